Context: an optimization exercise on an open-source flow, tuned for small area, a short achievable clock period and few clock cycles. The choices shown serve that exercise and are no tape-out recipe. At most, simulation tests tie the RTL to the original design; equivalence was not proved. Order is by start time. A run may have started before the one above it ended, and the first run may already hold edits. Not every run is shown, and edits may drop behaviour that the tests do not exercise. For runs 2 and 4, only the layout was checked, not whether the RTL still works. Power and IR drop assume default switching activity.

[design/flow/run.sh]
#!/bin/bash
# synth_recipe.tcl (not shown) runs the flow's synth.tcl, then flattens the netlist and writes it again
# the make line also repeats each setting of config.mk as NAME=value (left out here)
make -C /OpenROAD-flow-scripts/flow DESIGN_CONFIG=/design/flow/config.mk WORK_HOME=/design/flow/orfs CLKGATE_MAP_FILE= SYNTH_SCRIPT=/design/flow/synth_recipe.tcl finish
[design/flow/constraint.sdc]
create_clock -name core_clock -period 10.0 [get_ports {clk}]
set_input_delay 2.0000 -clock core_clock [delete_from_list [all_inputs] [get_ports {clk}]]
set_output_delay 2.0000 -clock core_clock [all_outputs]
set_load 0.01 [all_outputs]
[design/flow/config.mk]
export PLATFORM = sky130hd
export DESIGN_NAME = cpu
export DESIGN_NICKNAME = cpu
export VERILOG_FILES = /design/flow/design.v
export SDC_FILE = /design/flow/constraint.sdc
export NUM_CORES = 4
export LEC_CHECK = 0
export CAP_MARGIN = 20
export CORE_MARGIN = 2
export CORE_UTILIZATION = 40
export PLACE_DENSITY = 0.6
export SLEW_MARGIN = 20
[design/flow/design.v]
module alu (
    input [31:0] a, b,      
    input [2:0] f,             
    output reg [31:0] y,      
    output reg [2:0] t             
);
always @ (*)
begin
    t = 3'b000;
    case(f)
    3'b000: 
    begin
        y = a - b; 
        if(y == 0)
            t[0] = 1;
        if(a < b)
            t[2] = 1;
        if($signed(a) < $signed(b))
            t[1] = 1;
    end
    3'b001: y = a + b;
    3'b010: y = a & b;
    3'b011: y = a | b;
    3'b100: y = a ^ b;
    3'b101: y = a >> b;
    3'b110: y = a << b;
    3'b111: y = $signed(a) >>> b; 
    endcase
end
endmodule
module alu_control(
        input [6:0] opcode,
        input [2:0] funct3,
        input [6:0] funct7,
        output reg [2:0] alu_op);
    parameter R_TYPE = 7'b0110011;  
    parameter I_TYPE = 7'b0010011;  
    parameter I_LOAD = 7'b0000011;  
    parameter S_TYPE = 7'b0100011;  
    parameter I_JALR = 7'b1100111;  
    parameter B_TYPE = 7'b1100011;  
    parameter U_LUI = 7'b0110111;  
    parameter U_AUIPC = 7'b0010111;  
    parameter J_JAL  = 7'b1101111;  
    parameter SUB = 3'b000;
    parameter ADD = 3'b001;
    parameter AND = 3'b010;
    parameter OR  = 3'b011;
    parameter XOR = 3'b100;
    parameter SRL = 3'b101;
    parameter SL = 3'b110;
    parameter SRA = 3'b111;
    always @(*) begin
        alu_op = ADD;
        case(opcode)
            R_TYPE : begin
                case(funct3)
                    3'b000: alu_op = (funct7 == 0) ? ADD : SUB;  
                    3'b100: alu_op = XOR;  
                    3'b110: alu_op = OR;  
                    3'b111: alu_op = AND;  
                endcase
            end
            I_TYPE: begin
                case(funct3)
                    3'b000: alu_op = ADD;     
                    3'b001: alu_op = SL;     
                    3'b101: alu_op = (funct7 == 0) ? SRL : SRA;  
                endcase
            end
            B_TYPE: alu_op = SUB;
            default: alu_op = ADD;
        endcase
    end
endmodule
module branch_control(
        input [6:0] opcode,
        input [2:0] cc,
        input [2:0] funct3,
        output reg branch
    );
    parameter B_TYPE = 7'b1100011;  
    always @(*) begin
        if(opcode != B_TYPE)
            branch = 0;
        else begin
            case(funct3)
                0: branch = cc[0];  
                4: branch = cc[1];  
                6: branch = cc[2];
                default: branch = 0;
            endcase
        end
    end
endmodule
module control(
        input [6:0] opcode,
        input [2:0] funct3,
        input [6:0] funct7,
        output reg [2:0] reg_sel,
        output reg [2:0] pc_sel,
        output reg mem_write,
        output reg alu_src,
        output [2:0] alu_op,
        output reg reg_write
    );
    parameter R_TYPE = 7'b0110011;  
    parameter I_TYPE = 7'b0010011;  
    parameter I_LOAD = 7'b0000011;  
    parameter S_TYPE = 7'b0100011;  
    parameter I_JALR = 7'b1100111;  
    parameter B_TYPE = 7'b1100011;  
    parameter U_LUI = 7'b0110111;  
    parameter U_AUIPC = 7'b0010111;  
    parameter J_JAL  = 7'b1101111;  
    parameter FALSE = 1'b0;
    parameter TRUE = 1'b1;
    parameter rf_rd2 = 1'b0;
    parameter ext_imm = 1'b1;
    parameter next_pc = 3'b000;
    parameter mem_out = 3'b001;
    parameter alu_out = 3'b010;
    parameter imm_pc = 3'b011;
    parameter imm_only = 3'b100;
    always @(*) begin
        reg_sel = 0;
        pc_sel = 0;
        mem_write = 0;
        alu_src = 0;
        reg_write = 0;
        case(opcode)
            R_TYPE: begin
                reg_sel = alu_out;  
                pc_sel = next_pc;  
                mem_write = FALSE; 
                alu_src = rf_rd2;  
                reg_write = TRUE;
            end
            I_TYPE: begin
                reg_sel = alu_out;  
                pc_sel = next_pc;  
                mem_write = FALSE;
                alu_src = ext_imm;  
                reg_write = TRUE;
            end
            I_LOAD: begin
                reg_sel = mem_out;  
                pc_sel = next_pc;  
                mem_write = FALSE;
                alu_src = ext_imm;  
                reg_write = TRUE;
            end
            I_JALR: begin
                reg_sel = next_pc;  
                pc_sel = alu_out;  
                mem_write = FALSE;
                alu_src = ext_imm;  
                reg_write = TRUE;
            end
            S_TYPE: begin
                pc_sel = next_pc;  
                mem_write = TRUE;
                alu_src = ext_imm; 
                reg_write = FALSE;
            end
            B_TYPE: begin
                pc_sel = imm_pc;
                mem_write = FALSE;
                alu_src = rf_rd2;  
                reg_write = FALSE;
            end
            U_LUI: begin
                reg_sel = imm_only;  
                pc_sel = next_pc;  
                mem_write = FALSE;
                alu_src = ext_imm;
                reg_write = TRUE;
            end
            U_AUIPC: begin
                reg_sel = imm_pc;  
                pc_sel = next_pc;  
                mem_write = FALSE;
                alu_src = ext_imm;
                reg_write = TRUE;
            end
            J_JAL: begin
                reg_sel = next_pc;  
                pc_sel = imm_pc;  
                mem_write = FALSE;
                reg_write = TRUE;
            end
            default: begin
                reg_sel = 0;
                pc_sel = 0;
                mem_write = 0;
                alu_src = 0;
                reg_write = 0;
            end
        endcase
    end
    alu_control alu_control_inst(opcode, funct3, funct7,  alu_op);
endmodule
module forward (
    input [4:0] EX_rs1, EX_rs2, MEM_rd, WB_rd,
    input MEM_reg_write, WB_reg_write,
    input [2:0] MEM_reg_sel, WB_reg_sel,
    input [31:0] EX_a, EX_b, MEM_alu_out, WB_rf_wd, MEM_pc, MEM_dm_rd, MEM_imm,
    output reg [31:0] alu_in1, alu_in2
);
    parameter NEXT_PC = 3'b000;
    parameter MEM_OUT = 3'b001;
    parameter ALU_OUT = 3'b010;
    parameter IMM_PC = 3'b011;
    parameter IMM_ONLY = 3'b100;
    always@(*) begin
        if (MEM_rd == EX_rs1 && (MEM_rd != 0) && MEM_reg_write) begin
            case (MEM_reg_sel)
                ALU_OUT: alu_in1 = MEM_alu_out;
                NEXT_PC: alu_in1 = MEM_pc + 4;
                MEM_OUT: alu_in1 = MEM_dm_rd;
                IMM_PC: alu_in1 = MEM_pc + MEM_imm;
                IMM_ONLY: alu_in1 = MEM_imm;
                default: alu_in1 = MEM_alu_out;
            endcase
        end
        else if (WB_rd == EX_rs1 && (WB_rd != 0) && WB_reg_write) begin
            alu_in1 = WB_rf_wd;
        end
        else
            alu_in1 = EX_a;
        if (MEM_rd == EX_rs2 && (MEM_rd != 0) && MEM_reg_write) begin
            case (MEM_reg_sel)
                ALU_OUT: alu_in2 = MEM_alu_out;
                NEXT_PC: alu_in2 = MEM_pc + 4;
                MEM_OUT: alu_in2 = MEM_dm_rd;
                IMM_PC: alu_in2 = MEM_pc + MEM_imm;
                IMM_ONLY: alu_in2 = MEM_imm;
                default: alu_in2 = MEM_alu_out;
            endcase
        end
        else if (WB_rd == EX_rs2 && (WB_rd != 0) && WB_reg_write) begin
            alu_in2 = WB_rf_wd;
        end 
        else
            alu_in2 = EX_b;
    end
endmodule
module imm_gen (
    input [31:0] raw,
    input [6:0] opcode,
    input [2:0] funct3,
    output reg [31:0] ext_imm
);
parameter R_TYPE = 7'b0110011;  
parameter I_TYPE = 7'b0010011;  
parameter I_LOAD = 7'b0000011;  
parameter S_TYPE = 7'b0100011;  
parameter I_JALR = 7'b1100111;  
parameter B_TYPE = 7'b1100011;  
parameter U_LUI = 7'b0110111;  
parameter U_AUIPC = 7'b0010111;  
parameter J_JAL  = 7'b1101111;  
always @(*) begin
    case(opcode)
        R_TYPE: ext_imm = 0;
        I_TYPE: begin
            if (funct3)
                ext_imm = {27'b0, raw[24:20]};
            else 
                ext_imm = {{20{raw[31]}}, raw[31:20]};
        end
        I_JALR: ext_imm = {{20{raw[31]}}, raw[31:20]};
        I_LOAD: ext_imm = {{20{raw[31]}}, raw[31:20]};
        S_TYPE: ext_imm = {{20{raw[31]}}, raw[31:25], raw[11:7]};
        B_TYPE: ext_imm = {{19{raw[31]}}, raw[31], raw[7], raw[30:25], raw[11:8], {1'b0}};
        U_LUI: ext_imm = {raw[31:12], 12'b0};
        U_AUIPC: ext_imm = {raw[31:12], 12'b0};
        J_JAL: ext_imm = {{11{raw[31]}}, raw[31], raw[19:12], raw[20], raw[30:21], {1'b0}};
        default: ext_imm = 0;
    endcase
end
endmodule
module next_pc_sel(
        input [2:0] pc_sel,
        input branch,
        input [31:0] alu_out,
        input [31:0] pc,
        input [31:0] ext_imm,
        input [6:0] opcode,
        output reg [31:0] npc
    );
    parameter B_TYPE = 7'b1100011;  
    parameter J_JAL  = 7'b1101111;  
    parameter NEXT_PC = 3'b000;
    parameter MEM_OUT = 3'b001;
    parameter ALU_OUT = 3'b010;
    parameter IMM_PC = 3'b011;
    parameter IMM_ONLY = 3'b100;
    always@(*) begin
        case (pc_sel)
            ALU_OUT: npc = alu_out;
            NEXT_PC: npc = pc + 4;
            IMM_PC: begin
                if(opcode == B_TYPE)
                    npc = branch ? pc - 8 + ext_imm : pc + 4;
                else if (opcode == J_JAL)
                    npc = pc - 8 + ext_imm;
                else
                    npc = pc + 4;
            end
            default: npc = pc + 4;
        endcase
    end
endmodule
module IF_ID_reg (
    input rstn,
    input clk,
    input stall,
    input flush,
    input [31:0] pcd,
    input [31:0] ir,
    output reg [31:0] _pcd,
    output reg [4:0] _ra1, _ra2,
    output reg [31:0] _ir,
    output reg [4:0] _ire
);
always @ (posedge clk) begin
    if(!rstn) begin
        _pcd <= 0;
        _ir <= 0;
        _ra1 <= 0;
        _ra2 <= 0;
        _ire <= 0;
    end
    else begin
        if (!stall) begin
            if (flush) begin
                _pcd <= 0;
                _ir <= 0;
                _ra1 <= 0;
                _ra2 <= 0;
                _ire <= 0;
            end
            else begin
                _pcd <= pcd;
                _ir <= ir;
                _ra1 <= ir[19:15];
                _ra2 <= ir[24:20];
                _ire <= ir[11:7]; 
            end
        end
    end
end
endmodule
module ID_EX_reg (
    input rstn,
    input clk,
    input stall,
    input flush,
    input [31:0] ir,
    input alu_src,
    input [2:0] alu_op,
    input [2:0] pc_sel,
    input mem_write,
    input reg_write,
    input [2:0] reg_sel,
    input [4:0] rs1, rs2,
    input [31:0] pce,
    input [31:0] a, b,
    input [31:0] imm,
    input [4:0] ire,
    output reg [6:0] _EX,
    output reg _mem_write,
    output reg [3:0] _WB,
    output reg [4:0] _rs1, _rs2,
    output reg [31:0] _pce,
    output reg [31:0] _a, _b,
    output reg [31:0] _imm,
    output reg [4:0] _ire,
    output reg [31:0] _ir
);
always @ (posedge clk) begin
    if (!rstn) begin
        _EX <= 0;
        _mem_write <= 0;
        _WB <= 0;
        _rs1 <= 0;
        _rs2 <= 0;
        _pce <= 0;
        _a <= 0;
        _b <= 0;
        _imm <= 0;
        _ire <= 0;
        _ir <= 0;
    end
    else begin
        if (!stall && !flush) begin
            _EX <= {alu_src, alu_op, pc_sel};
            _mem_write <= mem_write;
            _WB <= {reg_write, reg_sel};
            _pce <= pce;
            _a <= a;
            _b <= b;
            _imm <= imm;
            _ire <= ire;
            _rs1 <= rs1;
            _rs2 <= rs2;
            _ir <= ir;
        end
        else begin
            _EX <= 0;
            _mem_write <= 0;
            _WB <= 0;
            _rs1 <= 0;
            _rs2 <= 0;
            _pce <= 0;
            _a <= 0;
            _b <= 0;
            _imm <= 0;
            _ire <= 0;
            _ir <= 0;
        end
    end
end
endmodule
module EX_MEM_reg (
    input rstn,
    input clk,
    input mem_write,
    input [3:0] WB,
    input [31:0] pcm,
    input [31:0] y,
    input [31:0] mdw,
    input [31:0] imm,
    input [4:0] irm,
    input [31:0] ir,
    input [6:0] opcode,
    output reg _mem_write,
    output reg [3:0] _WB,
    output reg [31:0] _pcm,
    output reg [31:0] _y,
    output reg [31:0] _mdw,
    output reg [4:0] _irm,
    output reg [31:0] _imm,
    output reg [31:0] _ir,
    output reg [6:0] _opcode
);
always @ (posedge clk) begin
    if (!rstn) begin
        _mem_write <= 0;
        _WB <= 0;
        _pcm <= 0;
        _y <= 0;
        _mdw <= 0;
        _irm <= 0;
        _imm <= 0;
        _ir <= 0;
        _opcode <= 0;
    end
    else begin
    _mem_write <= mem_write;
    _WB <= WB;
    _y <= y;
    _mdw <= mdw;
    _irm <= irm;
    _imm <= imm;
    _pcm <= pcm;
    _ir <= ir;
    _opcode <= opcode;
    end
end
endmodule
module MEM_WB_reg (
    input clk,
    input rstn,
    input [3:0] WB,
    input [31:0] pcw,
    input [31:0] mdr,
    input [31:0] vw,
    input [4:0] irw,
    input [31:0] _imm,
    input [31:0] ir,
    input [6:0] opcode,
    output reg [31:0] _pcw,
    output reg _reg_write,
    output reg [2:0] _reg_sel,
    output reg [31:0] _mdr,
    output reg [31:0] _vw,
    output reg [4:0] _irw,
    output reg [31:0] __imm,
    output reg [31:0] _ir,
    output reg [6:0] _opcode
);
always @ (posedge clk) begin
    if(!rstn) begin
        _pcw <= 0;
        _reg_write <= 0;
        _reg_sel <= 0;
        _mdr <= 0;
        _vw <= 0;
        _irw <= 0;
        __imm <= 0;
        _ir <= 0;
        _opcode <= 0;
    end
    else begin
    _reg_write <= WB[3];
    _reg_sel <= WB[2:0];
    _mdr <= mdr;
    _vw <= vw;
    _irw <= irw;
    __imm <= _imm;
    _pcw <= pcw;
    _ir <= ir;
    _opcode <= opcode;
    end
end
endmodule
module  reg_file(
    input  clk,                  
    input [4:0]  ra1, ra2,       
    output [31:0] rd1, rd2,      
    input [4:0]  wa,             
    input [31:0] wd,             
    input we                     
);
reg [31:0] rf [1:31];            
always  @(posedge  clk)
begin
    if (we && wa != 0)  rf[wa]  <=  wd;    
end
    assign rd1 = (ra1 == wa && we && wa != 0) ? wd : ((ra1 == 0) ? 0 : rf[ra1]);
    assign rd2 = (ra2 == wa && we && wa != 0) ? wd : ((ra2 == 0) ? 0 : rf[ra2]);
endmodule
module reg_file_sel(
        input [2:0] reg_sel,
        input [31:0] alu_out,
        input [31:0] pc,
        input [31:0] dm_rd,
        input [31:0] ext_imm,
        output reg [31:0] rf_wd
    );
    parameter NEXT_PC = 3'b000;
    parameter MEM_OUT = 3'b001;
    parameter ALU_OUT = 3'b010;
    parameter IMM_PC = 3'b011;
    parameter IMM_ONLY = 3'b100;
    always@(*) begin
        case (reg_sel)
            ALU_OUT: rf_wd = alu_out;
            NEXT_PC: rf_wd = pc + 4;
            MEM_OUT: rf_wd = dm_rd;
            IMM_PC: rf_wd = pc + ext_imm;
            IMM_ONLY: rf_wd = ext_imm;
            default: rf_wd = alu_out;
            endcase
    end
endmodule
module stall_flush (
    input branch,
    input [6:0] opcode,
    input [4:0] ire, rf_rs1, rf_rs2,
    output reg stall, flush
);
    parameter J_JAL = 7'b1101111;  
    parameter I_JALR = 7'b1100111;  
    parameter I_LOAD = 7'b0000011;  
    always@(*) begin
        stall = 0;
        if (branch || (opcode == J_JAL) || (opcode == I_JALR)) begin
            flush = 1;
        end
        else begin
            flush = 0;
        end
    end
endmodule
module cpu (
        input clk, rstn,
        output [31:0] imem_addr,
        input  [31:0] imem_rdata,
        output [31:0] dmem_addr,
        output [31:0] dmem_wdata,
        output        dmem_we,
        input  [31:0] dmem_rdata
    );
    wire stall, flush;
    wire flag;
    wire branch;
    wire [31:0] a_forward, b_forward;
    reg [31:0] IF_pc;
    wire [31:0] IF_ir;
    wire [31:0] IF_npc_temp;
    wire [31:0] IF_npc;
    wire [4:0] ID_rf_rs1, ID_rf_rs2, ID_rf_rd;
    wire [31:0] ID_pc, ID_ir;
    wire [31:0] ID_rf_rd1, ID_rf_rd2;
    wire [31:0] ID_imm;
    wire [6:0] ID_opcode;
    wire [2:0] ID_funct3;
    wire [6:0] ID_funct7;
    wire [2:0] ID_reg_sel;
    wire [2:0] ID_pc_sel, ID_alu_op;
    wire ID_mem_write;
    wire ID_alu_src;
    wire ID_reg_write;
    wire [31:0] EX_a, EX_b, EX_imm;
    wire [31:0] EX_pc, EX_ir;
    wire [4:0] EX_rf_rs1, EX_rf_rs2, EX_rf_rd;
    wire [6:0] EX_EX;
    wire EX_mem_write;
    wire [3:0] EX_WB;
    wire [31:0] EX_alu_in1, EX_alu_in2, EX_alu_out;
    wire [2:0] EX_alu_flag;
    wire [2:0] EX_alu_op, EX_pc_sel;
    wire EX_alu_src;
    wire [6:0] EX_opcode;
    wire [2:0] EX_funct3;
    wire MEM_mem_write; 
    wire [3:0] MEM_WB;
    wire [31:0] MEM_d, MEM_dm_rd;
    wire [4:0] MEM_rf_rd;
    wire [31:0]  MEM_addr;
    wire [31:0] MEM_pc, MEM_imm, MEM_y, MEM_ir;
    wire [6:0] MEM_opcode;
    wire [4:0] WB_rf_rd;
    wire [31:0] WB_vw, WB_data, WB_rf_wd;
    wire [31:0] WB_pc, WB_imm, WB_ir;
    wire [6:0] WB_opcode;
    wire WB_reg_write;
    wire [2:0] WB_reg_sel;
    assign imem_addr = IF_pc;
    assign IF_ir = imem_rdata;
    assign dmem_addr = MEM_addr;
    assign dmem_wdata = MEM_d;
    assign dmem_we = MEM_mem_write;
    assign MEM_dm_rd = dmem_rdata;
    assign IF_npc = rstn ? IF_npc_temp : 0;
    always@(posedge clk) begin
        if (~rstn) begin
            IF_pc <= 0;
        end
        else if(!stall) begin
            IF_pc <= IF_npc;
        end
    end
    assign ID_opcode = ID_ir[6:0];
    assign ID_funct3 = ID_ir[14:12];
    assign ID_funct7 = ID_ir[31:25];
    stall_flush stall_flush_inst(
        .branch(branch),
        .opcode(EX_opcode),
        .ire(EX_rf_rd),
        .rf_rs1(ID_rf_rs1),
        .rf_rs2(ID_rf_rs2),
        .stall(stall),
        .flush(flush)
    );
    IF_ID_reg IF_ID_reg_inst(
        .clk(clk), 
        .rstn(rstn),
        .stall(stall),
        .flush(flush),
        .pcd(IF_pc), 
        .ir(IF_ir), 
        ._pcd(ID_pc), 
        ._ir(ID_ir), 
        ._ra1(ID_rf_rs1), 
        ._ra2(ID_rf_rs2), 
        ._ire(ID_rf_rd)
    );
    reg_file rf_inst(
        .clk(clk), 
        .ra1(ID_rf_rs1), 
        .ra2(ID_rf_rs2), 
        .rd1(ID_rf_rd1), 
        .rd2(ID_rf_rd2), 
        .wa(WB_rf_rd),      
        .wd(WB_rf_wd), 
        .we(WB_reg_write)     
    );
    imm_gen imm_gen_inst(
        .raw(ID_ir), 
        .opcode(ID_opcode), 
        .funct3(ID_funct3), 
        .ext_imm(ID_imm)
    );
    control control_isnt(
        .opcode(ID_opcode), 
        .funct3(ID_funct3), 
        .funct7(ID_funct7), 
        .reg_sel(ID_reg_sel), 
        .pc_sel(ID_pc_sel), 
        .mem_write(ID_mem_write), 
        .alu_src(ID_alu_src), 
        .alu_op(ID_alu_op), 
        .reg_write(ID_reg_write)
    );
    assign EX_opcode = EX_ir[6:0];
    assign EX_funct3 = EX_ir[14:12];
    assign EX_alu_src = EX_EX[6];
    assign EX_alu_op = EX_EX[5:3];
    assign EX_pc_sel = EX_EX[2:0];
    ID_EX_reg ID_EX_reg_inst(
        .clk(clk), 
        .rstn(rstn),
        .stall(stall),
        .flush(flush),
        .alu_src(ID_alu_src), 
        .alu_op(ID_alu_op),
        .pc_sel(ID_pc_sel),
        .mem_write(ID_mem_write),
        .reg_write(ID_reg_write),
        .reg_sel(ID_reg_sel),
        .pce(ID_pc),
        .ir(ID_ir),
        .a(ID_rf_rd1),
        .b(ID_rf_rd2),
        .rs1(ID_rf_rs1),
        .rs2(ID_rf_rs2),
        .imm(ID_imm),
        .ire(ID_rf_rd),
        ._EX(EX_EX),
        ._mem_write(EX_mem_write),
        ._WB(EX_WB),
        ._pce(EX_pc),
        ._ir(EX_ir),
        ._a(EX_a),
        ._b(EX_b),
        ._imm(EX_imm),
        ._ire(EX_rf_rd),
        ._rs1(EX_rf_rs1),
        ._rs2(EX_rf_rs2)
    );
    assign EX_alu_in1 = a_forward;
    assign EX_alu_in2 = EX_alu_src ? EX_imm : b_forward;
    alu alu_inst(
        .a(EX_alu_in1), 
        .b(EX_alu_in2), 
        .f(EX_alu_op), 
        .y(EX_alu_out), 
        .t(EX_alu_flag)
    );
    branch_control branch_control_inst(
        .opcode(EX_opcode), 
        .cc(EX_alu_flag), 
        .funct3(EX_funct3), 
        .branch(branch)
    );
    next_pc_sel npc_sel_inst(
        .pc_sel(EX_pc_sel), 
        .branch(branch),
        .opcode(EX_opcode),
        .alu_out(EX_alu_out), 
        .pc(IF_pc), 
        .ext_imm(EX_imm), 
        .npc(IF_npc_temp)  
    );
    EX_MEM_reg EX_MEM_reg_inst (
        .clk(clk),
        .rstn(rstn),
        .mem_write(EX_mem_write),
        .WB(EX_WB),
        .imm(EX_imm),
        .pcm(EX_pc),
        .y(EX_alu_out),
        .mdw(b_forward),
        .irm(EX_rf_rd),
        .ir(EX_ir),
        .opcode(EX_opcode),
        ._mem_write(MEM_mem_write),
        ._WB(MEM_WB),
        ._y(MEM_addr),
        ._pcm(MEM_pc),
        ._imm(MEM_imm),
        ._mdw(MEM_d),
        ._irm(MEM_rf_rd),
        ._ir(MEM_ir),
        ._opcode(MEM_opcode)
    );
    MEM_WB_reg MEM_WB_reg_inst(
        .clk(clk),
        .rstn(rstn),
        .WB(MEM_WB),
        ._imm(MEM_imm),
        .pcw(MEM_pc),
        .mdr(MEM_dm_rd),
        .vw(MEM_addr),
        .irw(MEM_rf_rd),
        .ir(MEM_ir),
        .opcode(MEM_opcode),
        ._reg_write(WB_reg_write),
        ._reg_sel(WB_reg_sel),
        ._mdr(WB_data),
        ._vw(WB_vw),
        ._irw(WB_rf_rd),
        ._pcw(WB_pc),
        .__imm(WB_imm),
        ._ir(WB_ir),
        ._opcode(WB_opcode)
    );
    reg_file_sel rf_sel_inst(
        .reg_sel(WB_reg_sel), 
        .alu_out(WB_vw),
        .pc(WB_pc), 
        .dm_rd(WB_data), 
        .ext_imm(WB_imm), 
        .rf_wd(WB_rf_wd)
    );
    forward forward_inst(
        .EX_rs1(EX_rf_rs1),
        .EX_rs2(EX_rf_rs2),
        .MEM_rd(MEM_rf_rd),
        .WB_rd(WB_rf_rd),
        .MEM_reg_write(MEM_WB[3]),
        .WB_reg_write(WB_reg_write),
        .MEM_reg_sel(MEM_WB[2:0]),
        .WB_reg_sel(WB_reg_sel),
        .EX_a(EX_a),
        .EX_b(EX_b),
        .MEM_alu_out(MEM_addr),
        .WB_rf_wd(WB_rf_wd),
        .alu_in1(a_forward),
        .alu_in2(b_forward),
        .MEM_pc(MEM_pc),
        .MEM_dm_rd(MEM_dm_rd),
        .MEM_imm(MEM_imm)
    );
endmodule
==> results.sh, run 1 <==
export IMPL_grt_overflow=0
export IMPL_async_flop_share_pct=0
export IMPL_required_ps=10720
export IMPL_hold_viol=0
export IMPL_drive_above_1_share_pct=15.4
export IMPL_yosysSeqAreaShare_pct=47.5
export IMPL_slew_viol_final=0
export IMPL_synth_fp_nets=7883
export IMPL_cp_num_buf_inv=3
export IMPL_critPathLaunchType="flop"
export IMPL_wl_per_cell_um=36.3
export IMPL_grt_pass1_vias=67000
export IMPL_powerDensity_nw_per_um2=158
export IMPL_cp_common_cell="o21ai_0"
export IMPL_slowest_delay_ps=1020
export IMPL_place_hpwl_um=277000
export IMPL_yosysUniqueCellTypes=109
export IMPL_final_nets=7931
export IMPL_clkSinkCount=1527
export IMPL_ys_ff_latch=1527
export IMPL_area_delta_synth_final_pct=13.2
export IMPL_fin_skew_ps=59.2
export IMPL_pre_cts_ws_ps=702
export IMPL_final_antenna_net_count=0
export IMPL_cp_end_kind="flop"
export IMPL_tns_ps=0
export IMPL_wl_um=385000
export IMPL_ys_flop_type="edfxtp_1"
export IMPL_grt_max_degree=197
export IMPL_antenna_found_initial=38
export IMPL_ys_warn_count=15
export IMPL_placed_cells=10300
export IMPL_worst_slack_ps=757
export IMPL_grt_pass1_wl_um=530000
export IMPL_vdd_drop_max_mv=0.205
export IMPL_final_seq_area_um2=40500
export IMPL_fin_cells=10600
export IMPL_crit_path_top_delay_cell="o21ai_0"
export IMPL_regMostFlops="rf_inst.rf"
export IMPL_crit_family="compound AO/OA/AOI/OAI gates"
export IMPL_gp_congestion=1.06
export IMPL_largest_register_ffs=992
export IMPL_fin_crit_sh_pct=92.4
export IMPL_cp_max_fo=29
export IMPL_cts_inserted_buffers=164
export IMPL_tightest_slew_ps=1290
export IMPL_drc=0
export IMPL_worstHoldPathType="reg -> reg"
export IMPL_drtIter0Drc=10200
export IMPL_arrival_ps=9970
export IMPL_synth_edf_count=992
export IMPL_root_buffer="clkbuf_16"
export IMPL_final_cell_area_um2=96400
export IMPL_htreeDepth=4
export IMPL_finalSetupViolations=0
export IMPL_cts_path_max_buffers=3
export IMPL_multi_input_area_um2=42200
export IMPL_die_w_um=466
export IMPL_fin_crit_ps=9240
export IMPL_p_leak_uw=0.0340
export IMPL_syn_area_per_cell_um2=11.2
export IMPL_slew_headroom_pct=13.2
export IMPL_start_util_pct=40.2
export IMPL_placed_area_um2=90800
export IMPL_crit_chain="nor2b_1 > and2_1 > a221oi_1 > nor2_1 > a21oi_1 > o21ai_0 > o21ai_0 > buf_4 > ha_1 > o21ai_0 > o211ai_1 > a221o_1 > a211oi_1 > o211a_1 > nor2_1 > o21a_1 > o311ai_0 > nor4b_2 > buf_4 > o31ai_4 > buf_4 > mux2i_1 > o21ai_0 > a41o_1"
export IMPL_vias=70400
export IMPL_fillCellCount=19400
export IMPL_cts_resized=0
export IMPL_die_height_um=466
export IMPL_grt_use_total_pct=34.6
export IMPL_fmax_ghz=0.108
export IMPL_post_cts_buffers=0
export IMPL_core_um2=212000
export IMPL_status="complete, no violations"
export IMPL_port_buffers=162
export IMPL_postCtsHoldBufs=0
export IMPL_cap_violations=0
export IMPL_cts_clk_slew_worst_paths_ps=70
export IMPL_dieArea_um2=217000
export IMPL_synthCells=7590
export IMPL_drt_first_pass_iters=9
export IMPL_io_pins=163
export IMPL_synth_cell_area_um2=85200
export IMPL_viasPerCell=6.63
export IMPL_fp_row_count=169
export IMPL_rsz0062_at_grt="false"
export IMPL_worst_setup_path_type="reg -> reg"
export IMPL_worstSkewPairLatency_ps=850
export IMPL_cts_tree="done"
[path summary, 6_finish.rpt]
path	start	to	slack (ps)	cells after the start
max	EX_MEM_reg_inst._WB[0]$_SDFF_PN0_	IF_pc[19]$_SDFF_PN0_	760	24
min	ID_EX_reg_inst._pce[14]$_SDFF_PP0_	EX_MEM_reg_inst._pcm[14]$_SDFF_PN0_	420	1
max reg2reg	EX_MEM_reg_inst._WB[0]$_SDFF_PN0_	IF_pc[19]$_SDFF_PN0_	760	24
min reg2reg	ID_EX_reg_inst._pce[14]$_SDFF_PP0_	EX_MEM_reg_inst._pcm[14]$_SDFF_PN0_	420	1
[cells by family (layout without fill, tap and decap cells)]
family / Yosys count / after routing / share of synthesized area (%)
compound gates: 1846 / 1846 / 14.5
xor+xnor: 174 / 174 / 1.79
fa+ha+maj: 227 / 227 / 3.38
buf+inv: 799 / 982 / 3.65
flops: 1527 / 1527 / 47.5
mux: 823 / 823 / 16.5
other cells: 0 / 25 / 0
simple gates: 2194 / 2194 / 12.6
[per-layer routing]
layer  routed length, µm  part of all wire, %  global-route usage (%)  up-vias
met5                  94                0.024                       0        -
met4               29700                  7.7                    22.2       16
met3               40200                   10                    8.83     1133
met2              171000                   44                    53.1     4726
met1              144000                   37                    43.6    35300
li1                    -                    -                       -    29200
[cell type report]
cell class / instances / share of cell area [%]
antenna: 25 / 0.0649
clock buffer: 212 / 4.63
clock inverter: 89 / 1.01
inverter: 267 / 1.04
multi-input combinational: 5264 / 43.7
sequential: 1527 / 42.0
tap: 2821 / 3.66
timing repair buffer: 414 / 3.81
[placed cells by master, fill, tap and decap left out, drive strengths merged, types with 25 or more instances in the layout]
cell type	count
mux4	463
xnor2	139
o31ai	61
nor2b	53
o221ai	58
a211o	28
o21a	53
or2	31
a31oi	72
a211oi	77
nand2b	53
a221oi	52
and3	69
or4	26
dfxtp	535
edfxtp	992
nor3	152
diode	25
a21oi	538
nor4	54
a22oi	52
or3	48
nand4	62
o21ai	309
xor2	35
mux2	45
o211ai	90
nand3	170
clkinv	72
and2	334
mux2i	315
inv	269
clkdlybuf4s50	161
clkbuf	212
a21o	73
nand2	419
o22ai	71
ha	222
nor2	673
buf	253
[synthesized netlist by cell type, types with 55 or more instances]
cell type | count | area (µm²)
mux2i_1 | 315 | 3150
clkbuf_1 | 357 | 1340
dfxtp_1 | 535 | 10700
a21oi_1 | 536 | 2680
nand3_1 | 170 | 851
o31ai_1 | 61 | 458
o221ai_1 | 58 | 508
edfxtp_1 | 992 | 29800
nand4_1 | 62 | 388
o21ai_0 | 295 | 1480
ha_1 | 222 | 2780
a21o_1 | 73 | 548
and2_1 | 332 | 2080
nor2_1 | 669 | 2510
buf_1 | 111 | 417
buf_2 | 55 | 275
mux4_2 | 463 | 10400
inv_1 | 261 | 980
a31oi_1 | 71 | 444
a211oi_1 | 73 | 548
and3_1 | 69 | 432
o211ai_1 | 89 | 668
nand2_1 | 419 | 1570
o22ai_1 | 71 | 444
nor3_1 | 148 | 741
xnor2_1 | 139 | 1220
[worst register-to-register path, cell delays in order, from the launching register on]
cell,delay (ps)
dfxtp_2,730
nor2b_1,530
and2_1,850
a221oi_1,230
nor2_1,530
a21oi_1,150
o21ai_0,1020
o21ai_0,210
buf_4,240
ha_1,440
o21ai_0,370
o211ai_1,130
a221o_1,350
a211oi_1,410
o211a_1,230
nor2_1,110
o21a_1,210
o311ai_0,550
nor4b_2,220
buf_4,220
o31ai_4,610
buf_4,310
mux2i_1,190
o21ai_0,100
a41o_1,220
[stage by stage]
stage	hold WS (ps)	util, %	total power (µW)
after floorplan	406	-	8120
after global placement	419	42.9	9120
after detailed placement	414	42.9	9110
after CTS	421	45.4	15200
after global routing	426	45.5	15600
final	423	45.5	15200
[power breakdown]
group / switching, µW / leakage [µW] / internal (µW)
Combinational: 1480 / 0.0173 / 735
Sequential: 145 / 0.0140 / 6720
Clock: 2720 / 0.00263 / 3430
Testbench counts, summed over its fixed seeds: cycles 197,364.
==> run 2: changes to the inputs <==
==> design/flow/design.v (replaced) <==
module cpu (
        input clk, rstn,
        output [31:0] imem_addr,
        input  [31:0] imem_rdata,
        output [31:0] dmem_addr,
        output [31:0] dmem_wdata,
        output        dmem_we,
        input  [31:0] dmem_rdata
    );
    reg [31:0] pc;
    reg        d_v;
    reg [31:0] d_ir, d_pc;
    reg [31:0] e_a, e_b, e_c;
    reg [4:0]  e_rd;
    reg        e_wr, e_ld, e_st, e_jalr, e_pred;
    reg        e_beq, e_blt, e_bltu;
    reg        e_selc, e_fa, e_fb, e_sub, e_left, e_arith;
    reg        e_rsum, e_rand, e_ror, e_rxor, e_rsh, e_rc;
    reg        m_we, m_wr, m_ld;
    reg [4:0]  m_rd;
    reg [31:0] m_y, m_sd;
    reg [31:0] rf [1:31];
    assign dmem_addr  = m_y;
    assign dmem_wdata = m_sd;
    assign dmem_we    = m_we;
    wire [31:0] w_data = m_ld ? dmem_rdata : m_y;
    always @(posedge clk)
        if (m_wr) rf[m_rd] <= w_data;
    wire [4:0] op  = d_ir[6:2];
    wire [2:0] f3  = d_ir[14:12];
    wire [4:0] rs1 = d_ir[19:15];
    wire [4:0] rs2 = d_ir[24:20];
    wire [4:0] rd  = d_ir[11:7];
    wire is_r    = op == 5'b01100;
    wire is_i    = op == 5'b00100;
    wire is_ld   = op == 5'b00000;
    wire is_st   = op == 5'b01000;
    wire is_br   = op == 5'b11000;
    wire is_lui  = op == 5'b01101;
    wire is_aui  = op == 5'b00101;
    wire is_jal  = op == 5'b11011;
    wire is_jalr = op == 5'b11001;
    wire use1 = is_r | is_i | is_ld | is_st | is_br | is_jalr;
    wire use2 = is_r | is_st | is_br;
    wire wr   = (is_r | is_i | is_ld | is_lui | is_aui | is_jal | is_jalr) & (rd != 5'd0);
    wire [31:0] imm_i = {{20{d_ir[31]}}, d_ir[31:20]};
    wire [31:0] imm_s = {{20{d_ir[31]}}, d_ir[31:25], d_ir[11:7]};
    wire [31:0] imm_b = {{20{d_ir[31]}}, d_ir[7], d_ir[30:25], d_ir[11:8], 1'b0};
    wire [31:0] imm_u = {d_ir[31:12], 12'b0};
    wire [31:0] imm_j = {{12{d_ir[31]}}, d_ir[19:12], d_ir[20], d_ir[30:21], 1'b0};
    wire [31:0] pc_off = is_jal ? imm_j : is_br ? imm_b : imm_u;
    wire [31:0] pcimm  = d_pc + pc_off;
    wire [31:0] link   = d_pc + 32'd4;
    wire        pred   = is_br & d_ir[31];
    wire [31:0] r1 = (m_wr && m_rd == rs1) ? w_data : (rs1 == 5'd0) ? 32'd0 : rf[rs1];
    wire [31:0] r2 = (m_wr && m_rd == rs2) ? w_data : (rs2 == 5'd0) ? 32'd0 : rf[rs2];
    wire stall = d_v & e_ld & ((use1 && e_rd == rs1) || (use2 && e_rd == rs2));
    wire [31:0] a_f = e_fa ? m_y : e_a;
    wire [31:0] b_f = e_fb ? m_y : e_b;
    wire [31:0] in2 = e_selc ? e_c : b_f;
    wire [32:0] sum33 = {1'b0, a_f} + {1'b0, in2 ^ {32{e_sub}}} + {32'd0, e_sub};
    wire [31:0] sum   = sum33[31:0];
    wire        ltu   = ~sum33[32];
    wire        lts   = (a_f[31] ^ b_f[31]) ? a_f[31] : ltu;
    wire        eq    = a_f == b_f;
    wire        taken = (e_beq & eq) | (e_blt & lts) | (e_bltu & ltu);
    function [31:0] rev32(input [31:0] x);
        integer k;
        for (k = 0; k < 32; k = k + 1) rev32[k] = x[31-k];
    endfunction
    wire [31:0] sh_in = e_left ? rev32(a_f) : a_f;
    wire [32:0] sh_x  = {e_arith & a_f[31], sh_in};
    wire [32:0] sh_r  = $signed(sh_x) >>> e_b[4:0];
    wire [31:0] sh    = e_left ? rev32(sh_r[31:0]) : sh_r[31:0];
    wire [31:0] res = ({32{e_rsum}} & sum)
                    | ({32{e_rand}} & (a_f & b_f))
                    | ({32{e_ror}}  & (a_f | b_f))
                    | ({32{e_rxor}} & (a_f ^ b_f))
                    | ({32{e_rsh}}  & sh)
                    | ({32{e_rc}}   & e_c);
    wire        redir_ex  = e_jalr | (taken ^ e_pred);
    wire [31:0] target_ex = e_jalr ? sum : e_c;
    wire        redir_id  = d_v & ~stall & (is_jal | pred);
    assign imem_addr = pc;
    always @(posedge clk) begin
        if (!rstn)
            pc <= 32'd0;
        else if (redir_ex)
            pc <= target_ex;
        else if (redir_id)
            pc <= pcimm;
        else if (!stall)
            pc <= pc + 32'd4;
    end
    always @(posedge clk) begin
        if (!rstn || redir_ex || redir_id)
            d_v <= 1'b0;
        else if (!stall)
            d_v <= 1'b1;
        if (!stall) begin
            d_ir <= imem_rdata;
            d_pc <= pc;
        end
    end
    wire issue = rstn & d_v & ~stall & ~redir_ex;
    wire alt   = d_ir[30];
    always @(posedge clk) begin
        e_wr   <= issue & wr;
        e_ld   <= issue & is_ld & (rd != 5'd0);
        e_st   <= issue & is_st;
        e_jalr <= issue & is_jalr;
        e_pred <= issue & pred;
        e_beq  <= issue & is_br & (f3 == 3'b000);
        e_blt  <= issue & is_br & (f3 == 3'b100);
        e_bltu <= issue & is_br & (f3 == 3'b110);
        e_rd    <= rd;
        e_fa    <= e_wr & ~e_ld & (e_rd == rs1);
        e_fb    <= e_wr & ~e_ld & (e_rd == rs2) & use2;
        e_selc  <= is_st;
        e_sub   <= is_br | (is_r & f3 == 3'b000 & alt);
        e_left  <= f3 == 3'b001;
        e_arith <= alt;
        e_rsum  <= is_ld | is_st | ((is_r | is_i) & f3 == 3'b000);
        e_rand  <= is_r & f3 == 3'b111;
        e_ror   <= is_r & f3 == 3'b110;
        e_rxor  <= is_r & f3 == 3'b100;
        e_rsh   <= is_i & (f3 == 3'b001 || f3 == 3'b101);
        e_rc    <= is_lui | is_aui | is_jal | is_jalr;
        e_a <= r1;
        e_b <= use2 ? r2 : imm_i;
        e_c <= is_st  ? imm_s :
               is_lui ? imm_u :
               (is_jal | is_jalr | pred) ? link : pcimm;
    end
    always @(posedge clk) begin
        m_we <= rstn & e_st;
        m_wr <= rstn & e_wr;
        m_ld <= e_ld;
        m_rd <= e_rd;
        m_y  <= res;
        m_sd <= b_f;
    end
endmodule
==> run 2 against run 1 <==
  * Synthesized area is 21% lower
  * Utilization is 0.20 points lower
  * Combinational power is 19% lower
  * First-iteration DRC count is 45% lower
  * Critical path depth is 6 lower
  * Worst setup slack better by 3600 ps
  * Fmax is 65% higher
  * Clock power is 19% lower
  * Flip-flop and latch count is 237 lower
  * Critical path type unchanged
  * Highest routed layer unchanged
==> results.sh, run 2 <==
export IMPL_synth_cell_area_um2=67100
export IMPL_slowest_delay_ps=870
export IMPL_htreeDepth=4
export IMPL_drt_first_pass_iters=8
export IMPL_fillCellCount=14600
export IMPL_r2r_start="e_b[1]$_DFF_P_"
export IMPL_async_flop_share_pct=0
export IMPL_cts_resized=0
export IMPL_worst_setup_path_type="reg -> reg"
export IMPL_final_nets=4878
export IMPL_p_leak_uw=0.0257
export IMPL_synthTopCellsByArea="edfxtp_1 (47%), mux4_2 (20%), dfxtp_1 (7.0%)"
export IMPL_largest_register_ffs=992
export IMPL_cts_tree="done"
export IMPL_yosysTopAreaCell="edfxtp_1"
export IMPL_multi_input_area_um2=29200
export IMPL_post_cts_buffers=0
export IMPL_worstHoldPathType="reg -> reg"
export IMPL_root_buffer="clkbuf_16"
export IMPL_yosys_top_cells_count="edfxtp_1 (1054), mux4_2 (589), nand2_1 (304)"
export IMPL_viasPerCell=6.34
export IMPL_final_antenna_net_count=0
export IMPL_syn_area_per_cell_um2=14.5
export IMPL_crit_chain="buf_4 > inv_1 > o21ai_0 > mux2i_1 > xnor2_1 > inv_1 > fa_1 > nand2b_1 > a211o_1 > a31o_1 > o31ai_2 > a211oi_2 > a21oi_4 > xnor2_4 > buf_4 > nor2_4 > nand4_2 > nor4_1"
export IMPL_vdd_drop_max_mv=0.129
export IMPL_whs_ps=392
export IMPL_critPathLaunchType="flop"
export IMPL_final_common_cell="edfxtp_1"
export IMPL_io_pins=163
export IMPL_fin_crit_ps=5620
export IMPL_die_w_um=414
export IMPL_ys_ff_latch=1290
export IMPL_clkSinkCount=1290
export IMPL_cp_end_kind="flop"
export IMPL_worstRegToRegCells=18
export IMPL_cts_clk_slew_worst_paths_ps=60
export IMPL_whs_path_depth=0
export IMPL_core_um2=167000
export IMPL_wl_um=228000
export IMPL_postCtsHoldBufs=0
export IMPL_crit_path_top_delay_cell="o21ai_0"
export IMPL_drive_above_1_share_pct=22.3
export IMPL_ys_flop_type="edfxtp_1"
export IMPL_fin_crit_sh_pct=56.2
export IMPL_grt_overflow=0
export IMPL_grt_pass1_wl_um=321000
export IMPL_final_cell_mix="edfxtp_1 (1054), mux4_2 (589), nand2_1 (304)"
export IMPL_grt_max_degree=90
export IMPL_cts_path_max_buffers=3
export IMPL_arrival_ps=6310
export IMPL_synthCells=4621
export IMPL_hold_viol=0
export IMPL_ys_warn_count=1
export IMPL_min_from="e_rd[2]$_DFF_P_"
export IMPL_start_util_pct=40.2
export IMPL_die_height_um=414
export IMPL_worstSkewPairLatency_ps=790
export IMPL_antenna_found_initial=12
export IMPL_port_buffers=160
export IMPL_wl_per_cell_um=32.6
export IMPL_grt_use_total_pct=26.4
export IMPL_slew_headroom_pct=24.4
export IMPL_holdPathEnd="m_rd[2]$_DFF_P_"
export IMPL_cts_inserted_buffers=139
export IMPL_drc=0
export IMPL_required_ps=10690
export IMPL_synth_fp_nets=4816
export IMPL_area_delta_synth_final_pct=12.7
export IMPL_synth_edf_count=1054
export IMPL_vias=44300
export IMPL_dieArea_um2=171000
export IMPL_drtIter0Drc=5625
export IMPL_rr_endpoint="e_bltu$_DFF_P_"
export IMPL_r2r_slack_ps=4380
export IMPL_rsz0062_at_grt="false"
export IMPL_yosysUniqueCellTypes=97
export IMPL_gp_congestion=0.937
export IMPL_yosysMostFrequentCell="edfxtp_1"
export IMPL_finalSetupViolations=0
export IMPL_status="complete, no violations"
export IMPL_place_hpwl_um=146000
export IMPL_cap_violations=0
export IMPL_slew_viol_final=0
export IMPL_fp_row_count=150
export IMPL_yosysSeqAreaShare_pct=54.2
export IMPL_final_seq_area_um2=36400
export IMPL_fin_skew_ps=48.0
export IMPL_tns_ps=0
export IMPL_fmax_ghz=0.178
export IMPL_grt_pass1_vias=43600
export IMPL_tightest_slew_ps=1110
export IMPL_powerDensity_nw_per_um2=170
export IMPL_netlist_area_leader_share_pct=47.2
export IMPL_cp_max_fo=34
export IMPL_regMostFlops="rf"
[run 2: cell count changes after synthesis, moves of 95 or more]
cell      change
a21oi_1     -316
and2_1      -318
clkbuf_1    -129
dfxtp_1     -299
ha_1         -95
inv_1       -143
mux4_2      +126
nand2_1     -115
nand3_1     -115
nor2_1      -386
nor3_1      -113
o21ai_0     -161
[run 2: critical path, delay by kind of cell (launching register included)]
kind / cells / cell delay, ps
AO/OA/AOI/OAI: 6 / 2170
buffers and inverters: 4 / 820
multiplexers: 1 / 200
adder cells (fa/ha/maj): 1 / 430
flip-flops: 1 / 310
XOR/XNOR: 2 / 470
AND/OR/NAND/NOR: 4 / 1130
[run 2: worst max-delay path by stage]
stage | to | slack, ps | from
2_1_floorplan | pc[16]$_SDFFE_PN0P_ | 5720 | e_b[1]$_DFF_P_
3_3_place_gp | e_bltu$_DFF_P_ | 4490 | e_b[2]$_DFF_P_
3_5_place_dp | e_bltu$_DFF_P_ | 4530 | e_b[2]$_DFF_P_
4_1_cts | pc[16]$_SDFFE_PN0P_ | 4520 | e_fa$_DFF_P_
5_1_grt | e_bltu$_DFF_P_ | 4080 | e_b[1]$_DFF_P_
6_report | e_bltu$_DFF_P_ | 4380 | e_b[1]$_DFF_P_
[run 2: final cells by class]
class	instances	share of cell area (%)
Clock buffer	174	4.95
Antenna cell	2	0.00662
Sequential cell	1290	48.2
Timing Repair Buffer	266	3.22
Clock inverter	75	0.796
Inverter	126	0.627
Tap cell	2204	3.65
Multi-Input combinational cell	2860	38.6
[run 2: where the power goes]
group | switching (µW) | leakage (µW) | total, µW | internal (µW)
combinational | 1090 | 0.0117 | 1780 | 682
sequential | 191 | 0.0119 | 6130 | 5930
clock | 2210 | 0.00212 | 4980 | 2780
[run 2: through the flow]
stage / utilization, % / std cells / worst slack [ps] / total power [µW] / area (µm²)
after floorplan: - / 4621 / 5720 / 7240 / 67100
after detailed placement: 42.7 / 6746 / 4530 / 7980 / 71300
after CTS: 45.3 / 6995 / 4520 / 12900 / 75600
after global routing: 45.3 / 6996 / 4080 / 13300 / 75600
after global placement: 42.7 / 6746 / 4490 / 7980 / 71300
final: 45.3 / 6997 / 4380 / 12900 / 75600
[run 2: cell families after synthesis]
group                      Yosys count  share of synthesized area (%)
xor gates and xnor gates           164                           2.17
buffers and inverters              471                           2.76
adders and majority gates          129                           2.43
AOI/OAI and AO/OA                  811                           8.07
muxes                              912                           24.7
DFF                               1290                           54.2
and+or+nand+nor                    844                           5.67
[run 2: routing by layer]
| layer | routed length [µm] | track usage, % |
|---|---|---|
| met1 | 87500 | 34.3 |
| met2 | 107000 | 41.7 |
| met3 | 20600 | 5.75 |
| met4 | 12900 | 13.4 |
| met5 | 27 | 0 |
==> run 3: changes to the inputs <==
--- a/design/flow/design.v
+++ b/design/flow/design.v
@@ -17,4 +17,5 @@
     reg        e_selc, e_fa, e_fb, e_sub, e_left, e_arith;
     reg        e_rsum, e_rand, e_ror, e_rxor, e_rsh, e_rc;
+    reg [4:0]  e_shamt;
     reg        m_we, m_wr, m_ld;
     reg [4:0]  m_rd;
@@ -53,6 +54,16 @@
     wire [31:0] link   = d_pc + 32'd4;
     wire        pred   = is_br & d_ir[31];
-    wire [31:0] r1 = (m_wr && m_rd == rs1) ? w_data : (rs1 == 5'd0) ? 32'd0 : rf[rs1];
-    wire [31:0] r2 = (m_wr && m_rd == rs2) ? w_data : (rs2 == 5'd0) ? 32'd0 : rf[rs2];
+    reg [31:0] rf1, rf2;
+    integer i;
+    always @(*) begin
+        rf1 = 32'd0;
+        rf2 = 32'd0;
+        for (i = 1; i < 32; i = i + 1) begin
+            rf1 = rf1 | ({32{rs1 == i}} & rf[i]);
+            rf2 = rf2 | ({32{rs2 == i}} & rf[i]);
+        end
+    end
+    wire [31:0] r1 = (m_wr && m_rd == rs1) ? w_data : rf1;
+    wire [31:0] r2 = (m_wr && m_rd == rs2) ? w_data : rf2;
     wire stall = d_v & e_ld & ((use1 && e_rd == rs1) || (use2 && e_rd == rs2));
     wire [31:0] a_f = e_fa ? m_y : e_a;
@@ -71,5 +82,5 @@
     wire [31:0] sh_in = e_left ? rev32(a_f) : a_f;
     wire [32:0] sh_x  = {e_arith & a_f[31], sh_in};
-    wire [32:0] sh_r  = $signed(sh_x) >>> e_b[4:0];
+    wire [32:0] sh_r  = $signed(sh_x) >>> e_shamt;
     wire [31:0] sh    = e_left ? rev32(sh_r[31:0]) : sh_r[31:0];
     wire [31:0] res = ({32{e_rsum}} & sum)
@@ -115,4 +126,5 @@
         e_bltu <= issue & is_br & (f3 == 3'b110);
         e_rd    <= rd;
+        e_shamt <= rs2;
         e_fa    <= e_wr & ~e_ld & (e_rd == rs1);
         e_fb    <= e_wr & ~e_ld & (e_rd == rs2) & use2;
==> design/flow/flow/run.sh (new file) <==
#!/bin/bash
# Standard layout; keep a copy of the scripts for reference.
cp standard.sh standard.sh.txt
bash standard.sh > standard.log 2>&1
==> design/flow/standard.sh (new file) <==
#!/bin/bash
# synth_recipe.tcl (not shown) runs the flow's synth.tcl, then flattens the netlist and writes it again
# the make line also repeats each setting of config.mk as NAME=value (left out here)
make -C /OpenROAD-flow-scripts/flow DESIGN_CONFIG=/design/flow/config.mk WORK_HOME=/design/flow/orfs CLKGATE_MAP_FILE= SYNTH_SCRIPT=/design/flow/synth_recipe.tcl "${@:-finish}"
--- a/design/flow/config.mk
+++ b/design/flow/config.mk
@@ -10,3 +10,4 @@
 export CORE_UTILIZATION = 40
 export PLACE_DENSITY = 0.6
+export SETUP_SLACK_MARGIN = 5
 export SLEW_MARGIN = 20
removed: design/flow/run.sh
==> run 3 against run 2 <==
  * Non-clock buffer count up 33
  * Flip-flop and latch count down 5
  * Final area down 6.2%
  * Largest power group unchanged
  * Critical path type unchanged
  * Global-route usage up 11 points
==> results.sh, run 3 <==
export IMPL_yosysSeqAreaShare_pct=58.7
export IMPL_p_leak_uw=0.0239
export IMPL_synthXorXnorAreaFrac_pct=1.84
export IMPL_status="complete, no violations"
export IMPL_cts_tree="done"
export IMPL_htreeDepth=4
export IMPL_finalSetupViolations=0
export IMPL_worst_setup_path_type="reg -> reg"
export IMPL_ys_ff_latch=1285
export IMPL_placed_cells=6906
export IMPL_critPathLaunchType="flop"
export IMPL_powerDensity_nw_per_um2=181
export IMPL_synth_top_family_by_area="compound AO/OA/AOI/OAI gates"
export IMPL_final_common_cell="edfxtp_1"
export IMPL_die_height_um=397
export IMPL_synth_adder_area_share_pct=2.64
export IMPL_yosysUniqueCellTypes=93
export IMPL_worst_slack_ps=5260
export IMPL_io_pins=163
export IMPL_synth_edf_count=1054
export IMPL_cp_max_fo=32
export IMPL_tightest_slew_ps=1180
export IMPL_yosysMostFrequentCell="edfxtp_1"
export IMPL_fp_row_count=144
export IMPL_final_cell_mix="edfxtp_1 (1054), a221oi_1 (341), a22o_1 (325)"
export IMPL_grt_pass1_vias=49600
export IMPL_wl_per_cell_um=42.2
export IMPL_vias=54100
export IMPL_cp_end_kind="flop"
export IMPL_pre_cts_ws_ps=4690
export IMPL_gp_congestion=1.02
export IMPL_yosys_top_cells_count="edfxtp_1 (1054), a221oi_1 (341), a22o_1 (325)"
export IMPL_slew_headroom_pct=21.0
export IMPL_wl_um=303000
export IMPL_grt_max_degree=82
export IMPL_yosysTopAreaCell="edfxtp_1"
export IMPL_drc=0
export IMPL_cts_path_max_buffers=3
export IMPL_final_antenna_net_count=0
export IMPL_worstSkewPairLatency_ps=800
export IMPL_synth_simple_area_share_pct=7.94
export IMPL_synthTopCellsByArea="edfxtp_1 (51%), dfxtp_1 (7.5%), a221oi_1 (4.8%)"
export IMPL_rsz0062_at_grt="false"
export IMPL_cts_clk_slew_worst_paths_ps=60
export IMPL_antenna_found_initial=15
export IMPL_cts_inserted_buffers=137
export IMPL_area_delta_synth_final_pct=14.8
export IMPL_die_w_um=397
export IMPL_hold_viol=0
export IMPL_required_ps=10630
export IMPL_fin_crit_ps=4740
export IMPL_place_hpwl_um=172000
export IMPL_core_um2=154000
export IMPL_syn_area_per_cell_um2=12.5
export IMPL_fmax_ghz=0.211
export IMPL_async_flop_share_pct=0
export IMPL_post_route_util_pct=46.2
export IMPL_port_buffers=160
export IMPL_synthCells=4928
export IMPL_synth_cell_area_um2=61800
export IMPL_synth_fp_nets=5123
export IMPL_synthMuxAreaShare_pct=5.01
export IMPL_ys_flop_type="edfxtp_1"
export IMPL_worstHoldPathType="reg -> reg"
export IMPL_whs_ps=372
export IMPL_viasPerCell=7.54
export IMPL_arrival_ps=5380
export IMPL_start_util_pct=40.2
export IMPL_grt_use_total_pct=37.1
export IMPL_grt_pass1_wl_um=406000
export IMPL_drtIter0Drc=12600
export IMPL_ys_warn_count=1
export IMPL_clkSinkCount=1285
export IMPL_slew_viol_final=0
export IMPL_fin_crit_sh_pct=47.4
export IMPL_drt_first_pass_iters=10
export IMPL_largest_register_ffs=992
export IMPL_dieArea_um2=158000
export IMPL_root_buffer="clkbuf_16"
export IMPL_vdd_drop_max_mv=0.124
export IMPL_fin_skew_ps=28.8
export IMPL_cap_violations=0
export IMPL_netlist_area_leader_share_pct=51.2
export IMPL_synth_compound_area_share_pct=20.8
export IMPL_final_nets=5201
export IMPL_regMostFlops="rf"
export IMPL_tns_ps=0
export IMPL_fin_cells=7177
export IMPL_drive_above_1_share_pct=11.9
export IMPL_grt_overflow=0
==> run 3: cell types whose count changed after synthesis, moves of 99 or more <==
cell / delta
a22o_1: +310
nand2_1: -99
a22oi_1: +259
nand3_1: +99
a221oi_1: +330
mux2i_1: -129
mux4_2: -550
==> run 3: path summary, 6_finish.rpt <==
| kind | startpoint | endpoint | slack (ps) | cells past startpoint |
|---|---|---|---|---|
| worst max-delay path | e_fb$_DFF_P_ | m_y[31]$_DFF_P_ | 5260 | 14 |
| worst min-delay path | e_ld$_DFF_P_ | m_ld$_DFF_P_ | 370 | 0 |
| worst max register to register | e_fb$_DFF_P_ | m_y[31]$_DFF_P_ | 5260 | 14 |
| worst min register to register | e_ld$_DFF_P_ | m_ld$_DFF_P_ | 370 | 0 |
==> run 3: stage by stage <==
step | total power (µW) | area (µm²)
after floorplan | 6980 | 61800
after global placement | 7690 | 66300
after detailed placement | 7690 | 66300
after CTS | 12800 | 70800
after global routing | 13100 | 70900
final | 12900 | 70900
==> run 3: critical path, stage by stage, from the launching register on <==
cell and delay [ps]:
dfxtp_2 330, buf_8 300, mux2_2 500, mux2i_1 280
xnor2_1 110, ha_1 380, a21o_1 220, a2111o_1 430
o22a_1 230, a41o_1 300, o21ai_1 270, a31oi_1 190
a41oi_1 400, xor2_1 120, o21ai_0 500
==> run 3: area by class of cell <==
class | count | area, µm²
inverter | 124 | 470
timing repair buffer | 299 | 2670
sequential | 1285 | 36300
tap | 2044 | 2560
clock buffer | 186 | 3820
clock inverter | 63 | 679
multi-input combinational | 3159 | 24400
antenna | 17 | 42.5
fill | 13700 | 82800
==> run 3: cell families after synthesis <==
logic type      count (synthesis)
compound gates               1657
flops                        1285
simple gates                  995
buf+inv                       484
mux                           248
xor+xnor                      130
fa+ha+maj                     129
==> run 3: metal layers <==
layer	wire [µm]	vias to the layer above	GRT usage [%]
met1	103000	26200	46.2
met3	49400	1637	14.9
met5	526	-	1.51
li1	-	20400	-
met2	125000	5919	53.4
met4	24400	18	23.0
==> run 3: timing repair <==
action,in CTS,in global routing
setup buffers,0,5
gates resized for setup,7,15
setup endpoints to repair,42,38
hold buffers,0,0
==> run 3: power by group <==
part	leakage [µW]	total, µW	switching, µW	internal, µW
Combinational	0.00992	1570	1050	523
Sequential	0.0118	6100	178	5920
Clock	0.00218	5200	2280	2920
Total	0.0239	12900	3510	9360
Testbench counts for the RTL of run 3, summed over its fixed seeds: cycles 196,791.
==> run 4: changes to the inputs <==
--- a/design/flow/design.v
+++ b/design/flow/design.v
@@ -15,5 +15,5 @@
     reg        e_wr, e_ld, e_st, e_jalr, e_pred;
     reg        e_beq, e_blt, e_bltu;
-    reg        e_selc, e_fa, e_fb, e_sub, e_left, e_arith;
+    reg        e_fa, e_fb, e_fc, e_sub, e_left, e_arith;
     reg        e_rsum, e_rand, e_ror, e_rxor, e_rsh, e_rc;
     reg [4:0]  e_shamt;
@@ -52,5 +52,5 @@
     wire [31:0] pc_off = is_jal ? imm_j : is_br ? imm_b : imm_u;
     wire [31:0] pcimm  = d_pc + pc_off;
-    wire [31:0] link   = d_pc + 32'd4;
+    wire [31:0] link   = pc;
     wire        pred   = is_br & d_ir[31];
     reg [31:0] rf1, rf2;
@@ -68,12 +68,20 @@
     wire stall = d_v & e_ld & ((use1 && e_rd == rs1) || (use2 && e_rd == rs2));
     wire [31:0] a_f = e_fa ? m_y : e_a;
-    wire [31:0] b_f = e_fb ? m_y : e_b;
-    wire [31:0] in2 = e_selc ? e_c : b_f;
-    wire [32:0] sum33 = {1'b0, a_f} + {1'b0, in2 ^ {32{e_sub}}} + {32'd0, e_sub};
-    wire [31:0] sum   = sum33[31:0];
-    wire        ltu   = ~sum33[32];
-    wire        lts   = (a_f[31] ^ b_f[31]) ? a_f[31] : ltu;
-    wire        eq    = a_f == b_f;
-    wire        taken = (e_beq & eq) | (e_blt & lts) | (e_bltu & ltu);
+    wire [31:0] b_f = e_fb ? (m_y ^ {32{e_sub}}) : e_b;    
+    wire [31:0] c_f = e_fc ? m_y : e_c;                     
+    wire [32:0] sum33 = {a_f, 1'b1} + {b_f, e_sub};
+    wire [31:0] sum   = sum33[32:1];
+    wire [32:0] d_ab = {1'b0, e_a} - {1'b0, e_c};
+    wire [32:0] d_yb = {1'b0, m_y} - {1'b0, e_c};
+    wire [32:0] d_ay = {1'b0, e_a} - {1'b0, m_y};
+    wire eq_ab = e_a == e_c, eq_yb = m_y == e_c, eq_ay = e_a == m_y;
+    wire lu_ab = d_ab[32], lu_yb = d_yb[32], lu_ay = d_ay[32];
+    wire ls_ab = (e_a[31] ^ e_c[31]) ? e_a[31] : lu_ab;
+    wire ls_yb = (m_y[31] ^ e_c[31]) ? m_y[31] : lu_yb;
+    wire ls_ay = (e_a[31] ^ m_y[31]) ? e_a[31] : lu_ay;
+    wire eq  = e_fa ? (e_fc ? 1'b1 : eq_yb) : (e_fc ? eq_ay : eq_ab);
+    wire ltu = e_fa ? (e_fc ? 1'b0 : lu_yb) : (e_fc ? lu_ay : lu_ab);
+    wire lts = e_fa ? (e_fc ? 1'b0 : ls_yb) : (e_fc ? ls_ay : ls_ab);
+    wire taken = (e_beq & eq) | (e_blt & lts) | (e_bltu & ltu);
     function [31:0] rev32(input [31:0] x);
         integer k;
@@ -91,5 +99,5 @@
                     | ({32{e_rc}}   & e_c);
     wire        redir_ex  = e_jalr | (taken ^ e_pred);
-    wire [31:0] target_ex = e_jalr ? sum : e_c;
+    wire [31:0] target_ex = e_jalr ? sum : e_b;
     wire        redir_id  = d_v & ~stall & (is_jal | pred);
     assign imem_addr = pc;
@@ -128,7 +136,7 @@
         e_shamt <= rs2;
         e_fa    <= e_wr & ~e_ld & (e_rd == rs1);
-        e_fb    <= e_wr & ~e_ld & (e_rd == rs2) & use2;
-        e_selc  <= is_st;
-        e_sub   <= is_br | (is_r & f3 == 3'b000 & alt);
+        e_fb    <= e_wr & ~e_ld & (e_rd == rs2) & is_r;
+        e_fc    <= e_wr & ~e_ld & (e_rd == rs2) & (is_st | is_br);
+        e_sub   <= is_r & f3 == 3'b000 & alt;
         e_left  <= f3 == 3'b001;
         e_arith <= alt;
@@ -140,8 +148,8 @@
         e_rc    <= is_lui | is_aui | is_jal | is_jalr;
         e_a <= r1;
-        e_b <= use2 ? r2 : imm_i;
-        e_c <= is_st  ? imm_s :
+        e_b <= is_r ? (r2 ^ {32{alt}}) : is_st ? imm_s : is_br ? (pred ? link : pcimm) : imm_i;
+        e_c <= (is_st | is_br) ? r2 :
                is_lui ? imm_u :
-               (is_jal | is_jalr | pred) ? link : pcimm;
+               (is_jal | is_jalr) ? link : pcimm;
     end
     always @(posedge clk) begin
@@ -151,5 +159,5 @@
         m_rd <= e_rd;
         m_y  <= res;
-        m_sd <= b_f;
+        m_sd <= c_f;
     end
 endmodule
==> design/flow/flow/run.sh (replaced) <==
#!/bin/bash
# The standard layout, with a deeper setup repair target (repair_timing -setup_margin).
set -euo pipefail
sed -e "s/SETUP_SLACK_MARGIN=[-0-9.]*/SETUP_SLACK_MARGIN=7/" standard.sh > flow_std.sh
bash flow_std.sh > flow_std.log 2>&1
==> run 4 against run 3 <==
  * Utilization is 6.2 points higher
  * Non-clock buffer count is 526 higher
  * Worst setup slack better by 560 ps
  * Wire length is 17% higher
  * Register-to-register slack better by 560 ps
  * Die area is 3.8% higher
==> results.sh, run 4 <==
export IMPL_drtIter0Drc=13300
export IMPL_powerDensity_nw_per_um2=171
export IMPL_p_leak_uw=0.0294
export IMPL_viasPerCell=7.44
export IMPL_synth_top_family_by_area="compound AO/OA/AOI/OAI gates"
export IMPL_hold_viol=0
export IMPL_final_nets=6406
export IMPL_fin_cells=8357
export IMPL_worstSkewPairLatency_ps=820
export IMPL_synthCells=5555
export IMPL_yosysSeqAreaShare_pct=56.5
export IMPL_drt_first_pass_iters=14
export IMPL_final_cell_mix="edfxtp_1 (1054), a22oi_1 (450), buf_4 (435)"
export IMPL_yosysUniqueCellTypes=79
export IMPL_fin_crit_sh_pct=41.8
export IMPL_core_um2=160000
export IMPL_synth_adder_area_share_pct=3.78
export IMPL_die_w_um=405
export IMPL_synthMuxAreaShare_pct=3.86
export IMPL_htreeDepth=4
export IMPL_clkSinkCount=1285
export IMPL_required_ps=10730
export IMPL_synthTopCellsByArea="edfxtp_1 (49%), dfxtp_1 (7.2%), a22oi_1 (5.3%)"
export IMPL_vias=62200
export IMPL_final_antenna_net_count=0
export IMPL_fin_skew_ps=34.8
export IMPL_io_pins=163
export IMPL_whs_ps=374
export IMPL_cts_path_max_buffers=3
export IMPL_tightest_slew_ps=1300
export IMPL_cap_violations=0
export IMPL_worst_setup_path_type="reg -> reg"
export IMPL_dieArea_um2=164000
export IMPL_yosys_top_cells_count="edfxtp_1 (1054), a22oi_1 (450), nand2_1 (423)"
export IMPL_slowest_delay_ps=440
export IMPL_grt_use_total_pct=41.8
export IMPL_fin_crit_ps=4180
export IMPL_worstHoldPathType="reg -> reg"
export IMPL_die_height_um=405
export IMPL_fp_row_count=147
export IMPL_vdd_drop_max_mv=0.191
export IMPL_synth_edf_count=1054
export IMPL_gp_congestion=0.985
export IMPL_fillCellCount=13500
export IMPL_postCtsHoldBufs=0
export IMPL_ys_warn_count=1
export IMPL_wl_per_cell_um=42.5
export IMPL_critPathLaunchType="flop"
export IMPL_place_hpwl_um=191000
export IMPL_crit_path_top_delay_cell="edfxtp_1"
export IMPL_final_common_cell="edfxtp_1"
export IMPL_ys_flop_type="edfxtp_1"
export IMPL_rsz0062_at_grt="true"
export IMPL_root_buffer="clkbuf_16"
export IMPL_grt_overflow=0
export IMPL_synth_fp_nets=5814
export IMPL_area_delta_synth_final_pct=30.6
export IMPL_fmax_ghz=0.239
export IMPL_crit_chain="nand2b_4 > or3_4 > nor2_4 > buf_12 > nor2_4 > nor2b_2 > ha_4 > a21oi_4 > o211ai_1 > a211oi_2 > a21oi_2 > o31a_1 > a211oi_4 > a21oi_2 > xnor2_2 > a2111o_1 > a31oi_1"
export IMPL_wl_um=356000
export IMPL_status="complete, no violations"
export IMPL_drc=0
export IMPL_ys_ff_latch=1285
export IMPL_largest_register_ffs=992
export IMPL_synthXorXnorAreaFrac_pct=1.95
export IMPL_cts_inserted_buffers=140
export IMPL_syn_area_per_cell_um2=11.6
export IMPL_yosysTopAreaCell="edfxtp_1"
export IMPL_grt_pass1_wl_um=470000
export IMPL_synth_compound_area_share_pct=21.0
export IMPL_finalSetupViolations=0
export IMPL_placed_cells=7559
export IMPL_yosysMostFrequentCell="edfxtp_1"
export IMPL_placed_area_um2=69100
export IMPL_start_util_pct=40.1
export IMPL_grt_pass1_vias=57500
export IMPL_antenna_found_initial=11
export IMPL_final_cell_area_um2=83800
export IMPL_regMostFlops="rf"
export IMPL_grt_max_degree=71
export IMPL_arrival_ps=4910
export IMPL_slew_viol_final=0
export IMPL_cp_max_fo=5
export IMPL_tns_ps=0
export IMPL_async_flop_share_pct=0
export IMPL_cts_clk_slew_worst_paths_ps=60
export IMPL_netlist_area_leader_share_pct=49.3
export IMPL_cts_tree="done"
export IMPL_synth_cell_area_um2=64200
export IMPL_slew_headroom_pct=13.1
export IMPL_cp_end_kind="flop"
export IMPL_drive_above_1_share_pct=29.6
export IMPL_synth_simple_area_share_pct=9.25
export IMPL_port_buffers=160
## run 4: changes by cell type after synthesis, sizes merged, moves of 78 or more
cell / before / now
a21oi: 163 / 308
a221oi: 341 / 236
a22o: 325 / 233
a22oi: 280 / 450
clkbuf: 282 / 360
nand2: 205 / 423
o21ai: 166 / 260
## run 4: worst paths after layout
| check | startpoint | slack [ps] | endpoint | depth (start not counted) |
|---|---|---|---|---|
| worst max-delay path | d_ir[4]$_DFFE_PN_ | 5820 | pc[28]$_SDFFE_PN0P_ | 17 |
| worst min-delay path | e_ld$_DFF_P_ | 370 | m_ld$_DFF_P_ | 0 |
| worst max register to register | d_ir[4]$_DFFE_PN_ | 5820 | pc[28]$_SDFFE_PN0P_ | 17 |
| worst min register to register | e_ld$_DFF_P_ | 370 | m_ld$_DFF_P_ | 0 |
## run 4: critical path, delay by kind of cell (launching register included)
kind | cells | cell delay, ps
flip-flops | 1 | 440
XOR/XNOR | 1 | 180
AND/OR/NAND/NOR | 5 | 990
adder cells (fa/ha/maj) | 1 | 240
buffers and inverters | 1 | 140
AO/OA/AOI/OAI | 9 | 2130
## run 4: timing repair
action	4_1_cts	5_1_grt
endpoints found under the setup margin	1103	1537
hold endpoints to repair	0	0
buffers inserted	350	129
pin swaps	224	185
resized for setup	1380	350
gates cloned	45	7
## run 4: per-stage QoR
step / power, µW / worst slack, ps / utilization [%]
finish: 14400 / 5820 / 52.4
global route: 14600 / 5760 / 52.4
CTS: 14000 / 5900 / 50.7
detailed placement: 8180 / 4500 / 43.2
global placement: 8160 / 4470 / 43.2
floorplan: 7260 / 6010 / -
## run 4: cell families (layout without fill, tap and decap cells)
| family | Yosys count | count (layout) |
|---|---|---|
| compound gates | 1870 | 1870 |
| flops | 1285 | 1285 |
| simple gates | 1258 | 1263 |
| buf+inv | 610 | 1306 |
| mux | 196 | 196 |
| fa+ha+maj | 193 | 193 |
| xor+xnor | 143 | 143 |
| other cells | 0 | 15 |
## run 4: cell type report
type                            instances  area (µm²)  area share, %
Tap cell                             2086        2610           3.11
Inverter                              201         892           1.06
Antenna cell                           15        37.5         0.0448
Clock buffer                          174        3790           4.52
Timing Repair inverter                 29         221          0.264
Sequential cell                      1285       36600           43.6
Multi-Input combinational cell       3665       30200           36.0
Clock inverter                         77         977           1.17
Timing Repair Buffer                  825        8530           10.2
## run 4: routing by layer
metal	wire length (µm)	global-route usage, %	vias up
met3	64900	21.6	2126
li1	-	-	23300
met1	112000	47.7	29900
met5	529	1.31	-
met2	141000	59.0	6853
met4	37200	31.5	22
## run 4: power breakdown
part	switching, µW	internal, µW	total (µW)
clock	2370	3090	5460
sequential	185	5960	6150
combinational	1710	1050	2760
==> run 5: changes to the inputs <==
==> design/flow/design.v: back to that of run 3 <==
==> design/flow/run.sh (new file) <==
#!/bin/bash
# synth_recipe.tcl (not shown) runs the flow's synth.tcl, then flattens the netlist and writes it again
# the make line also repeats each setting of config.mk as NAME=value (left out here)
make -C /OpenROAD-flow-scripts/flow DESIGN_CONFIG=/design/flow/config.mk WORK_HOME=/design/flow/orfs CLKGATE_MAP_FILE= SYNTH_SCRIPT=/design/flow/synth_recipe.tcl finish
removed: design/flow/flow/run.sh
removed: design/flow/standard.sh
==> run 5 against run 4 <==
  * Clock skew decreased by 6.0 ps
  * Highest routed layer unchanged
  * Global-route usage is 4.7 points lower
  * Still clean
  * Wire length decreased by 15%
  * Largest power group unchanged
  * Sequential power decreased by 0.8%
  * Largest cell class unchanged
  * Synthesized cell count shrank 11%
==> results.sh, run 5 <==
export IMPL_status="complete, no violations"
export IMPL_synthCells=4928
export IMPL_die_height_um=397
export IMPL_power_switching_uw=3510
export IMPL_grt_use_total_pct=37.1
export IMPL_seq_power_share_pct=47.4
export IMPL_rsz0062_at_grt="false"
export IMPL_tns_ps=0
export IMPL_arrival_ps=5380
export IMPL_worst_setup_path_type="reg -> reg"
export IMPL_min_from="e_ld$_DFF_P_"
export IMPL_clkSinkCount=1285
export IMPL_io_pins=163
export IMPL_yosysSeqAreaShare_pct=58.7
export IMPL_cp_end_kind="flop"
export IMPL_fillCellCount=13700
export IMPL_cp_max_fo=32
export IMPL_die_w_um=397
export IMPL_regMostFlops="rf"
export IMPL_synth_fp_nets=5123
export IMPL_synthTopCellsByArea="edfxtp_1 (51%), dfxtp_1 (7.5%), a221oi_1 (4.8%)"
export IMPL_drc=0
export IMPL_yosysUniqueCellTypes=93
export IMPL_grt_max_degree=82
export IMPL_p_total_uw=12900
export IMPL_fin_skew_ps=28.8
export IMPL_yosysMostFrequentCell="edfxtp_1"
export IMPL_final_nets=5201
export IMPL_drive_above_1_share_pct=11.9
export IMPL_yosysTopAreaCell="edfxtp_1"
export IMPL_r2r_start="e_fb$_DFF_P_"
export IMPL_pre_cts_ws_ps=4690
export IMPL_dieArea_um2=158000
export IMPL_netlist_area_leader_share_pct=51.2
export IMPL_grt_pass1_wl_um=406000
export IMPL_post_route_util_pct=46.2
export IMPL_area_delta_synth_final_pct=14.8
export IMPL_wl_per_cell_um=42.2
export IMPL_final_cell_area_um2=70900
export IMPL_p_leak_uw=0.0239
export IMPL_pwr_share_comb_pct=12.2
export IMPL_yosys_top_cells_count="edfxtp_1 (1054), a221oi_1 (341), a22o_1 (325)"
export IMPL_final_antenna_net_count=0
export IMPL_fin_crit_sh_pct=47.4
export IMPL_slew_headroom_pct=21.0
export IMPL_cap_violations=0
export IMPL_required_ps=10630
export IMPL_tightest_slew_ps=1180
export IMPL_core_um2=154000
export IMPL_vias=54100
export IMPL_whs_path_depth=0
export IMPL_final_seq_area_um2=36300
export IMPL_synth_cell_area_um2=61800
export IMPL_synth_edf_count=1054
export IMPL_place_hpwl_um=172000
export IMPL_grt_pass1_vias=49600
export IMPL_root_buffer="clkbuf_16"
export IMPL_fp_row_count=144
export IMPL_largest_register_ffs=992
export IMPL_htreeDepth=4
export IMPL_cts_tree="done"
export IMPL_cts_clk_slew_worst_paths_ps=60
export IMPL_worstHoldPathType="reg -> reg"
export IMPL_async_flop_share_pct=0
export IMPL_r2r_slack_ps=5260
export IMPL_viasPerCell=7.54
export IMPL_worst_slack_ps=5260
export IMPL_holdPathEnd="m_ld$_DFF_P_"
export IMPL_p_sw_share_pct=27.2
export IMPL_hold_viol=0
export IMPL_antenna_found_initial=15
export IMPL_start_util_pct=40.2
export IMPL_critPathLaunchType="flop"
export IMPL_pwr_share_clk_pct=40.4
export IMPL_multi_input_area_um2=24400
export IMPL_port_buffers=160
export IMPL_ys_ff_latch=1285
export IMPL_vdd_drop_max_mv=0.124
export IMPL_rr_endpoint="m_y[31]$_DFF_P_"
export IMPL_drt_first_pass_iters=10
export IMPL_worstSkewPairLatency_ps=800
export IMPL_drtIter0Drc=12600
export IMPL_gp_congestion=1.02
export IMPL_worstRegToRegCells=14
export IMPL_ys_warn_count=1
export IMPL_ys_flop_type="edfxtp_1"
export IMPL_placed_area_um2=66300
export IMPL_fmax_ghz=0.211
export IMPL_fin_crit_ps=4740
export IMPL_syn_area_per_cell_um2=12.5
export IMPL_final_cell_mix="edfxtp_1 (1054), a221oi_1 (341), a22o_1 (325)"
export IMPL_cts_path_max_buffers=3
export IMPL_powerDensity_nw_per_um2=181
export IMPL_grt_overflow=0
export IMPL_final_common_cell="edfxtp_1"
export IMPL_wl_um=303000
export IMPL_slew_viol_final=0
export IMPL_cts_inserted_buffers=137
export IMPL_finalSetupViolations=0
export IMPL_p_int_uw=9360
## run 5: power by group through the flow
stage | Sequential, µW | Combinational, µW | Clock, µW
finish | 6100 | 1570 | 5200
global route | 6090 | 1630 | 5390
CTS | 6090 | 1500 | 5180
detailed placement | 6200 | 1490 | 0
global placement | 6200 | 1490 | 0
floorplan | 6090 | 886 | 0
## run 5: worst max-delay path by stage
| stage | startpoint | endpoint | slack (ps) |
|---|---|---|---|
| final | e_fb$_DFF_P_ | m_y[31]$_DFF_P_ | 5260 |
| after global routing | d_ir[4]$_DFFE_PN_ | pc[30]$_SDFFE_PN0P_ | 5010 |
| after CTS | e_fa$_DFF_P_ | pc[26]$_SDFFE_PN0P_ | 5040 |
| after detailed placement | e_fa$_DFF_P_ | pc[28]$_SDFFE_PN0P_ | 4690 |
| after global placement | e_fa$_DFF_P_ | pc[28]$_SDFFE_PN0P_ | 4700 |
| after floorplan | e_fa$_DFF_P_ | pc[20]$_SDFFE_PN0P_ | 5840 |
## run 5: cell type report
type                            count  share of cell area (%)
Inverter                          124                   0.663
Antenna cell                       17                  0.0600
Timing Repair Buffer              299                    3.76
Sequential cell                  1285                    51.2
Clock inverter                     63                   0.958
Multi-Input combinational cell   3159                    34.4
Tap cell                         2044                    3.61
Clock buffer                      186                    5.39
## run 5: layer usage
metal / GRT usage (%) / vias up / wire (µm)
li1: - / 20400 / -
met1: 46.2 / 26200 / 103000
met2: 53.4 / 5919 / 125000
met3: 14.9 / 1637 / 49400
met4: 23.0 / 18 / 24400
met5: 1.51 / - / 526
## run 5: timing repair
item,CTS,global route
setup buffers,0,5
pin swaps,0,0
hold buffers,0,0
gates resized for setup,7,15
setup endpoints to repair,42,38
## run 5: critical path, stage by stage, from the launching register on
cell	delay (ps)
dfxtp_2	330
buf_8	300
mux2_2	500
mux2i_1	280
xnor2_1	110
ha_1	380
a21o_1	220
a2111o_1	430
o22a_1	230
a41o_1	300
o21ai_1	270
a31oi_1	190
a41oi_1	400
xor2_1	120
o21ai_0	500
## run 5: metrics by stage
step	hold slack, ps	std cells
floorplan	345	4928
global placement	351	6906
detailed placement	359	6906
CTS	371	7155
global route	384	7162
finish	372	7177
## run 5: logic make-up (layout without fill, tap and decap cells)
family / Yosys count / in the layout / synth area share (%)
buf+inv: 484 / 672 / 3.10
mux: 248 / 248 / 5.01
xor+xnor: 130 / 130 / 1.84
other cells: 0 / 17 / 0
flops: 1285 / 1285 / 58.7
simple gates: 995 / 995 / 7.94
fa+ha+maj: 129 / 129 / 2.64
compound gates: 1657 / 1657 / 20.8
Testbench counts for the RTL of run 5, summed over its fixed seeds: cycles 196,791.
==> run 6: changes to the inputs <==
--- a/design/flow/design.v
+++ b/design/flow/design.v
@@ -11,9 +11,14 @@
     reg        d_v;
     reg [31:0] d_ir, d_pc;
+    reg        d_jal, d_br;    
+    reg        d_bt;           
+    reg        bt_v;
+    reg [11:2] bt_tag, bt_tgt;
     reg [31:0] e_a, e_b, e_c;
     reg [4:0]  e_rd;
+    reg        e_kill;      
     reg        e_wr, e_ld, e_st, e_jalr, e_pred;
     reg        e_beq, e_blt, e_bltu;
-    reg        e_selc, e_fa, e_fb, e_sub, e_left, e_arith;
+    reg        e_fa, e_fb, e_fc, e_sub, e_left, e_arith;
     reg        e_rsum, e_rand, e_ror, e_rxor, e_rsh, e_rc;
     reg [4:0]  e_shamt;
@@ -22,4 +27,20 @@
     reg [31:0] m_y, m_sd;
     reg [31:0] rf [1:31];
+    function [32:0] add32(input [31:0] a, input [31:0] b, input ci);
+        reg [31:0] g, p, t;
+        integer i, d;
+        begin
+            t = a ^ b;
+            g = a & b;
+            p = t;
+            g[0] = g[0] | (p[0] & ci);
+            for (d = 1; d < 32; d = d * 2)
+                for (i = 31; i >= d; i = i - 1) begin
+                    g[i] = g[i] | (p[i] & g[i-d]);
+                    p[i] = p[i] & p[i-d];
+                end
+            add32 = {g[31], t ^ {g[30:0], ci}};
+        end
+    endfunction
     assign dmem_addr  = m_y;
     assign dmem_wdata = m_sd;
@@ -50,7 +71,10 @@
     wire [31:0] imm_u = {d_ir[31:12], 12'b0};
     wire [31:0] imm_j = {{12{d_ir[31]}}, d_ir[19:12], d_ir[20], d_ir[30:21], 1'b0};
-    wire [31:0] pc_off = is_jal ? imm_j : is_br ? imm_b : imm_u;
-    wire [31:0] pcimm  = d_pc + pc_off;
-    wire [31:0] link   = d_pc + 32'd4;
+    wire [31:0] pc_off = d_jal ? imm_j : d_br ? imm_b : imm_u;
+    wire [31:0] pcimm  = add32(d_pc, pc_off, 1'b0);
+    wire [31:0] link   = pc;
+    wire [11:2] seq_lo = d_pc[11:2] + 10'd1;
+    wire [12:0] lo_sum = {1'b0, d_pc[11:0]} + {1'b0, imm_b[11:0]};
+    wire        bt_ok  = lo_sum[12] & (d_pc[11:2] != 10'h3ff);
     wire        pred   = is_br & d_ir[31];
     reg [31:0] rf1, rf2;
@@ -66,14 +90,21 @@
     wire [31:0] r1 = (m_wr && m_rd == rs1) ? w_data : rf1;
     wire [31:0] r2 = (m_wr && m_rd == rs2) ? w_data : rf2;
-    wire stall = d_v & e_ld & ((use1 && e_rd == rs1) || (use2 && e_rd == rs2));
+    wire stall = d_v & e_ld & ~e_kill & ((use1 && e_rd == rs1) || (use2 && e_rd == rs2));
     wire [31:0] a_f = e_fa ? m_y : e_a;
-    wire [31:0] b_f = e_fb ? m_y : e_b;
-    wire [31:0] in2 = e_selc ? e_c : b_f;
-    wire [32:0] sum33 = {1'b0, a_f} + {1'b0, in2 ^ {32{e_sub}}} + {32'd0, e_sub};
-    wire [31:0] sum   = sum33[31:0];
-    wire        ltu   = ~sum33[32];
-    wire        lts   = (a_f[31] ^ b_f[31]) ? a_f[31] : ltu;
-    wire        eq    = a_f == b_f;
-    wire        taken = (e_beq & eq) | (e_blt & lts) | (e_bltu & ltu);
+    wire [31:0] b_f = e_fb ? (m_y ^ {32{e_sub}}) : e_b;    
+    wire [31:0] c_f = e_fc ? m_y : e_c;                     
+    wire [31:0] sum   = add32(a_f, b_f, e_sub);
+    wire [32:0] d_ab = add32(e_a, ~e_c, 1'b1);
+    wire [32:0] d_yb = add32(m_y, ~e_c, 1'b1);
+    wire [32:0] d_ay = add32(e_a, ~m_y, 1'b1);
+    wire eq_ab = e_a == e_c, eq_yb = m_y == e_c, eq_ay = e_a == m_y;
+    wire lu_ab = ~d_ab[32], lu_yb = ~d_yb[32], lu_ay = ~d_ay[32];
+    wire ls_ab = (e_a[31] ^ e_c[31]) ? e_a[31] : lu_ab;
+    wire ls_yb = (m_y[31] ^ e_c[31]) ? m_y[31] : lu_yb;
+    wire ls_ay = (e_a[31] ^ m_y[31]) ? e_a[31] : lu_ay;
+    wire eq  = e_fa ? (e_fc ? 1'b1 : eq_yb) : (e_fc ? eq_ay : eq_ab);
+    wire ltu = e_fa ? (e_fc ? 1'b0 : lu_yb) : (e_fc ? lu_ay : lu_ab);
+    wire lts = e_fa ? (e_fc ? 1'b0 : ls_yb) : (e_fc ? ls_ay : ls_ab);
+    wire taken = (e_beq & eq) | (e_blt & lts) | (e_bltu & ltu);
     function [31:0] rev32(input [31:0] x);
         integer k;
@@ -90,7 +121,8 @@
                     | ({32{e_rsh}}  & sh)
                     | ({32{e_rc}}   & e_c);
-    wire        redir_ex  = e_jalr | (taken ^ e_pred);
-    wire [31:0] target_ex = e_jalr ? sum : e_c;
-    wire        redir_id  = d_v & ~stall & (is_jal | pred);
+    wire        redir_ex  = ~e_kill & (e_jalr | (taken ^ e_pred));
+    wire [31:0] target_ex = e_jalr ? sum : e_b;
+    wire        redir_id  = d_v & ~stall & (is_jal | (pred & ~d_bt));
+    wire        bt_hit    = bt_v & (pc[11:2] == bt_tag);
     assign imem_addr = pc;
     always @(posedge clk) begin
@@ -102,5 +134,5 @@
             pc <= pcimm;
         else if (!stall)
-            pc <= pc + 32'd4;
+            pc <= bt_hit ? {pc[31:12], bt_tgt, 2'b00} : pc + 32'd4;
     end
     always @(posedge clk) begin
@@ -112,9 +144,25 @@
             d_ir <= imem_rdata;
             d_pc <= pc;
-        end
-    end
-    wire issue = rstn & d_v & ~stall & ~redir_ex;
+            d_jal <= imem_rdata[6:2] == 5'b11011;
+            d_bt  <= bt_hit;
+            d_br  <= imem_rdata[6:2] == 5'b11000;
+        end
+    end
+    wire bt_wr = d_v & ~stall & pred & bt_ok;
+    always @(posedge clk) begin
+        if (!rstn)
+            bt_v <= 1'b0;
+        else if (bt_wr)
+            bt_v <= 1'b1;
+        if (bt_wr) begin
+            bt_tag <= d_pc[11:2];
+            bt_tgt <= lo_sum[11:2];
+        end
+    end
+    wire issue = rstn & d_v & ~stall;
+    wire e_fwd = e_wr & ~e_ld & ~e_kill;
     wire alt   = d_ir[30];
     always @(posedge clk) begin
+        e_kill <= redir_ex;
         e_wr   <= issue & wr;
         e_ld   <= issue & is_ld & (rd != 5'd0);
@@ -127,8 +175,8 @@
         e_rd    <= rd;
         e_shamt <= rs2;
-        e_fa    <= e_wr & ~e_ld & (e_rd == rs1);
-        e_fb    <= e_wr & ~e_ld & (e_rd == rs2) & use2;
-        e_selc  <= is_st;
-        e_sub   <= is_br | (is_r & f3 == 3'b000 & alt);
+        e_fa    <= e_fwd & (e_rd == rs1);
+        e_fb    <= e_fwd & (e_rd == rs2) & is_r;
+        e_fc    <= e_fwd & (e_rd == rs2) & (is_st | is_br);
+        e_sub   <= is_r & f3 == 3'b000 & alt;
         e_left  <= f3 == 3'b001;
         e_arith <= alt;
@@ -140,16 +188,16 @@
         e_rc    <= is_lui | is_aui | is_jal | is_jalr;
         e_a <= r1;
-        e_b <= use2 ? r2 : imm_i;
-        e_c <= is_st  ? imm_s :
+        e_b <= is_r ? (r2 ^ {32{alt}}) : is_st ? imm_s : is_br ? (pred ? (d_bt ? {d_pc[31:12], seq_lo, 2'b00} : link) : pcimm) : imm_i;
+        e_c <= (is_st | is_br) ? r2 :
                is_lui ? imm_u :
-               (is_jal | is_jalr | pred) ? link : pcimm;
-    end
-    always @(posedge clk) begin
-        m_we <= rstn & e_st;
-        m_wr <= rstn & e_wr;
+               (is_jal | is_jalr) ? link : pcimm;
+    end
+    always @(posedge clk) begin
+        m_we <= rstn & e_st & ~e_kill;
+        m_wr <= rstn & e_wr & ~e_kill;
         m_ld <= e_ld;
         m_rd <= e_rd;
         m_y  <= res;
-        m_sd <= b_f;
+        m_sd <= c_f;
     end
 endmodule
==> design/flow/flow/run.sh (new file) <==
#!/bin/bash
# The standard layout with a deeper setup repair target (repair_timing
# -setup_margin 7) and buf_4 port buffers; make's output goes to flow_std.log.
set -euo pipefail
sed -e "s/SETUP_SLACK_MARGIN=[-0-9.]*/SETUP_SLACK_MARGIN=7/" standard.sh > flow_std.sh
bash flow_std.sh "BUFFER_PORTS_ARGS=-buffer_cell sky130_fd_sc_hd__buf_4" finish > flow_std.log 2>&1
==> design/flow/standard.sh (new file) <==
#!/bin/bash
# synth_recipe.tcl (not shown) runs the flow's synth.tcl, then flattens the netlist and writes it again
# the make line also repeats each setting of config.mk as NAME=value (left out here)
make -C /OpenROAD-flow-scripts/flow DESIGN_CONFIG=/design/flow/config.mk WORK_HOME=/design/flow/orfs CLKGATE_MAP_FILE= SYNTH_SCRIPT=/design/flow/synth_recipe.tcl "${@:-finish}"
--- a/design/flow/config.mk
+++ b/design/flow/config.mk
@@ -9,5 +9,9 @@
 export CORE_MARGIN = 2
 export CORE_UTILIZATION = 40
+export CTS_BUF_LIST = sky130_fd_sc_hd__clkbuf_16
+export CTS_CLUSTER_DIAMETER = 100
+export CTS_CLUSTER_SIZE = 20
 export PLACE_DENSITY = 0.6
 export SETUP_SLACK_MARGIN = 5
 export SLEW_MARGIN = 20
+export TNS_END_PERCENT = 0
removed: design/flow/run.sh
==> run 6 against run 5 <==
  * Cell count is 12% higher
  * Critical endpoint is now e_b[29]$_DFF_P_
  * Largest cell class unchanged
  * Synthesized area grew 7.5%
  * First-iteration DRC count rose by 6.4%
  * Utilization increased by 0.16 points
  * Worst setup slack better by 910 ps
  * Sequential share of layout area down 2.6 points
  * Flip-flop and latch count is 25 higher
  * Critical path depth down 2
  * Clock power fell by 33%
  * Combinational power is 45% higher
  * Synthesized cell count increased by 15%
==> results.sh, run 6 <==
export IMPL_status="complete, no violations"
export IMPL_hold_viol=0
export IMPL_arrival_ps=4400
export IMPL_netlist_area_leader_share_pct=48.7
export IMPL_drive_above_1_share_pct=17.9
export IMPL_finalSetupViolations=0
export IMPL_start_util_pct=40.3
export IMPL_drt_first_pass_iters=25
export IMPL_vias=59600
export IMPL_yosysTopAreaCell="edfxtp_1"
export IMPL_die_height_um=411
export IMPL_postCtsHoldBufs=0
export IMPL_core_um2=165000
export IMPL_yosys_top_cells_count="edfxtp_1 (1077), a22oi_1 (456), nor2_1 (356)"
export IMPL_synth_fp_nets=5920
export IMPL_grt_pass1_wl_um=456000
export IMPL_crit_path_top_delay_cell="or3b_2"
export IMPL_wl_per_cell_um=42.4
export IMPL_path_depth=12
export IMPL_grt_overflow=0
export IMPL_tightest_slew_ps=1210
export IMPL_critPathLaunchType="flop"
export IMPL_synthTopCellsByArea="edfxtp_1 (49%), dfxtp_1 (7.0%), a22oi_1 (5.2%)"
export IMPL_powerDensity_nw_per_um2=157
export IMPL_final_cell_mix="edfxtp_1 (1077), a22oi_1 (456), buf_4 (394)"
export IMPL_drc=0
export IMPL_slowest_delay_ps=610
export IMPL_cts_clk_slew_worst_paths_ps=90
export IMPL_fin_crit_sh_pct=38.3
export IMPL_final_common_cell="edfxtp_1"
export IMPL_tns_ps=0
export IMPL_final_cell_area_um2=76400
export IMPL_async_flop_share_pct=0
export IMPL_fin_crit_ps=3830
export IMPL_synth_edf_count=1077
export IMPL_antenna_found_initial=12
export IMPL_worstRegToRegCells=12
export IMPL_synth_cell_area_um2=66400
export IMPL_largest_register_ffs=992
export IMPL_grt_use_total_pct=38.8
export IMPL_area_delta_synth_final_pct=15.1
export IMPL_rr_endpoint="e_b[29]$_DFF_P_"
export IMPL_final_antenna_net_count=0
export IMPL_io_pins=163
export IMPL_p_total_uw=12000
export IMPL_r2r_slack_ps=6170
export IMPL_cp_common_cell="buf_4"
export IMPL_fmax_ghz=0.261
export IMPL_grt_pass1_vias=55600
export IMPL_wl_um=341000
export IMPL_gp_congestion=1.04
export IMPL_cp_max_fo=19
export IMPL_crit_chain="buf_4 > or3b_2 > nor2_4 > buf_4 > buf_8 > a22oi_1 > nand3_1 > nor2_1 > and3_1 > a21oi_4 > xnor2_1 > o32ai_1"
export IMPL_synthCells=5650
export IMPL_slew_viol_final=0
export IMPL_final_nets=6074
export IMPL_whs_path_depth=0
export IMPL_rsz0062_at_grt="true"
export IMPL_cts_inserted_buffers=79
export IMPL_cts_path_max_buffers=3
export IMPL_ys_ff_latch=1310
export IMPL_regMostFlops="rf"
export IMPL_post_route_util_pct=46.3
export IMPL_place_hpwl_um=201000
export IMPL_p_leak_uw=0.0267
export IMPL_port_buffers=160
export IMPL_ys_warn_count=1
export IMPL_dieArea_um2=169000
export IMPL_yosysSeqAreaShare_pct=55.7
export IMPL_r2r_start="d_ir[24]$_DFFE_PN_"
export IMPL_required_ps=10570
export IMPL_grt_max_degree=48
export IMPL_critPathLaunch="d_ir[24]$_DFFE_PN_"
export IMPL_worst_setup_path_type="reg -> reg"
export IMPL_viasPerCell=7.42
export IMPL_slew_headroom_pct=17.2
export IMPL_critPathCapture="e_b[29]$_DFF_P_"
export IMPL_drtIter0Drc=13400
export IMPL_root_buffer="clkbuf_16"
export IMPL_die_w_um=411
export IMPL_syn_area_per_cell_um2=11.8
export IMPL_worstSkewPairLatency_ps=810
export IMPL_crit_family="simple AND/OR/NAND/NOR gates"
export IMPL_fin_skew_ps=95.7
export IMPL_worstHoldPathType="reg -> reg"
export IMPL_ys_flop_type="edfxtp_1"
export IMPL_cp_end_kind="flop"
export IMPL_cp_num_buf_inv=3
export IMPL_yosysUniqueCellTypes=86
export IMPL_cts_tree="done"
export IMPL_placed_area_um2=71100
export IMPL_whs_ps=398
export IMPL_cap_violations=0
export IMPL_clkSinkCount=1310
export IMPL_htreeDepth=3
export IMPL_fp_row_count=149
export IMPL_vdd_drop_max_mv=0.149
export IMPL_yosysMostFrequentCell="edfxtp_1"
## run 6: cell count changes after synthesis, sizes merged, moves of 33 or more
cell / change
a221oi: -105
clkbuf: +68
ha: +73
inv: +89
a21oi: +86
nand2: +108
a22o: -91
a221o: -34
nand4: +37
nor2: +101
nor3: +33
nand3: -59
a22oi: +176
xnor2: +55
## run 6: worst min-delay path by stage
stage | startpoint | endpoint | slack (ps)
after global placement | e_rd[1]$_DFF_P_ | m_rd[1]$_DFF_P_ | 380
after floorplan | d_ir[22]$_DFFE_PN_ | e_shamt[2]$_DFF_P_ | 350
final | e_rd[0]$_DFF_P_ | m_rd[0]$_DFF_P_ | 400
after CTS | e_rd[2]$_DFF_P_ | m_rd[2]$_DFF_P_ | 400
after detailed placement | e_rd[1]$_DFF_P_ | m_rd[1]$_DFF_P_ | 380
after global routing | e_rd[0]$_DFF_P_ | m_rd[0]$_DFF_P_ | 410
## run 6: kinds of logic after synthesis
family / Yosys count / synth area share [%]
xor gates and xnor gates: 214 / 2.82
and+or+nand+nor: 1243 / 8.95
DFF: 1310 / 55.7
buffers and inverters: 611 / 3.52
muxes: 262 / 4.83
adders and majority gates: 204 / 3.89
AOI/OAI and AO/OA: 1806 / 20.3
## run 6: timing repair
item | CTS | global route
setup buffers | 88 | 13
gates resized for setup | 388 | 46
gates cloned | 11 | 2
endpoints found under the hold margin | 0 | 0
pin swaps | 62 | 21
endpoints found under the setup margin | 585 | 734
## run 6: worst reg2reg max path, stage by stage, from the launching register on
cell	delay, ps
edfxtp_1	370
buf_4	250
or3b_2	620
nor2_4	120
buf_4	490
buf_8	390
a22oi_1	160
nand3_1	140
nor2_1	50
and3_1	350
a21oi_4	360
xnor2_1	200
o32ai_1	170
## run 6: per-layer routing
metal	global-route usage, %	up-vias	part of all wire, %
li1	-	22800	-
met1	45.8	28600	33
met2	55.5	6283	41
met3	17.8	1898	17
met4	27.9	24	9.6
met5	2.06	-	0.19
## run 6: through the flow
step	cells	setup WS, ps
4_1_cts	8020	6420
5_1_grt	8036	6260
6_report	8040	6170
3_5_place_dp	7798	4600
2_1_floorplan	5650	6580
3_3_place_gp	7798	4600
## run 6: area by class of cell
type | instances | area, µm²
fill | 15000 | 88600
sequential | 1310 | 37100
multi-input combinational | 3732 | 29200
timing repair buffer | 467 | 4170
tap | 2189 | 2740
clock buffer | 79 | 1980
inverter | 213 | 812
clock inverter | 44 | 379
antenna | 5 | 12.5
timing repair inverter | 1 | 6.26
## run 6: power breakdown
part	internal, µW	switching (µW)	total [µW]	leakage [µW]
logic	777	1490	2270	0.0134
registers	6050	212	6260	0.0120
clock network	1480	2020	3500	0.00124
Testbench counts for the RTL of run 6, summed over its fixed seeds: cycles 189,519.
==> run 7: changes to the inputs <==
--- a/design/flow/config.mk
+++ b/design/flow/config.mk
@@ -9,7 +9,4 @@
 export CORE_MARGIN = 2
 export CORE_UTILIZATION = 40
-export CTS_BUF_LIST = sky130_fd_sc_hd__clkbuf_16
-export CTS_CLUSTER_DIAMETER = 100
-export CTS_CLUSTER_SIZE = 20
 export PLACE_DENSITY = 0.6
 export SETUP_SLACK_MARGIN = 5
==> run 7 against run 6 <==
  * Clock power is 64% higher
  * Cell count is 1.7% higher
  * Combinational power hardly changed
  * Synthesized cell count stayed put
  * Sequential share of layout area is 1.7 points lower
  * Utilization is 1.6 points higher
  * Sequential power hardly changed
  * Largest cell class unchanged
  * Largest power group unchanged
==> results.sh, run 7 <==
export IMPL_status="complete, no violations"
export IMPL_port_buffers=160
export IMPL_grt_pass1_vias=56400
export IMPL_ys_flop_type="edfxtp_1"
export IMPL_vdd_drop_max_mv=0.160
export IMPL_cts_inserted_buffers=146
export IMPL_fp_row_count=149
export IMPL_core_um2=165000
export IMPL_rsz0062_at_grt="true"
export IMPL_worstHoldPathType="reg -> reg"
export IMPL_fmax_ghz=0.259
export IMPL_grt_overflow=0
export IMPL_antenna_found_initial=14
export IMPL_post_route_util_pct=47.9
export IMPL_synthTopCellsByArea="edfxtp_1 (49%), dfxtp_1 (7.0%), a22oi_1 (5.2%)"
export IMPL_grt_max_degree=48
export IMPL_die_height_um=411
export IMPL_fin_crit_ps=3860
export IMPL_tightest_slew_ps=1170
export IMPL_fin_crit_sh_pct=38.6
export IMPL_yosysTopAreaCell="edfxtp_1"
export IMPL_synth_fp_nets=5920
export IMPL_syn_area_per_cell_um2=11.8
export IMPL_htreeDepth=4
export IMPL_dieArea_um2=169000
export IMPL_slew_headroom_pct=19.6
export IMPL_final_common_cell="edfxtp_1"
export IMPL_async_flop_share_pct=0
export IMPL_synthCells=5650
export IMPL_cts_clk_slew_worst_paths_ps=50
export IMPL_root_buffer="clkbuf_16"
export IMPL_arrival_ps=4500
export IMPL_crit_path_top_delay_cell="edfxtp_1"
export IMPL_viasPerCell=7.40
export IMPL_yosysMostFrequentCell="edfxtp_1"
export IMPL_ys_warn_count=1
export IMPL_final_cell_mix="edfxtp_1 (1077), a22oi_1 (456), buf_4 (378)"
export IMPL_cts_path_max_buffers=3
export IMPL_whs_path_depth=0
export IMPL_worst_setup_path_type="reg -> reg"
export IMPL_grt_use_total_pct=39.0
export IMPL_p_leak_uw=0.0278
export IMPL_synth_edf_count=1077
export IMPL_drtIter0Drc=13900
export IMPL_cp_num_buf_inv=1
export IMPL_cts_tree="done"
export IMPL_slowest_delay_ps=820
export IMPL_powerDensity_nw_per_um2=181
export IMPL_hold_viol=0
export IMPL_slew_viol_final=0
export IMPL_cp_max_fo=24
export IMPL_cap_violations=0
export IMPL_place_hpwl_um=201000
export IMPL_clkSinkCount=1310
export IMPL_crit_chain="nand2_2 > nor2_4 > buf_6 > a22o_1 > a221oi_1 > nand4_1 > nor3_1 > a21oi_1"
export IMPL_netlist_area_leader_share_pct=48.7
export IMPL_finalSetupViolations=0
export IMPL_yosysUniqueCellTypes=86
export IMPL_final_nets=6132
export IMPL_gp_congestion=1.04
export IMPL_final_antenna_net_count=0
export IMPL_critPathLaunch="d_ir[19]$_DFFE_PN_"
export IMPL_postCtsHoldBufs=0
export IMPL_drc=0
export IMPL_critPathCapture="e_a[9]$_DFF_P_"
export IMPL_ys_ff_latch=1310
export IMPL_drt_first_pass_iters=29
export IMPL_io_pins=163
export IMPL_crit_family="simple AND/OR/NAND/NOR gates"
export IMPL_grt_pass1_wl_um=458000
export IMPL_wl_um=343000
export IMPL_worstRegToRegCells=8
export IMPL_required_ps=10640
export IMPL_r2r_slack_ps=6140
export IMPL_fin_cells=8175
export IMPL_wl_per_cell_um=41.9
export IMPL_placed_cells=7798
export IMPL_vias=60500
export IMPL_yosysSeqAreaShare_pct=55.7
export IMPL_rr_endpoint="e_a[9]$_DFF_P_"
export IMPL_r2r_start="d_ir[19]$_DFFE_PN_"
export IMPL_synth_cell_area_um2=66400
export IMPL_fin_skew_ps=63.2
export IMPL_regMostFlops="rf"
export IMPL_path_depth=8
export IMPL_tns_ps=0
export IMPL_yosys_top_cells_count="edfxtp_1 (1077), a22oi_1 (456), nor2_1 (356)"
export IMPL_worstSkewPairLatency_ps=850
export IMPL_area_delta_synth_final_pct=19.0
export IMPL_cp_end_kind="flop"
export IMPL_drive_above_1_share_pct=19.6
export IMPL_die_w_um=411
export IMPL_start_util_pct=40.3
export IMPL_critPathLaunchType="flop"
export IMPL_largest_register_ffs=992
[run 7: cell counts after synthesis]
Identical to the previous run, type by type.
[run 7: metrics by stage]
| step | cell area, µm² | setup slack [ps] | hold slack [ps] | power, µW |
|---|---|---|---|---|
| 2_1_floorplan | 66500 | 6580 | 346 | 7390 |
| 3_3_place_gp | 71100 | 4600 | 385 | 8300 |
| 3_5_place_dp | 71100 | 4600 | 384 | 8310 |
| 4_1_cts | 77900 | 6350 | 394 | 14000 |
| 5_1_grt | 79000 | 6250 | 407 | 14500 |
| 6_report | 79000 | 6140 | 395 | 14300 |
[run 7: cell families (layout without fill, tap and decap cells)]
family                     count (synthesis)  after routing  share of synthesized area, %
DFF                                     1310           1310                          55.7
and+or+nand+nor                         1243           1245                          8.95
AOI/OAI and AO/OA                       1806           1808                          20.3
xor gates and xnor gates                 214            214                          2.82
buffers and inverters                    611            939                          3.52
other                                      0              4                             0
muxes                                    262            262                          4.83
adders and majority gates                204            204                          3.89
[run 7: power breakdown]
| part | internal [µW] | switching (µW) |
|---|---|---|
| clock | 3280 | 2450 |
| combinational | 780 | 1490 |
| sequential | 6060 | 218 |
| total | 10100 | 4160 |
[run 7: worst min path at each step]
stage | from | to
floorplan | d_ir[22]$_DFFE_PN_ | e_shamt[2]$_DFF_P_
finish | e_rd[2]$_DFF_P_ | m_rd[2]$_DFF_P_
global placement | e_rd[1]$_DFF_P_ | m_rd[1]$_DFF_P_
CTS | e_rd[2]$_DFF_P_ | m_rd[2]$_DFF_P_
global route | e_rd[0]$_DFF_P_ | m_rd[0]$_DFF_P_
detailed placement | e_rd[1]$_DFF_P_ | m_rd[1]$_DFF_P_
[run 7: per-layer routing]
layer | GRT usage [%] | wire (µm) | up-vias
met5 | 2.32 | 767 | -
met4 | 28.3 | 32900 | 30
li1 | - | - | 23000
met3 | 18.5 | 58600 | 1903
met2 | 55.5 | 139000 | 6382
met1 | 45.5 | 111000 | 29200
[run 7: final cells by class]
type / count / area [µm²]
Antenna cell: 4 / 10.0
Clock buffer: 182 / 3900
Clock inverter: 86 / 1140
Fill cell: 14700 / 86000
Inverter: 213 / 817
Multi-Input combinational cell: 3733 / 29200
Sequential cell: 1310 / 37100
Tap cell: 2189 / 2740
Timing Repair Buffer: 456 / 4080
Timing Repair inverter: 2 / 21.3
[run 7: timing repair]
item | CTS | global route
gates cloned | 9 | 6
hold endpoints to repair | 0 | 0
buffers inserted | 62 | 27
setup endpoints to repair | 536 | 619
pin swaps | 47 | 40
gates resized for setup | 275 | 154
==> run 8: changes to the inputs <==
--- a/design/flow/design.v
+++ b/design/flow/design.v
@@ -12,4 +12,6 @@
     reg [31:0] d_ir, d_pc;
     reg        d_jal, d_br;    
+    reg [3:0]  d_r1h, d_r2h;   
+    reg [7:0]  d_r1l, d_r2l;   
     reg        d_bt;           
     reg        bt_v;
@@ -84,6 +86,6 @@
         rf2 = 32'd0;
         for (i = 1; i < 32; i = i + 1) begin
-            rf1 = rf1 | ({32{rs1 == i}} & rf[i]);
-            rf2 = rf2 | ({32{rs2 == i}} & rf[i]);
+            rf1 = rf1 | ({32{d_r1h[i/8] & d_r1l[i%8]}} & rf[i]);
+            rf2 = rf2 | ({32{d_r2h[i/8] & d_r2l[i%8]}} & rf[i]);
         end
     end
@@ -145,4 +147,8 @@
             d_pc <= pc;
             d_jal <= imem_rdata[6:2] == 5'b11011;
+            d_r1h <= 4'b0001 << imem_rdata[19:18];
+            d_r1l <= 8'b00000001 << imem_rdata[17:15];
+            d_r2h <= 4'b0001 << imem_rdata[24:23];
+            d_r2l <= 8'b00000001 << imem_rdata[22:20];
             d_bt  <= bt_hit;
             d_br  <= imem_rdata[6:2] == 5'b11000;
--- a/design/flow/config.mk
+++ b/design/flow/config.mk
@@ -9,4 +9,7 @@
 export CORE_MARGIN = 2
 export CORE_UTILIZATION = 40
+export CTS_BUF_LIST = sky130_fd_sc_hd__clkbuf_16
+export CTS_CLUSTER_DIAMETER = 100
+export CTS_CLUSTER_SIZE = 20
 export PLACE_DENSITY = 0.6
 export SETUP_SLACK_MARGIN = 5
==> run 8 against run 7 <==
  * Still clean
  * Die area rose by 0.55%
  * Combinational power fell by 11%
  * Worst hold slack barely moved
  * Clock power fell by 38%
  * Critical path type unchanged
  * Largest power group unchanged
==> results.sh, run 8 <==
export IMPL_synthMuxAreaShare_pct=4.71
export IMPL_synth_adder_area_share_pct=3.87
export IMPL_crit_chain="buf_4 > xor2_1 > nor4_1 > and3_2 > buf_4 > buf_4 > nor3_1 > a21oi_1 > xnor2_1 > a21o_1"
export IMPL_fin_cells=7822
export IMPL_fp_row_count=149
export IMPL_die_w_um=413
export IMPL_final_common_cell="edfxtp_1"
export IMPL_synthCells=5554
export IMPL_synthTopCellsByArea="edfxtp_1 (50%), dfxtp_1 (7.0%), a221oi_1 (4.9%)"
export IMPL_cp_num_buf_inv=3
export IMPL_io_pins=163
export IMPL_p_leak_uw=0.0261
export IMPL_worstSkewPairLatency_ps=770
export IMPL_seq_power_share_pct=53.5
export IMPL_postCtsHoldBufs=0
export IMPL_vias=57900
export IMPL_synth_edf_count=1101
export IMPL_required_ps=10660
export IMPL_die_height_um=413
export IMPL_yosysMostFrequentCell="edfxtp_1"
export IMPL_p_sw_share_pct=30.0
export IMPL_cts_inserted_buffers=80
export IMPL_grt_pass1_vias=53100
export IMPL_dieArea_um2=170000
export IMPL_cts_clk_slew_worst_paths_ps=90
export IMPL_cts_path_max_buffers=3
export IMPL_placed_area_um2=70700
export IMPL_clkSinkCount=1334
export IMPL_viasPerCell=7.40
export IMPL_root_buffer="clkbuf_16"
export IMPL_crit_family="buffers and inverters"
export IMPL_htreeDepth=3
export IMPL_crit_path_top_delay_cell="a21oi_1"
export IMPL_slew_headroom_pct=11.5
export IMPL_cts_tree="done"
export IMPL_grt_overflow=0
export IMPL_final_antenna_net_count=0
export IMPL_drive_above_1_share_pct=15.8
export IMPL_synth_cell_area_um2=66800
export IMPL_port_buffers=160
export IMPL_antenna_found_initial=9
export IMPL_ys_flop_type="edfxtp_1"
export IMPL_gp_congestion=1.05
export IMPL_core_um2=165000
export IMPL_syn_area_per_cell_um2=12.0
export IMPL_grt_use_total_pct=37.6
export IMPL_rsz0062_at_grt="true"
export IMPL_cap_violations=0
export IMPL_final_nets=5859
export IMPL_drc=0
export IMPL_regMostFlops="rf"
export IMPL_place_hpwl_um=205000
export IMPL_power_switching_uw=3610
export IMPL_p_int_uw=8410
export IMPL_synth_top_family_by_area="compound AO/OA/AOI/OAI gates"
export IMPL_cp_common_cell="buf_4"
export IMPL_hold_viol=0
export IMPL_synth_fp_nets=5824
export IMPL_fillCellCount=15000
export IMPL_powerDensity_nw_per_um2=161
export IMPL_ys_ff_latch=1334
export IMPL_finalSetupViolations=0
export IMPL_worst_setup_path_type="reg -> reg"
export IMPL_synth_simple_area_share_pct=8.04
export IMPL_netlist_area_leader_share_pct=49.5
export IMPL_tightest_slew_ps=1320
export IMPL_final_cell_mix="edfxtp_1 (1101), a221oi_1 (369), buf_4 (368)"
export IMPL_pwr_share_clk_pct=29.7
export IMPL_start_util_pct=40.4
export IMPL_yosysTopAreaCell="edfxtp_1"
export IMPL_synthXorXnorAreaFrac_pct=2.87
export IMPL_wl_um=333000
export IMPL_status="complete, no violations"
export IMPL_cp_end_kind="flop"
export IMPL_worstHoldPathType="reg -> reg"
export IMPL_placed_cells=7632
export IMPL_yosys_top_cells_count="edfxtp_1 (1101), a221oi_1 (370), clkbuf_1 (365)"
export IMPL_vdd_drop_max_mv=0.160
export IMPL_tns_ps=0
export IMPL_area_delta_synth_final_pct=11.7
export IMPL_wl_per_cell_um=42.6
export IMPL_drt_first_pass_iters=14
export IMPL_arrival_ps=4590
export IMPL_slew_viol_final=0
export IMPL_grt_max_degree=57
export IMPL_final_cell_area_um2=74600
export IMPL_async_flop_share_pct=0
export IMPL_post_route_util_pct=45.1
export IMPL_yosysSeqAreaShare_pct=56.5
export IMPL_critPathLaunchType="flop"
export IMPL_fin_crit_ps=3920
export IMPL_worst_slack_ps=6080
export IMPL_pwr_share_comb_pct=16.8
export IMPL_largest_register_ffs=992
export IMPL_cp_max_fo=34
export IMPL_grt_pass1_wl_um=442000
export IMPL_synth_compound_area_share_pct=20.2
export IMPL_fmax_ghz=0.255
export IMPL_slowest_delay_ps=810
export IMPL_fin_crit_sh_pct=39.2
export IMPL_yosysUniqueCellTypes=81
export IMPL_drtIter0Drc=12600
export IMPL_fin_skew_ps=62.3
export IMPL_ys_warn_count=1
export IMPL_pre_cts_ws_ps=5070
[run 8: changes by cell type in the layout (fill, tap and decap cells not counted), moves of 59 or more]
| cell | change |
|---|---|
| nor2_4 | -63 |
| a22oi_1 | -259 |
| a21oi_1 | +76 |
| a22o_1 | +124 |
| clkbuf_16 | -68 |
| and2_2 | +59 |
| a221oi_1 | +133 |
| nor2_1 | -72 |
[run 8: metrics by stage]
step	power [µW]	hold WS (ps)
floorplan	7450	346
global placement	8320	390
detailed placement	8330	395
CTS	11800	404
global route	12200	410
finish	12000	395
[run 8: layout make-up]
| cell class | instances | area, µm² | share of cell area (%) |
|---|---|---|---|
| clock buffer | 82 | 2050 | 2.75 |
| sequential | 1334 | 37800 | 50.6 |
| tap | 2189 | 2740 | 3.67 |
| clock inverter | 36 | 360 | 0.483 |
| multi-input combinational | 3573 | 27600 | 37.1 |
| timing repair buffer | 394 | 3230 | 4.33 |
| inverter | 206 | 782 | 1.05 |
| antenna | 8 | 20.0 | 0.0268 |
[run 8: layer usage]
layer  GRT usage [%]  wire [µm]
met1            45.7     113000
met2            54.4     137000
met3            14.5      51900
met4            26.9      31100
met5           0.820        412
[run 8: cells by family after synthesis]
kind of cell               count (synthesis)
xor gates and xnor gates                 219
AOI/OAI and AO/OA                       1808
DFF                                     1334
and+or+nand+nor                         1079
muxes                                    262
buffers and inverters                    648
adders and majority gates                204
[run 8: timing repair]
| action | 4_1_cts | 5_1_grt |
|---|---|---|
| pin swaps | 13 | 27 |
| cloned | 4 | 2 |
| hold endpoints to repair | 0 | 0 |
| setup buffers | 26 | 29 |
| endpoints found under the setup margin | 735 | 1046 |
| resized for setup | 112 | 69 |
[run 8: worst paths after layout]
kind / end / slack, ps / cells past startpoint / startpoint
worst max-delay path: e_b[17]$_DFF_P_ / 6080 / 10 / d_ir[22]$_DFFE_PN_
worst min-delay path: m_rd[0]$_DFF_P_ / 400 / 0 / e_rd[0]$_DFF_P_
worst max register to register: e_b[17]$_DFF_P_ / 6080 / 10 / d_ir[22]$_DFFE_PN_
worst min register to register: m_rd[0]$_DFF_P_ / 400 / 0 / e_rd[0]$_DFF_P_
[run 8: power groups by stage]
stage / registers (µW) / clock network, µW / logic (µW)
after floorplan: 6370 / 0 / 1080
after global placement: 6530 / 0 / 1790
after detailed placement: 6530 / 0 / 1800
after CTS: 6400 / 3550 / 1860
after global routing: 6410 / 3730 / 2100
final: 6420 / 3570 / 2020
Testbench counts for the RTL of run 8, summed over its fixed seeds: cycles 189,519.
==> run 9: changes to the inputs <==
==> design/flow/flow/run.sh (replaced) <==
#!/bin/bash
# The standard layout with a deeper setup repair target (repair_timing
# -setup_margin 7), buf_4 port buffers and a clock tree without dummy loads;
# make's output goes to flow_std.log (each step's log is under orfs/logs/).
set -euo pipefail
sed -e "s/SETUP_SLACK_MARGIN=[-0-9.]*/SETUP_SLACK_MARGIN=7/" standard.sh > flow_std.sh
bash flow_std.sh "BUFFER_PORTS_ARGS=-buffer_cell sky130_fd_sc_hd__buf_4" \
  "CTS_ARGS=-sink_clustering_enable -repair_clock_nets -sink_clustering_size 20 -sink_clustering_max_diameter 100 -buf_list sky130_fd_sc_hd__clkbuf_16 -dont_use_dummy_load" \
  finish > flow_std.log 2>&1
==> run 9 against run 8 <==
  * Sequential share of layout area rose by 0.20 points
  * Critical path depth fell by 1
  * Fmax rose by 2.6%
  * Power fell by 2.2%
  * Critical endpoint is now e_c[27]$_DFF_P_
  * Largest cell class unchanged
==> results.sh, run 9 <==
export IMPL_status="complete, no violations"
export IMPL_io_pins=163
export IMPL_grt_pass1_vias=53000
export IMPL_drt_first_pass_iters=14
export IMPL_p_leak_uw=0.0259
export IMPL_cts_inserted_buffers=80
export IMPL_yosysMostFrequentCell="edfxtp_1"
export IMPL_die_height_um=413
export IMPL_yosysUniqueCellTypes=81
export IMPL_fp_row_count=149
export IMPL_final_seq_area_um2=37800
export IMPL_powerDensity_nw_per_um2=158
export IMPL_synthCells=5554
export IMPL_busiest_layer="met2"
export IMPL_grt_pass1_wl_um=441000
export IMPL_placed_area_um2=70700
export IMPL_synth_fp_nets=5824
export IMPL_fin_cells=7789
export IMPL_antenna_found_initial=9
export IMPL_drive_above_1_share_pct=15.9
export IMPL_critPathCapture="e_c[27]$_DFF_P_"
export IMPL_cts_path_max_buffers=3
export IMPL_worstHoldPathType="reg -> reg"
export IMPL_cts_clk_slew_worst_paths_ps=90
export IMPL_worst_setup_path_type="reg -> reg"
export IMPL_async_flop_share_pct=0
export IMPL_yosysSeqAreaShare_pct=56.5
export IMPL_drtIter0Drc=13100
export IMPL_syn_area_per_cell_um2=12.0
export IMPL_synth_cell_area_um2=66800
export IMPL_wl_per_cell_um=42.8
export IMPL_tns_ps=0
export IMPL_grtUsageMet1_pct=45.7
export IMPL_vias=58000
export IMPL_final_antenna_net_count=0
export IMPL_fmax_ghz=0.261
export IMPL_critPathLaunch="d_r2h[0]$_SDFFCE_PP0N_"
export IMPL_worst_slack_ps=6170
export IMPL_final_cell_mix="edfxtp_1 (1101), buf_4 (371), a221oi_1 (369)"
export IMPL_dieArea_um2=170000
export IMPL_hold_viol=0
export IMPL_critPathLaunchType="flop"
export IMPL_postCtsHoldBufs=0
export IMPL_slew_headroom_pct=8.44
export IMPL_gr_usage_met2_pct=54.2
export IMPL_fin_skew_ps=89.7
export IMPL_final_common_cell="edfxtp_1"
export IMPL_grt_util_met3_pct=14.4
export IMPL_core_um2=165000
export IMPL_viasPerCell=7.45
export IMPL_cts_tree="done"
export IMPL_gp_congestion=1.05
export IMPL_wl_um=333000
export IMPL_cap_violations=0
export IMPL_worstSkewPairLatency_ps=770
export IMPL_ys_warn_count=1
export IMPL_yosysTopAreaCell="edfxtp_1"
export IMPL_clkSinkCount=1334
export IMPL_fillCellCount=15000
export IMPL_multi_input_area_um2=27700
export IMPL_grt_overflow=0
export IMPL_die_w_um=413
export IMPL_placed_cells=7632
export IMPL_htreeDepth=3
export IMPL_rsz0062_at_grt="true"
export IMPL_place_hpwl_um=205000
export IMPL_regMostFlops="rf"
export IMPL_r2r_start="d_r2h[0]$_SDFFCE_PP0N_"
export IMPL_largest_register_ffs=992
export IMPL_netlist_area_leader_share_pct=49.5
export IMPL_final_nets=5865
export IMPL_r2r_slack_ps=6170
export IMPL_worstRegToRegCells=9
export IMPL_finalSetupViolations=0
export IMPL_final_cell_area_um2=74300
export IMPL_root_buffer="clkbuf_16"
export IMPL_slew_viol_final=0
export IMPL_arrival_ps=4460
export IMPL_area_delta_synth_final_pct=11.3
export IMPL_tightest_slew_ps=1360
export IMPL_start_util_pct=40.4
export IMPL_port_buffers=160
export IMPL_fin_crit_ps=3830
export IMPL_pre_cts_ws_ps=5070
export IMPL_vdd_drop_max_mv=0.125
export IMPL_rr_endpoint="e_c[27]$_DFF_P_"
export IMPL_cp_max_fo=17
export IMPL_ys_ff_latch=1334
export IMPL_grt_use_total_pct=37.5
export IMPL_synth_edf_count=1101
export IMPL_synthTopCellsByArea="edfxtp_1 (50%), dfxtp_1 (7.0%), a221oi_1 (4.9%)"
export IMPL_ys_flop_type="edfxtp_1"
export IMPL_yosys_top_cells_count="edfxtp_1 (1101), a221oi_1 (370), clkbuf_1 (365)"
export IMPL_required_ps=10630
export IMPL_drc=0
export IMPL_fin_crit_sh_pct=38.3
export IMPL_grt_max_degree=57
export IMPL_cp_end_kind="flop"
-- run 9: per-stage QoR --
step	power, µW	util [%]	hold WS (ps)
floorplan	7450	-	346
global placement	8320	42.8	390
detailed placement	8330	42.8	395
CTS	11500	44.5	404
global route	12000	44.9	412
finish	11700	44.9	403
-- run 9: cell type report --
type	instances	area share, %
Timing Repair Buffer	400	4.46
Sequential cell	1334	50.8
Antenna cell	7	0.0236
Tap cell	2189	3.69
Multi-Input combinational cell	3573	37.3
Inverter	206	1.05
Clock buffer	80	2.69
-- run 9: cells by family (layout without fill, tap and decap cells) --
| logic type | after synthesis | in the layout | share of synthesized area [%] |
|---|---|---|---|
| compound gates | 1808 | 1808 | 20.2 |
| flops | 1334 | 1334 | 56.5 |
| mux | 262 | 262 | 4.71 |
| simple gates | 1079 | 1080 | 8.04 |
| other cells | 0 | 7 | 0 |
| buf+inv | 648 | 686 | 3.77 |
| fa+ha+maj | 204 | 204 | 3.87 |
| xor+xnor | 219 | 219 | 2.87 |
-- run 9: where the power goes --
group | leakage [µW] | switching [µW] | internal (µW)
Clock | 0.000986 | 1870 | 1420
Sequential | 0.0123 | 266 | 6160
Combinational | 0.0126 | 1330 | 707
Total | 0.0259 | 3460 | 8290
-- run 9: worst min path at each step --
stage	end	start	slack, ps	depth (start not counted)
6_report	m_rd[3]$_DFF_P_	e_rd[3]$_DFF_P_	400	0
5_1_grt	m_rd[0]$_DFF_P_	e_rd[0]$_DFF_P_	410	0
4_1_cts	m_rd[0]$_DFF_P_	e_rd[0]$_DFF_P_	400	0
3_5_place_dp	m_rd[3]$_DFF_P_	e_rd[3]$_DFF_P_	400	0
3_3_place_gp	m_rd[3]$_DFF_P_	e_rd[3]$_DFF_P_	390	0
2_1_floorplan	e_shamt[0]$_DFF_P_	d_ir[20]$_DFFE_PN_	350	0
-- run 9: layer usage --
metal,vias to the layer above,share of wire [%]
met3,1721,16
met2,6005,41
met5,-,0.033
met1,28200,34
met4,13,9.3
li1,22100,-
-- run 9: worst max-delay path, cell delays in order (launching register included) --
cell and delay, ps:
edfxtp_1 470, and2_2 810, buf_4 580, a22o_1 240
a221oi_1 60, nand4_1 140, nor3_1 110, a21oi_1 860
o22ai_1 220, a21oi_1 190
-- run 9: repair_timing --
item	CTS	global route
gates cloned	4	4
gates resized for setup	111	81
setup buffers	27	31
pin swaps	13	28
setup endpoints to repair	766	1039
==> run 10: changes to the inputs <==
--- a/design/flow/config.mk
+++ b/design/flow/config.mk
@@ -8,5 +8,5 @@
 export CAP_MARGIN = 20
 export CORE_MARGIN = 2
-export CORE_UTILIZATION = 40
+export CORE_UTILIZATION = 50
 export CTS_BUF_LIST = sky130_fd_sc_hd__clkbuf_16
 export CTS_CLUSTER_DIAMETER = 100
==> run 10 against run 9 <==
  * Still clean
  * Non-clock buffer count fell by 2
  * Cell count fell by 5.4%
  * Synthesized cell count did not move
  * Wire length barely moved
  * Utilization rose by 11 points
  * Worst setup slack got worse by 99 ps
  * Critical path depth did not move
  * Clock skew rose by 24 ps
  * Critical path type unchanged
==> results.sh, run 10 <==
export IMPL_grt_max_degree=59
export IMPL_cap_violations=0
export IMPL_worst_setup_path_type="reg -> reg"
export IMPL_cp_max_fo=21
export IMPL_async_flop_share_pct=0
export IMPL_core_um2=133000
export IMPL_port_buffers=160
export IMPL_synth_edf_count=1101
export IMPL_cts_tree="done"
export IMPL_vdd_drop_max_mv=0.173
export IMPL_pwr_share_comb_pct=17.9
export IMPL_crit_family="compound AO/OA/AOI/OAI gates"
export IMPL_yosysUniqueCellTypes=81
export IMPL_final_cell_mix="edfxtp_1 (1101), buf_4 (376), a221oi_1 (366)"
export IMPL_tightest_slew_ps=1300
export IMPL_arrival_ps=4510
export IMPL_vias=57900
export IMPL_grt_overflow=0
export IMPL_cp_num_buf_inv=1
export IMPL_critPathLaunch="d_r2h[3]$_SDFFCE_PN0N_"
export IMPL_whs_path_depth=0
export IMPL_regMostFlops="rf"
export IMPL_power_switching_uw=3480
export IMPL_grt_pass1_wl_um=443000
export IMPL_critPathLaunchType="flop"
export IMPL_synth_fp_nets=5824
export IMPL_rsz0062_at_grt="true"
export IMPL_cts_path_max_buffers=3
export IMPL_pwr_share_clk_pct=27.7
export IMPL_final_common_cell="edfxtp_1"
export IMPL_finalSetupViolations=0
export IMPL_largest_register_ffs=992
export IMPL_final_nets=5861
export IMPL_synthCells=5554
export IMPL_placed_area_um2=70200
export IMPL_synth_cell_area_um2=66800
export IMPL_crit_chain="and2_2 > buf_4 > a22o_1 > a221oi_1 > nand4_1 > nor3_2 > a21oi_1 > o22ai_1 > a31oi_4"
export IMPL_yosysTopAreaCell="edfxtp_1"
export IMPL_syn_area_per_cell_um2=12.0
export IMPL_cts_clk_slew_worst_paths_ps=90
export IMPL_r2r_slack_ps=6080
export IMPL_ys_ff_latch=1334
export IMPL_multi_input_area_um2=28000
export IMPL_required_ps=10580
export IMPL_r2r_start="d_r2h[3]$_SDFFCE_PN0N_"
export IMPL_grt_pass1_vias=53100
export IMPL_final_antenna_net_count=0
export IMPL_fin_skew_ps=114
export IMPL_viasPerCell=7.85
export IMPL_min_from="e_rd[0]$_DFF_P_"
export IMPL_cts_inserted_buffers=79
export IMPL_worstSkewPairLatency_ps=770
export IMPL_fin_crit_ps=3920
export IMPL_yosysSeqAreaShare_pct=56.5
export IMPL_start_util_pct=50.2
export IMPL_drc=0
export IMPL_drtIter0Drc=13500
export IMPL_final_seq_area_um2=37800
export IMPL_fp_row_count=134
export IMPL_slowest_delay_ps=790
export IMPL_slew_headroom_pct=13.5
export IMPL_fin_crit_sh_pct=39.2
export IMPL_seq_power_share_pct=54.4
export IMPL_area_delta_synth_final_pct=11.0
export IMPL_wl_per_cell_um=45.3
export IMPL_die_height_um=369
export IMPL_grt_use_total_pct=47.4
export IMPL_clkSinkCount=1334
export IMPL_place_hpwl_um=203000
export IMPL_cp_end_kind="flop"
export IMPL_worstHoldPathType="reg -> reg"
export IMPL_htreeDepth=3
export IMPL_gp_congestion=0.989
export IMPL_tns_ps=0
export IMPL_drive_above_1_share_pct=16.7
export IMPL_status="complete, no violations"
export IMPL_io_pins=163
export IMPL_hold_viol=0
export IMPL_slew_viol_final=0
export IMPL_powerDensity_nw_per_um2=159
export IMPL_die_w_um=369
export IMPL_worstRegToRegCells=9
export IMPL_rr_endpoint="e_c[20]$_DFF_P_"
export IMPL_postCtsHoldBufs=0
export IMPL_p_sw_share_pct=29.5
export IMPL_final_cell_area_um2=74100
export IMPL_holdPathEnd="m_rd[0]$_DFF_P_"
export IMPL_yosys_top_cells_count="edfxtp_1 (1101), a221oi_1 (370), clkbuf_1 (365)"
export IMPL_wl_um=333000
export IMPL_drt_first_pass_iters=13
export IMPL_p_int_uw=8300
export IMPL_antenna_found_initial=14
export IMPL_fmax_ghz=0.255
export IMPL_fillCellCount=11100
export IMPL_crit_path_top_delay_cell="and2_2"
export IMPL_ys_warn_count=1
export IMPL_yosysMostFrequentCell="edfxtp_1"
export IMPL_p_leak_uw=0.0260
export IMPL_ys_flop_type="edfxtp_1"
export IMPL_dieArea_um2=137000
export IMPL_synthTopCellsByArea="edfxtp_1 (50%), dfxtp_1 (7.0%), a221oi_1 (4.9%)"
export IMPL_netlist_area_leader_share_pct=49.5
export IMPL_root_buffer="clkbuf_16"
-- run 10: worst max-delay path by stage --
stage | endpoint | cells after the start | slack, ps
after floorplan | pc[24]$_SDFFE_PN0P_ | 18 | 6640
after global routing | m_y[24]$_DFF_P_ | 16 | 6240
after detailed placement | pc[7]$_SDFFE_PN0P_ | 12 | 4460
final | e_c[20]$_DFF_P_ | 9 | 6080
after global placement | pc[7]$_SDFFE_PN0P_ | 12 | 4480
after CTS | pc[24]$_SDFFE_PN0P_ | 16 | 6320
-- run 10: cell type report --
class,instances,area share (%)
Inverter,206,1.06
Sequential cell,1334,51.0
Multi-Input combinational cell,3572,37.8
Tap cell,1768,2.98
Timing Repair Buffer,398,4.47
Antenna cell,10,0.0338
Clock buffer,79,2.67
-- run 10: power groups by stage --
stage          clock network, µW  logic, µW  registers [µW]
3_5_place_dp                   0       1830            6510
2_1_floorplan                  0       1080            6370
3_3_place_gp                   0       1820            6510
5_1_grt                     3410       2190            6400
6_report                    3270       2110            6400
4_1_cts                     3240       1960            6390
-- run 10: cell families after synthesis --
| family | Yosys count | synth area share (%) |
|---|---|---|
| simple gates | 1079 | 8.04 |
| xor+xnor | 219 | 2.87 |
| flops | 1334 | 56.5 |
| mux | 262 | 4.71 |
| fa+ha+maj | 204 | 3.87 |
| buf+inv | 648 | 3.77 |
| compound gates | 1808 | 20.2 |
-- run 10: stage by stage --
| stage | worst slack [ps] | instances | hold slack (ps) | utilization (%) | power [µW] |
|---|---|---|---|---|---|
| floorplan | 6640 | 5554 | 346 | - | 7450 |
| global placement | 4480 | 7208 | 398 | 52.8 | 8330 |
| detailed placement | 4460 | 7208 | 398 | 52.8 | 8340 |
| CTS | 6320 | 7337 | 411 | 55.3 | 11600 |
| global route | 6240 | 7358 | 413 | 55.7 | 12000 |
| finish | 6080 | 7367 | 410 | 55.8 | 11800 |
-- run 10: timing repair --
action / 4_1_cts / 5_1_grt
resized for setup: 179 / 87
setup buffers: 43 / 20
cloned: 7 / 0
pin swaps: 31 / 36
endpoints found under the setup margin: 752 / 886
-- run 10: metal layers --
metal	part of all wire, %	GRT usage, %	up-vias
li1	-	-	22100
met1	33	57.7	27900
met2	41	68.7	6074
met3	15	16.7	1771
met4	10	36.4	32
met5	0.29	3.45	-
==> run 11: changes to the inputs <==
--- a/design/flow/config.mk
+++ b/design/flow/config.mk
@@ -8,9 +8,9 @@
 export CAP_MARGIN = 20
 export CORE_MARGIN = 2
-export CORE_UTILIZATION = 50
+export CORE_UTILIZATION = 45
 export CTS_BUF_LIST = sky130_fd_sc_hd__clkbuf_16
 export CTS_CLUSTER_DIAMETER = 100
 export CTS_CLUSTER_SIZE = 20
-export PLACE_DENSITY = 0.6
+export PLACE_DENSITY = 0.65
 export SETUP_SLACK_MARGIN = 5
 export SLEW_MARGIN = 20
==> run 11 against run 10 <==
  * Still clean
  * Fmax shrank 3.1%
  * Sequential share of layout area grew 0.11 points
  * Synthesized area is the same
  * Critical path type unchanged
  * Critical endpoint is now e_b[12]$_DFF_P_
==> results.sh, run 11 <==
export IMPL_status="complete, no violations"
export IMPL_required_ps=10590
export IMPL_fp_row_count=141
export IMPL_port_buffers=160
export IMPL_drtIter0Drc=13300
export IMPL_cp_end_kind="flop"
export IMPL_final_common_cell="edfxtp_1"
export IMPL_ys_warn_count=1
export IMPL_slew_viol_final=0
export IMPL_drt_first_pass_iters=13
export IMPL_worstSkewPairLatency_ps=780
export IMPL_grt_max_degree=57
export IMPL_viasPerCell=7.79
export IMPL_regMostFlops="rf"
export IMPL_htreeDepth=3
export IMPL_wl_per_cell_um=44.0
export IMPL_yosysUniqueCellTypes=81
export IMPL_yosysTopAreaCell="edfxtp_1"
export IMPL_cts_tree="done"
export IMPL_cts_path_max_buffers=3
export IMPL_fin_crit_sh_pct=40.5
export IMPL_synthTopCellsByArea="edfxtp_1 (50%), dfxtp_1 (7.0%), a221oi_1 (4.9%)"
export IMPL_whs_ps=389
export IMPL_cts_clk_slew_worst_paths_ps=100
export IMPL_synth_edf_count=1101
export IMPL_cp_max_fo=19
export IMPL_dieArea_um2=152000
export IMPL_drc=0
export IMPL_ys_ff_latch=1334
export IMPL_vdd_drop_max_mv=0.125
export IMPL_gp_congestion=1.09
export IMPL_powerDensity_nw_per_um2=159
export IMPL_worstHoldPathType="reg -> reg"
export IMPL_p_leak_uw=0.0258
export IMPL_final_cell_mix="edfxtp_1 (1101), a221oi_1 (368), a22o_1 (358)"
export IMPL_grt_pass1_wl_um=440000
export IMPL_synth_fp_nets=5824
export IMPL_antenna_found_initial=11
export IMPL_yosysMostFrequentCell="edfxtp_1"
export IMPL_grt_use_total_pct=41.9
export IMPL_crit_path_top_delay_cell="nor3_1"
export IMPL_cts_inserted_buffers=80
export IMPL_postCtsHoldBufs=0
export IMPL_tns_ps=0
export IMPL_critPathLaunchType="flop"
export IMPL_drive_above_1_share_pct=15.7
export IMPL_yosys_top_cells_count="edfxtp_1 (1101), a221oi_1 (370), clkbuf_1 (365)"
export IMPL_vias=58500
export IMPL_final_antenna_net_count=0
export IMPL_crit_chain="and2_2 > buf_4 > a22o_1 > a221oi_1 > nand4_1 > nor3_1 > a21oi_1 > xnor2_1 > o21ai_0"
export IMPL_root_buffer="clkbuf_16"
export IMPL_grt_pass1_vias=53400
export IMPL_fmax_ghz=0.247
export IMPL_wl_um=330000
export IMPL_arrival_ps=4650
export IMPL_largest_register_ffs=992
export IMPL_rsz0062_at_grt="true"
export IMPL_tightest_slew_ps=1450
export IMPL_ys_flop_type="edfxtp_1"
export IMPL_io_pins=163
export IMPL_syn_area_per_cell_um2=12.0
export IMPL_slew_headroom_pct=2.63
export IMPL_hold_viol=0
export IMPL_netlist_area_leader_share_pct=49.5
export IMPL_finalSetupViolations=0
export IMPL_fin_crit_ps=4050
export IMPL_worst_setup_path_type="reg -> reg"
export IMPL_final_nets=5845
export IMPL_core_um2=147000
export IMPL_start_util_pct=45.3
export IMPL_cap_violations=0
export IMPL_slowest_delay_ps=870
export IMPL_yosysSeqAreaShare_pct=56.5
export IMPL_die_height_um=389
export IMPL_async_flop_share_pct=0
export IMPL_synthCells=5554
export IMPL_grt_overflow=0
export IMPL_clkSinkCount=1334
export IMPL_synth_cell_area_um2=66800
export IMPL_die_w_um=389
export IMPL_fin_skew_ps=99.8
export IMPL_area_delta_synth_final_pct=10.8
export IMPL_place_hpwl_um=198000
## run 11: cell families (layout without fill, tap and decap cells)
| group | Yosys count | in the layout | synth area share (%) |
|---|---|---|---|
| AOI/OAI and AO/OA | 1808 | 1808 | 20.2 |
| adders and majority gates | 204 | 204 | 3.87 |
| and+or+nand+nor | 1079 | 1079 | 8.04 |
| buffers and inverters | 648 | 667 | 3.77 |
| muxes | 262 | 262 | 4.71 |
| xor gates and xnor gates | 219 | 219 | 2.87 |
| DFF | 1334 | 1334 | 56.5 |
| other | 0 | 10 | 0 |
## run 11: area by class of cell
cell class | instances | area (µm²)
fill | 12800 | 73500
sequential | 1334 | 37800
multi-input combinational | 3572 | 27700
timing repair buffer | 381 | 3240
tap | 1930 | 2410
clock buffer | 80 | 2000
inverter | 206 | 792
antenna | 10 | 25.0
## run 11: what timing repair did
item / CTS / global route
setup endpoints to repair: 747 / 1126
gates resized for setup: 147 / 45
pin swaps: 34 / 19
gates cloned: 7 / 1
hold endpoints to repair: 0 / 0
buffers inserted: 40 / 12
## run 11: worst max-delay path: cells and delay by family, from the launching register on
family / cells / cell delay, ps
AO/OA/AOI/OAI: 4 / 1090
AND/OR/NAND/NOR: 3 / 1590
buffers and inverters: 1 / 470
XOR/XNOR: 1 / 240
flip-flops: 1 / 520
## run 11: through the flow
step | utilization [%] | instances | setup WS, ps | total power [µW] | area (µm²)
after global placement | 47.7 | 7362 | 4830 | 8320 | 70300
after CTS | 49.9 | 7490 | 6280 | 11600 | 73500
after detailed placement | 47.7 | 7363 | 4850 | 8330 | 70300
after floorplan | - | 5554 | 6640 | 7450 | 66900
final | 50.2 | 7513 | 5950 | 11700 | 74000
after global routing | 50.1 | 7504 | 6140 | 11900 | 73900
## run 11: worst paths after layout
check | startpoint | depth (start not counted) | slack, ps | end
setup / recovery | d_r2h[3]$_SDFFCE_PN0N_ | 9 | 5950 | e_b[12]$_DFF_P_
hold / removal | e_rd[4]$_DFF_P_ | 0 | 390 | m_rd[4]$_DFF_P_
setup reg to reg | d_r2h[3]$_SDFFCE_PN0N_ | 9 | 5950 | e_b[12]$_DFF_P_
hold reg to reg | e_rd[4]$_DFF_P_ | 0 | 390 | m_rd[4]$_DFF_P_
## run 11: per-layer routing
layer	vias up	share of wire (%)	track usage, %
met4	20	10	32.1
met2	6444	40	59.5
met3	2040	17	19.0
met1	27900	32	49.4
met5	-	0.084	0.159
li1	22100	-	-
## run 11: power by group
part	total (µW)	internal, µW	switching, µW
sequential	6430	6160	277
clock	3280	1420	1860
combinational	2040	699	1340
total	11700	8280	3470

static timing again, ports no longer ideal:
The flow's constraints put no driver on any port. The routed layouts listed below were extracted and timed again, unchanged, in two steps. Step 1 (the two cells are an assumption about what drives the block):
set clk [get_ports {clk}]
set_driving_cell -lib_cell sky130_fd_sc_hd__clkbuf_16 $clk
set_driving_cell -lib_cell sky130_fd_sc_hd__buf_2 [delete_from_list [all_inputs] $clk]
Step 2, shift: input delay + t, output delay - t, t = (earliest + latest rising clock arrival at the registers) / 2. This alone moves slack from input paths to output paths. a / b / c = ideal / step 1 / step 2; a / b = the first two.
run	shift t [ns]	setup WS [ns]	worst hold slack (ns)	clock arrival spread, ns
run 1	0.911	0.757 / 0.757 / 0.241	0.423 / 0.423 / 0.423	0.067 / 0.067
run 2	0.849	4.382 / 4.382 / 4.382	0.392 / 0.392 / 0.392	0.048 / 0.048
run 3	0.867	5.257 / 5.257 / 5.257	0.372 / 0.372 / 0.372	0.040 / 0.040
run 4	0.883	5.820 / 5.820 / 5.820	0.374 / 0.374 / 0.374	0.037 / 0.038
run 5	0.867	5.257 / 5.257 / 5.257	0.372 / 0.372 / 0.372	0.040 / 0.040
run 6	0.844	6.170 / 6.170 / 5.601	0.398 / 0.398 / 0.398	0.099 / 0.099
run 7	0.898	6.141 / 6.141 / 5.512	0.395 / 0.395 / 0.395	0.071 / 0.070
run 8	0.824	6.076 / 6.076 / 5.657	0.395 / 0.395 / 0.395	0.067 / 0.067
run 9	0.787	6.174 / 6.174 / 5.662	0.403 / 0.403 / 0.403	0.123 / 0.124
run 10	0.793	6.075 / 6.075 / 5.738	0.410 / 0.410 / 0.410	0.115 / 0.115
run 11	0.796	5.949 / 5.949 / 5.492	0.389 / 0.389 / 0.389	0.119 / 0.118
After both steps every run listed still meets setup and hold. For run 7, which loses most, drivers alone change the setup slack by 0.000 ns; drivers and shift together by -0.629 ns.
